This is an optimization exercise on Yosys and OpenROAD, whose aim is a short achievable clock period and few clock cycles, not a production implementation. Where RTL was checked, it was by simulation tests only, not by an equivalence proof against the original. Order is by start time. A run may have started before the one above it ended, and the first run may already hold edits. The series may have gaps, and a smaller design here may also do less where the tests do not look. Function not checked in runs 1 and 2: the RTL went through the layout flow alone. Power figures rest on the tool's default switching activity, not on a simulated workload.

==> flow/design.v <==
module ALU(
        input [15:0] in1,in2,
        input [2:0] op,
        output [15:0] out,
        output [3:0] flags
    );
    wire z,s,o;
    reg c;
    reg [15:0] val;
    always @(*) begin
        c = 1'b0;
        case (op)
            3'b000: {c,val} = in1 + in2;
            3'b001: begin
                val = in1 - in2;
                c = !val[15];
            end
            3'b010: val = in1 * in2;
            3'b011: val = in1 >> in2;
            3'b100: val = in1 & in2;
            3'b101: val = in1 | in2;
            3'b110: val = in1 ^ in2;
            3'b111: val = in1 << in2;
        endcase
    end
    assign o = out[15] ^ out[14];
    assign z = (out == 0)? 1'b1 : 1'b0;
    assign s = out[15];
    assign flags = {c,z,s,o};
    assign out = val;
endmodule
module MCU  (
        input clk,reset,
        input [15:0] data_in,
        input mem_ready,
        output reg [15:0] addr_bus,
        output reg mem_en,write_en,
        output reg [15:0] data_out
    );
    localparam ST_FETCH = 3'b000;
    localparam ST_DECODE = 3'b001;
    localparam ST_EXECUTE = 3'b010;
    localparam ST_WRITEBACK = 3'b100;
    localparam ST_DONE = 3'b111;
    localparam REG_PC = 4'b0100;
    localparam REG_SP = 4'b0101;
    localparam REG_FLG = 4'b0110;
    localparam REG_CTL = 4'b0111;
    localparam OP_JUMP = 4'b1000;
    localparam OP_LOAD = 4'b1001;
    localparam OP_MOVE = 4'b1010;
    reg [2:0] state;
    reg [15:0] ir;
    reg [15:0] r[0:7];
    wire [3:0] op = ir[3:0];
    wire is_alu = !op[3];
    wire [3:0] x = ir[7:4];
    wire [3:0] y = ir[11:8];
    wire [3:0] z = ir[15:12];
    wire [3:0] flags = r[REG_FLG][3:0];
    wire [15:0] alu_op1 = x[3] ? {13'b0, x[2:0]} : r[x[2:0]];
    wire [15:0] alu_op2 = y[3] ? {13'b0, y[2:0]} : r[y[2:0]];
    wire [15:0] alu_out;
    wire [3:0] alu_flags;
    ALU alu(
            .op(op[2:0]),
            .in1(alu_op1),
            .in2(alu_op2),
            .flags(alu_flags),
            .out(alu_out)
        );
    reg mem_read,mem_write,jmp_en,decr_y,incr_z,reg_write;
    reg [15:0] out;  
    reg [15:0] new_pc;
    integer i;
    always @(posedge clk or negedge reset) begin
        if (!reset) begin
            for(i=0;i<8;i=i+1) begin
                r[i] <= 0;
            end
            state <= 0;
            ir <= 0;
            mem_read <= 0;
            mem_en <= 0;
            write_en <= 0;
        end else begin
            case(state)
                ST_FETCH: begin
                    mem_read <= 1'b0;
                    mem_write <= 1'b0;
                    incr_z <= 1'b0;
                    decr_y <= 1'b0;
                    jmp_en <= 1'b0;
                    reg_write <= 1'b0;
                    if (mem_ready) begin
                        ir <= data_in;
                        mem_en <= 1'b0;
                        state <= ST_DECODE;
                    end else begin
                        addr_bus <= r[REG_PC];
                        mem_en <= 1'b1;
                        write_en <= 1'b0;
                        state <= ST_FETCH;
                    end
                end
                ST_DECODE:begin
                    if (op == OP_MOVE) begin  
                        mem_read <= x[0];
                        mem_write <= x[1];
                        incr_z <= x[2];
                        decr_y <= x[3];
                        reg_write <= !x[1] && (z < 4'b0111);
                        out <= y[3] ? {13'b0, y[2:0]} : r[y[2:0]];
                    end else if (op == OP_JUMP) begin  
                        jmp_en <= ((x&flags)==y)?1'b1:1'b0;
                        out <= z[3] ? {13'b0, z[2:0]} : r[z[2:0]];
                        reg_write <= (z < 4'b0111);
                    end else if (op == OP_LOAD) begin  
                        out <= z[3] ? {x,y,r[z[2:0]][7:0]} : {r[z[2:0]][15:8],x,y};
                        reg_write <= (z[2:0] != 3'b111);
                    end else if (is_alu) begin
                        reg_write <= (z < 4'b0111);
                    end
                    state <= ST_EXECUTE;
                end
                ST_EXECUTE:begin
                    if (is_alu) begin
                        out <= alu_out;
                        new_pc <= r[REG_PC] + 1;
                        r[REG_FLG][3:0] <= {alu_flags};
                        state <= ST_WRITEBACK;
                    end else if(mem_read) begin
                        if (mem_ready) begin
                            out <= data_in;
                            mem_en <= 1'b0;
                            write_en <= 1'b0;
                            new_pc <= r[REG_PC] + 1;
                            state <= ST_WRITEBACK;
                        end else begin
                            addr_bus <= y[3]?{13'b0, y[2:0]}:r[y[2:0]];
                            mem_en <= 1'b1;
                            write_en <= 1'b0;
                            state <= ST_EXECUTE;
                        end
                    end else if (jmp_en) begin
                        new_pc <= out;
                        state <= ST_WRITEBACK;
                    end else begin
                        new_pc <= r[REG_PC] + 1;
                        state <= ST_WRITEBACK;
                    end
                end
                ST_WRITEBACK:begin
                    if(mem_write) begin
                        if (mem_ready) begin
                            mem_en <= 1'b0;
                            state <= ST_DONE;
                        end else begin
                            addr_bus <= z[3]?{13'b0, z[2:0]}:r[z[2:0]];
                            data_out <= out;
                            mem_en <= 1'b1;
                            write_en <= 1'b1;
                            state <= ST_WRITEBACK;
                        end
                    end else begin
                        if (reg_write) r[z[2:0]] <= out;
                        state <= ST_DONE;
                    end
                end
                ST_DONE: begin
                    r[REG_PC] <= new_pc;
                    if(incr_z && !z[3]) r[z[2:0]] <= r[z[2:0]] + 1;
                    if(decr_y && !y[3]) r[y[2:0]] <= r[y[2:0]] - 1;
                    state <= ST_FETCH;
                end
                default: state <= state;
            endcase
        end
    end
endmodule
==> flow/run.sh <==
#!/bin/bash
# synth_recipe.tcl (not shown) runs the flow's synth.tcl, then flattens the netlist and writes it again
# the make line also repeats each setting of config.mk as NAME=value (left out here)
make -C /OpenROAD-flow-scripts/flow DESIGN_CONFIG=/design/flow/config.mk WORK_HOME=/design/flow/orfs CLKGATE_MAP_FILE= SYNTH_SCRIPT=/design/flow/synth_recipe.tcl finish
==> flow/config.mk <==
export PLATFORM = sky130hd
export DESIGN_NAME = MCU
export DESIGN_NICKNAME = MCU
export VERILOG_FILES = /design/flow/design.v
export SDC_FILE = /design/flow/constraint.sdc
export NUM_CORES = 4
export LEC_CHECK = 0
export CAP_MARGIN = 20
export CORE_MARGIN = 2
export CORE_UTILIZATION = 40
export SLEW_MARGIN = 20
==> flow/constraint.sdc <==
create_clock -name core_clock -period 12.0 [get_ports {clk}]
set_input_delay 2.4000 -clock core_clock [delete_from_list [all_inputs] [get_ports {clk}]]
set_output_delay 2.4000 -clock core_clock [all_outputs]
set_load 0.01 [all_outputs]
==> results.json, run 1 <==
{
  "start_util": 0.406,
  "yosysMostFrequentCell": "nand2_1",
  "tns_ns": 0,
  "rsz0062_at_grt": "no",
  "synth-compound-area-share": 0.279,
  "holdPathStages": 2,
  "synth_area_leaders": "dfrtp_1 (15%), edfxtp_1 (8.2%), fa_1 (6.5%)",
  "portBuffers": 52,
  "area_growth_pct": 8.88,
  "cp-end-kind": "flop",
  "slew_headroom": 0.179,
  "r2r-end": "r[6][2]",
  "synth_edf_count": 69,
  "route.detailed.drc": 0,
  "status": "complete, no violations",
  "yosysUniqueCellTypes": 116,
  "fin_nets": 3301,
  "critical_path_arrival_ns": 10.08,
  "crit_type": "reg -> reg",
  "synthAdderAreaFrac": 0.114,
  "worst_hold_path.endpoint": "mem_en",
  "slowest_stage": "dfrtp_1",
  "dp_cells": 3907,
  "root_buffer": "clkbuf_16",
  "cts_hold_buf": 0,
  "die_width_um": 255,
  "die_h_um": 255,
  "syn_avg_cell_area_um2": 7.93,
  "seq_area_frac_synth": 0.232,
  "synth-simple-area-share": 0.197,
  "critPathMostFrequentCell": "inv_1",
  "antenna_found_initial": 3,
  "viasPerCell": 6.88,
  "skew_ns": 0.0551,
  "place_congestion": 1.13,
  "postCtsSetupRepairBufs": 0,
  "cp_max_fo": 21,
  "worstSkewPairLatency_ns": 0.64,
  "cp.required_ns": 12.52,
  "synth_xor_area_frac": 0.0342,
  "startpoint_type": "flop",
  "core_area_um2": 61900,
  "clock_sinks": 219,
  "post_drt_wl_per_cell_um": 34.8,
  "grt_max_degree": 75,
  "synth_top_cell_by_area": "dfrtp_1",
  "cts_resized": 0,
  "ys_seq_elements": 219,
  "synthArstFlopShare": 0.685,
  "reg2reg_from": "ir[6]",
  "drv_slew": 0,
  "worstMarginPinSlew_ns": 1.23,
  "fillCellCount": 6284,
  "max_freq_ghz": 0.105,
  "reg2reg_depth": 35,
  "hold_class": "reg -> reg",
  "final_antenna_net_count": 0,
  "cts_htree_levels": 1,
  "setup_violations": 0,
  "drive_above_1_share": 0.0950,
  "rows": 91,
  "cts_buffers": 29,
  "drt_iter0_markers": 3942,
  "grt_pass1_vias": 25800,
  "r2r_slack_ns": 2.43,
  "hpwl_mm": 102,
  "cpPeakStageDelay_ns": 1.01,
  "yosys-top-cells-count": "nand2_1 (372), nor2_1 (369), o21ai_0 (207)",
  "ios": 53,
  "synth.area.mux_share": 0.0649,
  "netlist_instances": 3168,
  "drt-total-wl_mm": 138,
  "syn_nets": 3366,
  "cts_tree": "yes",
  "hp-start": "mem_en",
  "synth_area_um2": 25100,
  "synth_warnings": 3,
  "synth_top_area_share": 0.149,
  "via_count": 27300,
  "cts.clk_slew.worst_paths_ns": 0.07,
  "fin_crit_sh": 0.797,
  "post-route-min-period_ns": 9.57,
  "grt_pass1_wl_mm": 194,
  "hold_viol_final": 0,
  "cts_max_path_buffers": 3,
  "instances_no_fill": 3965,
  "drt-pass1-iter-count": 8,
  "grt.total_usage": 0.419,
  "grt-ovfl-total": 0,
  "whs_ns": 0.481,
  "ys.flop_type": "dfrtp_1",
  "synth_top_family_by_area": "compound AO/OA/AOI/OAI gates",
  "drv_cap": 0,
  "dieArea_um2": 64900
}
## state kept, by name, indices dropped and copies added, names as in the netlist, 3 cells and up
signal,flops
r,128
addr_bus,16
data_out,16
ir,16
new_pc,16
out,16
state,3
## per-stage QoR
| stage | worst slack, ns | utilization | cell area (um2) |
|---|---|---|---|
| 4_1_cts | 2.63 | 0.441 | 27300 |
| 3_5_place_dp | 2.67 | 0.425 | 26300 |
| 3_3_place_gp | 2.82 | 0.424 | 26300 |
| 2_1_floorplan | 4.49 | - | 25100 |
| 6_report | 2.43 | 0.442 | 27400 |
| 5_1_grt | 1.92 | 0.442 | 27400 |
## kinds of logic (layout without fill, tap and decap cells)
kind of cell               after synthesis  in the layout
AOI/OAI and AO/OA                     1003           1003
xor gates and xnor gates                92             92
adders and majority gates              179            179
buffers and inverters                  440            398
DFF                                    219            219
muxes                                  152            152
other                                    0              2
and+or+nand+nor                       1083           1083
## critical path, delay by kind of cell (launching register included)
family,cells,cell delay (ns)
adder cells (fa/ha/maj),8,2.86
AO/OA/AOI/OAI,9,2.78
AND/OR/NAND/NOR,9,1.38
buffers and inverters,8,1.23
flip-flops,1,1.01
XOR/XNOR,1,0.22
## cell usage in the layout (no fill, tap or decap), types with 20 or more instances in the layout
cell,instances
nand2_1,370
a21oi_1,175
nor2b_1,33
edfxtp_1,69
a221oi_1,31
mux2i_1,127
o31ai_1,94
nor4_1,27
nand2b_1,42
o22ai_1,57
buf_4,101
o211ai_1,46
a211oi_1,143
a22oi_1,20
nor2_1,361
inv_1,173
ha_1,97
nor3_1,65
a31oi_1,27
nand3_1,48
dfrtp_1,144
clkdlybuf4s50_1,51
o21ai_0,203
xnor2_1,65
clkbuf_16,29
fa_1,82
o221ai_1,27
## per-layer routing
metal / GRT usage / vias up / share of wire
li1: - / 11400 / -
met1: 0.506 / 13400 / 0.36
met2: 0.637 / 1934 / 0.43
met3: 0.0896 / 557 / 0.10
met4: 0.357 / 0 / 0.10
met5: 0 / - / 0
## layout make-up
cell class,instances,area [um2],area share
tap,837,1050,0.0383
inverter,189,712,0.0260
clock buffer,35,758,0.0277
sequential,219,5830,0.213
timing repair buffer,155,1310,0.0477
antenna,2,5.00,0.000183
clock inverter,19,225,0.00823
multi-input combinational,2509,17500,0.639
## worst max-delay path by stage
stage / startpoint / end / depth (start not counted)
after floorplan: ir[10] / r[6][2] / 31
after global placement: ir[6] / r[6][2] / 35
after detailed placement: ir[6] / r[6][2] / 35
after CTS: ir[6] / r[6][2] / 35
after global routing: ir[6] / r[6][2] / 35
final: ir[6] / r[6][2] / 35
Power of run 1 is left out: the tool's default activity adds up to more than one toggle a clock period on the data nets, which glitch-free logic cannot reach.
==> inputs of run 2 (changes only) <==
==> flow/design.v (replaced) <==
module ALU(
        input [15:0] in1,in2,
        input [2:0] op,
        output reg [15:0] out,
        output [3:0] flags
    );
    wire [16:0] sum = {1'b0, in1} + {1'b0, in2};
    wire [15:0] diff = in1 - in2;
    wire [15:0] t = in1 ^ in2;
    wire [15:0] g = in1 | in2;
    wire [15:0] n = in1 & in2;
    reg c, zf;
    always @(*) begin
        c = 1'b0;
        case (op)
            3'd0: begin out = sum[15:0]; c = sum[16]; zf = (t == {g[14:0], 1'b0}); end
            3'd1: begin out = diff; c = !diff[15]; zf = (t == 16'h0); end
            3'd4: begin out = n; zf = (n == 16'h0); end
            3'd5: begin out = g; zf = (g == 16'h0); end
            default: begin out = t; zf = (t == 16'h0); end
        endcase
    end
    assign flags = {c, zf, out[15], out[15] ^ out[14]};
endmodule
module SHIFT(
        input [15:0] in1, in2,
        input left,
        output [15:0] out,
        output [3:0] flags
    );
    wire big = |in2[15:4];
    wire [15:0] shr = in1 >> in2[3:0];
    wire [15:0] shl = in1 << in2[3:0];
    wire [15:0] hmask = 16'hffff << in2[3:0];    
    wire [15:0] lmask = 16'hffff >> in2[3:0];    
    assign out = big ? 16'h0 : (left ? shl : shr);
    wire zf = big || ((in1 & (left ? lmask : hmask)) == 16'h0);
    assign flags = {1'b0, zf, out[15], out[15] ^ out[14]};
endmodule
module MULROWS(
        input [15:0] in1, in2,
        output [15:0] q0, q1, q2, q3
    );
    function [15:0] fs(input [15:0] a, input [15:0] b, input [15:0] d);
        fs = a ^ b ^ d;
    endfunction
    function [15:0] fc(input [15:0] a, input [15:0] b, input [15:0] d);
        fc = ((a & b) | (a & d) | (b & d)) << 1;
    endfunction
    wire [15:0] r [0:15];
    genvar gi;
    generate
        for (gi = 0; gi < 16; gi = gi + 1) begin : pp
            assign r[gi] = in2[gi] ? (in1 << gi) : 16'h0;
        end
    endgenerate
    wire [15:0] a0 = fs(r[0], r[1], r[2]),    a1 = fc(r[0], r[1], r[2]);
    wire [15:0] a2 = fs(r[3], r[4], r[5]),    a3 = fc(r[3], r[4], r[5]);
    wire [15:0] a4 = fs(r[6], r[7], r[8]),    a5 = fc(r[6], r[7], r[8]);
    wire [15:0] a6 = fs(r[9], r[10], r[11]),  a7 = fc(r[9], r[10], r[11]);
    wire [15:0] a8 = fs(r[12], r[13], r[14]), a9 = fc(r[12], r[13], r[14]);
    wire [15:0] a10 = r[15];
    wire [15:0] b0 = fs(a0, a1, a2), b1 = fc(a0, a1, a2);
    wire [15:0] b2 = fs(a3, a4, a5), b3 = fc(a3, a4, a5);
    wire [15:0] b4 = fs(a6, a7, a8), b5 = fc(a6, a7, a8);
    wire [15:0] b6 = a9, b7 = a10;
    wire [15:0] c0 = fs(b0, b1, b2), c1 = fc(b0, b1, b2);
    wire [15:0] c2 = fs(b3, b4, b5), c3 = fc(b3, b4, b5);
    wire [15:0] c4 = b6, c5 = b7;
    assign q0 = fs(c0, c1, c2);
    assign q1 = fc(c0, c1, c2);
    assign q2 = fs(c3, c4, c5);
    assign q3 = fc(c3, c4, c5);
endmodule
module MULSUM(
        input [15:0] q0, q1, q2, q3,
        output [15:0] out,
        output [3:0] flags
    );
    wire [15:0] d0 = q0 ^ q1 ^ q2;
    wire [15:0] d1 = ((q0 & q1) | (q0 & q2) | (q1 & q2)) << 1;
    wire [15:0] s = d0 ^ d1 ^ q3;
    wire [15:0] c = ((d0 & d1) | (d0 & q3) | (d1 & q3)) << 1;
    assign out = s + c;
    wire [15:0] t = s ^ c;
    wire [15:0] g = s | c;
    assign flags = {1'b0, t == {g[14:0], 1'b0}, out[15], out[15] ^ out[14]};
endmodule
module MCU  (
        input clk,reset,
        input [15:0] data_in,
        input mem_ready,
        output reg [15:0] addr_bus,
        output reg mem_en,write_en,
        output reg [15:0] data_out
    );
    localparam E_RUN = 2'd0;
    localparam E_MUL = 2'd1;
    localparam E_FIX = 2'd2;
    reg [15:0] r[0:7];       
    reg bdat;                
    reg [15:0] nfa;          
    reg issued;
    reg [15:0] ir, pcr;      
    reg irv;
    reg [1:0] es;
    reg ev;
    reg [15:0] ire, pce;
    reg ejd;                 
    reg [15:0] A, B, PZ;     
    reg [15:0] SA, SB;       
    reg [15:0] MA, MB;       
    reg [15:0] q0, q1, q2, q3;
    reg [15:0] waddr;        
    reg [15:0] mtgt;         
    reg [15:0] mnfa1;        
    reg [15:0] mdr;
    reg [2:0] mz;            
    reg m_w, m_rw, m_x1, m_conf, m_dec, m_zpc, m_redir;
    wire bus_free = !mem_en || mem_ready;
    wire [3:0] op = ire[3:0];
    wire [3:0] x = ire[7:4];
    wire [3:0] y = ire[11:8];
    wire [3:0] z = ire[15:12];
    wire [15:0] alu_out, sh_out, mres;
    wire [3:0] alu_flags, sh_flags, mflags;
    ALU alu(.in1(A), .in2(B), .op(op[2:0]), .out(alu_out), .flags(alu_flags));
    SHIFT shift(.in1(SA), .in2(SB), .left(op[2]), .out(sh_out), .flags(sh_flags));
    wire [15:0] q0_n, q1_n, q2_n, q3_n;
    MULROWS mulrows(.in1(MA), .in2(MB), .q0(q0_n), .q1(q1_n), .q2(q2_n), .q3(q3_n));
    MULSUM mulsum(.q0(q0), .q1(q1), .q2(q2), .q3(q3), .out(mres), .flags(mflags));
    wire is_sh = !op[3] && op[1:0] == 2'd3;
    wire is_mul = !op[3] && op[2:0] == 3'd2;
    wire is_alu = !op[3] && !is_sh && !is_mul;
    wire is_jmp = op == 4'd8;
    wire is_load = op == 4'd9;
    wire is_move = op == 4'd10;
    wire is_mem = is_move && (x[0] || x[1]);
    wire zlt7 = z < 4'd7;
    wire [15:0] cz = z[3] ? {13'b0, z[2:0]} : PZ;        
    wire jmp_take = (x & r[6][3:0]) == y;
    wire w_e = !x[0] && !x[1] && zlt7;                   
    wire readc = x[0] && !x[1] && zlt7;                  
    wire inc_now = x[2] && !z[3] && !readc;
    wire dec_conf = readc && x[3] && !y[3] && y[2:0] == z[2:0];
    wire dec_now = x[3] && !y[3] && !dec_conf;
    wire [15:0] binc = B + 16'd1;
    wire [15:0] pzinc = PZ + 16'd1;
    wire [15:0] incval = w_e ? binc : pzinc;
    wire [15:0] decval = B - 16'd1;
    wire dec_pc = dec_now && y[2:0] == 3'd4;
    wire mv_redir = (inc_now && w_e && z[2:0] == 3'd4) || dec_pc;
    wire [15:0] mv_tgt = dec_pc ? decval : incval;
    wire zdst = z[2:0] != 3'd4;
    wire wz_alu = is_alu && zlt7 && zdst;
    wire wz_sh = is_sh && zlt7 && zdst;
    wire wz_ld = is_load && z[2:0] != 3'd7 && zdst;
    wire wz_mv = is_move && (w_e || inc_now) && zdst;
    wire wz_en = wz_alu || wz_sh || wz_ld || wz_mv;
    wire [15:0] ld_v = z[3] ? {x, y, PZ[7:0]} : {PZ[15:8], x, y};
    wire [15:0] mv_v = inc_now ? incval : B;
    wire [15:0] oth_v = is_load ? ld_v : mv_v;       
    wire [15:0] wz_v = wz_alu ? alu_out : wz_sh ? sh_out : oth_v;
    wire wy_en = is_move && dec_now && y[2:0] != 3'd4;
    wire fl_en = is_alu || is_sh;
    wire [3:0] flv = is_sh ? sh_flags : alu_flags;
    wire [15:0] r6f = {r[6][15:4], flv};
    wire e_act = ev && es == E_RUN;                  
    wire e_slow = e_act && fl_en;                    
    wire e_redir = e_act && ((is_jmp && !ejd && jmp_take) || (is_move && !is_mem && mv_redir));
    wire [15:0] e_tgt = is_jmp ? cz : mv_tgt;
    wire d_rd = bdat && !write_en;                   
    wire ld_act = d_rd && m_w;                       
    wire pend_w = d_rd && m_rw;                      
    wire d_last = bdat && (write_en || !m_rw);       
    wire smc = m_x1 && waddr == mnfa1;               
    wire m_block = bdat && (m_conf || m_redir || smc);
    wire m_squash = d_last && (m_conf || m_redir || smc);
    wire [15:0] m_tgt = m_redir ? mtgt : mnfa1;
    wire mul2 = es == E_MUL;
    wire [15:0] fixval = m_dec ? mdr - 16'd1 : mdr + 16'd1;
    wire fix_redir = es == E_FIX && m_zpc;
    wire [3:0] rop = ir[3:0];
    wire [3:0] rx = ir[7:4];
    wire [3:0] ry = ir[11:8];
    wire [3:0] rz = ir[15:12];
    function [15:0] raw(input [2:0] k);
        case (k)
            3'd0: raw = r[0];
            3'd1: raw = r[1];
            3'd2: raw = r[2];
            3'd3: raw = r[3];
            3'd4: raw = pcr;
            3'd5: raw = r[5];
            3'd6: raw = r[6];
            default: raw = r[7];
        endcase
    endfunction
    function [15:0] rdf(input [3:0] f);
        reg [2:0] k;
        reg imm, kr, hy, hz, hf, hm, hmf, hl;
        begin
            k = f[2:0];
            imm = f[3];
            kr = !imm && k != 3'd4;
            hy = kr && e_act && wy_en && k == y[2:0];
            hz = kr && e_act && wz_en && k == z[2:0] && !hy;
            hf = kr && e_act && fl_en && k == 3'd6 && !hy && !hz;
            hm = kr && mul2 && m_w && k == mz;
            hmf = kr && mul2 && k == 3'd6 && !hm;
            hl = kr && ld_act && k == mz && !hy && !hz;
            rdf = ({16{imm}} & {13'b0, k})
                | ({16{hy}} & decval)
                | ({16{hz && wz_alu}} & alu_out)
                | ({16{hz && wz_sh}} & sh_out)
                | ({16{hz && !wz_alu && !wz_sh}} & oth_v)
                | ({16{hf}} & r6f)
                | ({16{hm}} & mres)
                | ({16{hmf}} & {r[6][15:4], mflags})
                | ({16{hl}} & data_in)
                | ({16{!imm && !hy && !hz && !hf && !hm && !hmf && !hl}} & raw(k));
        end
    endfunction
    wire [15:0] A_rr = rdf(rx);
    wire [15:0] B_rr = rdf(ry);
    wire [15:0] PZ_rr = rdf({1'b0, rz[2:0]});
    wire [15:0] cz_rr = rz[3] ? {13'b0, rz[2:0]} : PZ_rr;
    wire r_sh = !rop[3] && rop[1:0] == 2'd3;
    wire r_mul = !rop[3] && rop[2:0] == 3'd2;
    wire r_jmp = rop == 4'd8;
    wire r_mem = rop == 4'd10 && (rx[0] || rx[1]);
    wire r_zlt7 = rz < 4'd7;
    wire r_readc = rx[0] && !rx[1] && r_zlt7;
    wire r_dec_conf = r_readc && rx[3] && !ry[3] && ry[2:0] == rz[2:0];
    wire r_conf = r_readc && (rx[2] || r_dec_conf);
    wire r_dec_pc = rx[3] && !ry[3] && !r_dec_conf && ry[2:0] == 3'd4;
    wire sq_e = e_redir || m_squash || fix_redir;
    wire e_busy = e_act && is_mul;                   
    wire r_adv = irv && !sq_e && !e_busy && !m_block && !(r_mem && pend_w);
    wire jz_hit = !rz[3] && rz[2:0] == z[2:0];
    wire j_fast = !mul2 && !ld_act && !(e_act && (fl_en || (wz_en && (z[2:0] == 3'd6 || (jz_hit && !wz_ld)))
                                                  || (wy_en && (y[2:0] == 3'd6 || (!rz[3] && rz[2:0] == y[2:0])))));
    wire [15:0] j_tgt = rz[3] ? {13'b0, rz[2:0]} : ((e_act && wz_ld && jz_hit) ? ld_v : raw(rz[2:0]));
    wire r_redir = r_adv && r_jmp && j_fast && ((rx & r[6][3:0]) == ry);
    wire redir = sq_e || r_redir;
    wire [15:0] tgt = e_redir ? e_tgt : fix_redir ? fixval : m_squash ? m_tgt : j_tgt;
    wire f_land = mem_en && !bdat && !redir;
    wire k_next = f_land || (irv && !r_adv && !sq_e);   
    wire d_next = pend_w || (r_adv && r_mem);           
    wire f_ok = !d_next && !(k_next && r_adv && r_mul);
    wire [15:0] fa = redir ? tgt : (issued ? nfa + 16'd1 : nfa);
    integer i;
    always @(posedge clk or negedge reset) begin
        if (!reset) begin
            for (i = 0; i < 8; i = i + 1) r[i] <= 16'h0;
            mem_en <= 1'b0;
            write_en <= 1'b0;
            bdat <= 1'b0;
            nfa <= 16'h0;
            issued <= 1'b0;
            irv <= 1'b0;
            ev <= 1'b0;
            es <= E_RUN;
        end else if (bus_free) begin
            if (e_act) begin
                for (i = 0; i < 8; i = i + 1) begin
                    if (wy_en && y[2:0] == i) r[i] <= decval;
                    else if (wz_en && z[2:0] == i) r[i] <= wz_v;
                    else if (fl_en && i == 6) r[i][3:0] <= flv;
                end
                if (is_mul) begin
                    q0 <= q0_n;
                    q1 <= q1_n;
                    q2 <= q2_n;
                    q3 <= q3_n;
                    es <= E_MUL;
                end
            end
            if (mul2) begin
                r[6][3:0] <= mflags;
                if (m_w) r[mz] <= mres;
                es <= E_RUN;
            end
            if (es == E_FIX) begin
                if (!m_zpc) r[mz] <= fixval;
                es <= E_RUN;
            end
            if (ld_act) r[mz] <= data_in;
            if (d_rd) mdr <= data_in;
            if (d_last && m_conf) es <= E_FIX;
            if (r_adv) begin
                ire <= ir;
                pce <= pcr;
                ejd <= r_jmp && j_fast;
                A <= A_rr;
                B <= B_rr;
                PZ <= PZ_rr;
                if (r_sh) begin
                    SA <= A_rr;
                    SB <= B_rr;
                end
                if (r_mul) begin
                    MA <= A_rr;
                    MB <= B_rr;
                    mz <= rz[2:0];
                    m_w <= r_zlt7 && rz[2:0] != 3'd4;
                end
            end
            if (!(e_act && is_mul)) ev <= r_adv;
            if (mem_en && !bdat) begin
                ir <= data_in;
                pcr <= addr_bus;
            end
            irv <= f_land || (irv && !r_adv && !sq_e);
            if (pend_w) begin
                addr_bus <= waddr;
                data_out <= data_in;
                write_en <= 1'b1;
                mem_en <= 1'b1;
                bdat <= 1'b1;
            end else if (r_adv && r_mem) begin
                addr_bus <= rx[0] ? B_rr : cz_rr;
                write_en <= !rx[0];
                data_out <= B_rr;
                waddr <= cz_rr;
                mem_en <= 1'b1;
                bdat <= 1'b1;
                mtgt <= pcr - 16'd1;
                mnfa1 <= pcr + 16'd1;
                mz <= rz[2:0];
                m_w <= r_readc && rz[2:0] != 3'd4;
                m_rw <= rx[0] && rx[1];
                m_x1 <= rx[1];
                m_conf <= r_conf;
                m_dec <= r_dec_conf;
                m_zpc <= r_conf && rz[2:0] == 3'd4;
                m_redir <= r_dec_pc;
            end else if (f_ok) begin
                addr_bus <= fa;
                write_en <= 1'b0;
                mem_en <= 1'b1;
                bdat <= 1'b0;
            end else begin
                write_en <= 1'b0;
                mem_en <= 1'b0;
                bdat <= 1'b0;
            end
            if (!d_next && f_ok) begin
                nfa <= fa;
                issued <= 1'b1;
            end else if (redir) begin
                nfa <= tgt;
                issued <= 1'b0;
            end
        end
    end
endmodule
==> flow/flow/run.sh (new file) <==
#!/bin/bash
# Layout flow: the standard flow (standard.sh, unchanged synthesis), with
# timing repair aimed well below the clock period so that the resizer works on
# the paths that set the achieved period. The SDC is the standard flow's, unchanged.
bash standard.sh SETUP_SLACK_MARGIN=8.5 finish > standard.log 2>&1
==> flow/standard.sh (new file) <==
#!/bin/bash
# synth_recipe.tcl (not shown) runs the flow's synth.tcl, then flattens the netlist and writes it again
# the make line also repeats each setting of config.mk as NAME=value (left out here)
make -C /OpenROAD-flow-scripts/flow DESIGN_CONFIG=/design/flow/config.mk WORK_HOME=/design/flow/orfs CLKGATE_MAP_FILE= SYNTH_SCRIPT=/design/flow/synth_recipe.tcl "${@:-finish}"
--- a/flow/config.mk
+++ b/flow/config.mk
@@ -9,3 +9,3 @@
 export CORE_MARGIN = 2
-export CORE_UTILIZATION = 40
+export CORE_UTILIZATION = 25
 export SLEW_MARGIN = 20
removed: flow/run.sh
==> run 2 against run 1 <==
The layout now fails its checks (max-capacitance violations, max-slew violations); non-clock buffer count increased by 678; cell area increased by 110%; sequential share of layout area increased by 0.43 points; first-iteration DRC count increased by 110%; utilization decreased by 8.7 points; flip-flop and latch count increased by 217; critical path type is now in -> reg.
==> results.json, run 2 <==
{
  "hp-start": "ir[3]",
  "die_width_um": 407,
  "portBuffers": 52,
  "drt-pass1-iter-count": 8,
  "cp-end-kind": "flop",
  "syn_avg_cell_area_um2": 8.54,
  "viasPerCell": 6.52,
  "yosys-top-cells-count": "nor2_1 (452), nand2_1 (445), a21oi_1 (317)",
  "synth_edf_count": 300,
  "so_faults": "max-capacitance violations, max-slew violations",
  "drv_slew": 2,
  "drv_cap": 1,
  "power.density_nw_per_um2": 126,
  "yosysMostFrequentCell": "nor2_1",
  "via_count": 48900,
  "hpwl_mm": 190,
  "area_growth_pct": 40.6,
  "slew_headroom": -0.00417,
  "critical_path_arrival_ns": 4.48,
  "setup_violations": 0,
  "synth_top_area_share": 0.222,
  "worstMarginPinSlew_ns": 1.50,
  "synth_top_cell_by_area": "edfxtp_1",
  "yosysUniqueCellTypes": 111,
  "skew_ns": 0.0631,
  "cts_hold_buf": 0,
  "tns_ns": 0,
  "cts_buffers": 56,
  "crit_start": "data_in[12]",
  "largest_register_ffs": 112,
  "drt_iter0_markers": 8473,
  "vdd_ir_drop_max_mv": 0.133,
  "ys_seq_elements": 436,
  "ios": 53,
  "drive_above_1_share": 0.326,
  "crit_type": "in -> reg",
  "dieArea_um2": 166000,
  "post-route-min-period_ns": 4.02,
  "hold_viol_final": 0,
  "seq_area_frac_synth": 0.306,
  "die_h_um": 407,
  "route.detailed.drc": 0,
  "fin_crit_sh": 0.335,
  "holdPathStages": 0,
  "hold_class": "reg -> reg",
  "grt.total_usage": 0.321,
  "fin_util": 0.355,
  "synth_warnings": 4,
  "rsz0062_at_grt": "yes",
  "clock_sinks": 436,
  "cp_max_fo": 17,
  "startpoint_type": "input port",
  "cts_max_path_buffers": 3,
  "reg2reg_from": "ire[15]",
  "top_register": "r",
  "rows": 147,
  "fin_nets": 5496,
  "final_antenna_net_count": 0,
  "start_util": 0.252,
  "netlist_instances": 4756,
  "core_area_um2": 161000,
  "instances_no_fill": 7498,
  "synth_area_leaders": "edfxtp_1 (22%), dfrtp_1 (8.4%), fa_1 (4.3%)",
  "synth_area_um2": 40600,
  "synthArstFlopShare": 0.312,
  "cts_htree_levels": 2,
  "grt_pass1_wl_mm": 371,
  "final_cell_mix": "buf_4 (519), nand2_1 (410), nor2_1 (391)",
  "dp_cells": 6805,
  "worstSkewPairLatency_ns": 0.73,
  "fillCellCount": 16300,
  "grt-ovfl-total": 0,
  "drt-total-wl_mm": 282,
  "place_congestion": 1.07,
  "ys.flop_type": "edfxtp_1",
  "status": "finished with violations",
  "post_drt_wl_per_cell_um": 37.5,
  "cts.clk_slew.worst_paths_ns": 0.07,
  "grt_max_degree": 61,
  "reg2reg_depth": 17,
  "final_common_cell": "buf_4",
  "antenna_found_initial": 28,
  "grt_pass1_vias": 44100,
  "max_freq_ghz": 0.249,
  "root_buffer": "clkbuf_16",
  "cts_tree": "yes",
  "syn_nets": 4979,
  "cp.required_ns": 12.46,
  "p_leak_nw": 20.8
}
==> run 2: area by class of cell <==
cell class              instances  area [um2]  area share
flip-flops and latches        436       12400       0.217
inverters                     205         851      0.0149
well taps                    2160        2700      0.0473
clock buffers                  66        1480      0.0259
repair buffers                833        8370       0.147
diodes                         17        42.5    0.000745
clock inverters                40         430     0.00754
multi-input cells            3741       30800       0.540
==> run 2: cells by family after synthesis <==
group / synth area share
buffers and inverters: 0.0558
and+or+nand+nor: 0.184
muxes: 0.0679
xor gates and xnor gates: 0.0453
AOI/OAI and AO/OA: 0.262
adders and majority gates: 0.0790
DFF: 0.306
==> run 2: metrics by stage <==
stage          setup WS, ns  total power, mW  hold WS [ns]  instance area (um2)
3_3_place_gp           6.47             4.42         0.448                44600
3_5_place_dp           6.42             4.42         0.457                44600
5_1_grt                7.92             7.28         0.492                57100
6_report               7.98             7.21         0.483                57100
4_1_cts                8.00             6.66         0.467                52700
2_1_floorplan          7.47             3.33         0.421                41000
==> run 2: per-layer routing <==
layer	track usage	vias to the layer above	share of wire
li1	-	19000	-
met5	0	-	0.00074
met4	0.251	26	0.10
met3	0.131	1383	0.15
met2	0.447	4592	0.39
met1	0.389	23900	0.35
==> run 2: what timing repair did <==
action | CTS | global route
cloned | 22 | 10
resized for setup | 835 | 518
endpoints found under the setup margin | 619 | 415
setup buffers | 323 | 214
hold endpoints to repair | 0 | 0
pin swaps | 188 | 281
==> run 2: path summary, 6_finish.rpt <==
kind                            slack, ns            to
worst max-delay path                 7.98  addr_bus[12]
worst min-delay path                 0.48        ire[3]
worst max register to register       8.01     waddr[12]
worst min register to register       0.48        ire[3]
max in group asynchronous            9.13       r[5][6]
min in group asynchronous            1.66      r[1][10]
==> run 2: critical path: stages <==
cell             delay, ns
clkdlybuf4s50_1       0.41
buf_6                 0.23
a222oi_1              0.53
o2111ai_4             0.33
a222oi_1              0.46
nand2_1               0.09
==> run 2: power breakdown <==
| part | leakage, nW | switching (mW) | internal, mW | total, mW |
|---|---|---|---|---|
| sequential | 4.24 | 0.466 | 1.84 | 2.30 |
| combinational | 15.7 | 1.83 | 1.24 | 3.07 |
| clock | 0.903 | 0.835 | 1.00 | 1.84 |
==> inputs of run 3 (changes only) <==
--- a/flow/design.v
+++ b/flow/design.v
@@ -100,2 +100,4 @@
     reg [15:0] r[0:7];       
+    reg [15:0] ab, dout;
+    reg men, wen;
     reg bdat;                
@@ -108,3 +110,2 @@
     reg [15:0] ire, pce;
-    reg ejd;                 
     reg [15:0] A, B, PZ;     
@@ -113,2 +114,4 @@
     reg [15:0] q0, q1, q2, q3;
+    reg e_jmp, e_jres, e_mul, e_mem, e_we, e_inc, e_mvredir, e_decpc;
+    reg e_wz_alu, e_wz_sh, e_wz_ld, e_wz_en, e_wy_en, e_fl_en, e_sh;
     reg [15:0] waddr;        
@@ -119,3 +122,3 @@
     reg m_w, m_rw, m_x1, m_conf, m_dec, m_zpc, m_redir;
-    wire bus_free = !mem_en || mem_ready;
+    wire bus_free = !men || mem_ready;
     wire [3:0] op = ire[3:0];
@@ -131,46 +134,22 @@
     MULSUM mulsum(.q0(q0), .q1(q1), .q2(q2), .q3(q3), .out(mres), .flags(mflags));
-    wire is_sh = !op[3] && op[1:0] == 2'd3;
-    wire is_mul = !op[3] && op[2:0] == 3'd2;
-    wire is_alu = !op[3] && !is_sh && !is_mul;
-    wire is_jmp = op == 4'd8;
-    wire is_load = op == 4'd9;
-    wire is_move = op == 4'd10;
-    wire is_mem = is_move && (x[0] || x[1]);
-    wire zlt7 = z < 4'd7;
     wire [15:0] cz = z[3] ? {13'b0, z[2:0]} : PZ;        
     wire jmp_take = (x & r[6][3:0]) == y;
-    wire w_e = !x[0] && !x[1] && zlt7;                   
-    wire readc = x[0] && !x[1] && zlt7;                  
-    wire inc_now = x[2] && !z[3] && !readc;
-    wire dec_conf = readc && x[3] && !y[3] && y[2:0] == z[2:0];
-    wire dec_now = x[3] && !y[3] && !dec_conf;
     wire [15:0] binc = B + 16'd1;
     wire [15:0] pzinc = PZ + 16'd1;
-    wire [15:0] incval = w_e ? binc : pzinc;
+    wire [15:0] incval = e_we ? binc : pzinc;
     wire [15:0] decval = B - 16'd1;
-    wire dec_pc = dec_now && y[2:0] == 3'd4;
-    wire mv_redir = (inc_now && w_e && z[2:0] == 3'd4) || dec_pc;
-    wire [15:0] mv_tgt = dec_pc ? decval : incval;
-    wire zdst = z[2:0] != 3'd4;
-    wire wz_alu = is_alu && zlt7 && zdst;
-    wire wz_sh = is_sh && zlt7 && zdst;
-    wire wz_ld = is_load && z[2:0] != 3'd7 && zdst;
-    wire wz_mv = is_move && (w_e || inc_now) && zdst;
-    wire wz_en = wz_alu || wz_sh || wz_ld || wz_mv;
+    wire [15:0] mv_tgt = e_decpc ? decval : incval;
     wire [15:0] ld_v = z[3] ? {x, y, PZ[7:0]} : {PZ[15:8], x, y};
-    wire [15:0] mv_v = inc_now ? incval : B;
-    wire [15:0] oth_v = is_load ? ld_v : mv_v;       
-    wire [15:0] wz_v = wz_alu ? alu_out : wz_sh ? sh_out : oth_v;
-    wire wy_en = is_move && dec_now && y[2:0] != 3'd4;
-    wire fl_en = is_alu || is_sh;
-    wire [3:0] flv = is_sh ? sh_flags : alu_flags;
+    wire [15:0] mv_v = e_inc ? incval : B;
+    wire [15:0] oth_v = e_wz_ld ? ld_v : mv_v;       
+    wire [15:0] wz_v = e_wz_alu ? alu_out : e_wz_sh ? sh_out : oth_v;
+    wire [3:0] flv = e_sh ? sh_flags : alu_flags;
     wire [15:0] r6f = {r[6][15:4], flv};
     wire e_act = ev && es == E_RUN;                  
-    wire e_slow = e_act && fl_en;                    
-    wire e_redir = e_act && ((is_jmp && !ejd && jmp_take) || (is_move && !is_mem && mv_redir));
-    wire [15:0] e_tgt = is_jmp ? cz : mv_tgt;
-    wire d_rd = bdat && !write_en;                   
+    wire e_redir = e_act && ((e_jmp && !e_jres && jmp_take) || e_mvredir);
+    wire [15:0] e_tgt = e_jmp ? cz : mv_tgt;
+    wire d_rd = bdat && !wen;                        
     wire ld_act = d_rd && m_w;                       
     wire pend_w = d_rd && m_rw;                      
-    wire d_last = bdat && (write_en || !m_rw);       
+    wire d_last = bdat && (wen || !m_rw);            
     wire smc = m_x1 && waddr == mnfa1;               
@@ -200,3 +179,3 @@
         reg [2:0] k;
-        reg imm, kr, hy, hz, hf, hm, hmf, hl;
+        reg imm, kr, hy, hz, hf, hl;
         begin
@@ -205,7 +184,5 @@
             kr = !imm && k != 3'd4;
-            hy = kr && e_act && wy_en && k == y[2:0];
-            hz = kr && e_act && wz_en && k == z[2:0] && !hy;
-            hf = kr && e_act && fl_en && k == 3'd6 && !hy && !hz;
-            hm = kr && mul2 && m_w && k == mz;
-            hmf = kr && mul2 && k == 3'd6 && !hm;
+            hy = kr && e_act && e_wy_en && k == y[2:0];
+            hz = kr && e_act && e_wz_en && k == z[2:0] && !hy;
+            hf = kr && e_act && e_fl_en && k == 3'd6 && !hy && !hz;
             hl = kr && ld_act && k == mz && !hy && !hz;
@@ -213,10 +190,8 @@
                 | ({16{hy}} & decval)
-                | ({16{hz && wz_alu}} & alu_out)
-                | ({16{hz && wz_sh}} & sh_out)
-                | ({16{hz && !wz_alu && !wz_sh}} & oth_v)
+                | ({16{hz && e_wz_alu}} & alu_out)
+                | ({16{hz && e_wz_sh}} & sh_out)
+                | ({16{hz && !e_wz_alu && !e_wz_sh}} & oth_v)
                 | ({16{hf}} & r6f)
-                | ({16{hm}} & mres)
-                | ({16{hmf}} & {r[6][15:4], mflags})
                 | ({16{hl}} & data_in)
-                | ({16{!imm && !hy && !hz && !hf && !hm && !hmf && !hl}} & raw(k));
+                | ({16{!imm && !hy && !hz && !hf && !hl}} & raw(k));
         end
@@ -229,16 +204,37 @@
     wire r_mul = !rop[3] && rop[2:0] == 3'd2;
+    wire r_alu = !rop[3] && !r_sh && !r_mul;
     wire r_jmp = rop == 4'd8;
-    wire r_mem = rop == 4'd10 && (rx[0] || rx[1]);
+    wire r_load = rop == 4'd9;
+    wire r_move = rop == 4'd10;
+    wire r_mem = r_move && (rx[0] || rx[1]);
     wire r_zlt7 = rz < 4'd7;
+    wire r_zdst = rz[2:0] != 3'd4;
+    wire r_we = !rx[0] && !rx[1] && r_zlt7;
     wire r_readc = rx[0] && !rx[1] && r_zlt7;
+    wire r_inc = rx[2] && !rz[3] && !r_readc;
     wire r_dec_conf = r_readc && rx[3] && !ry[3] && ry[2:0] == rz[2:0];
+    wire r_dec = rx[3] && !ry[3] && !r_dec_conf;
     wire r_conf = r_readc && (rx[2] || r_dec_conf);
-    wire r_dec_pc = rx[3] && !ry[3] && !r_dec_conf && ry[2:0] == 3'd4;
+    wire r_dec_pc = r_dec && ry[2:0] == 3'd4;
+    wire r_mvredir = r_move && !r_mem && ((r_inc && r_we && rz[2:0] == 3'd4) || r_dec_pc);
+    wire r_wz_alu = r_alu && r_zlt7 && r_zdst;
+    wire r_wz_sh = r_sh && r_zlt7 && r_zdst;
+    wire r_wz_ld = r_load && rz[2:0] != 3'd7 && r_zdst;
+    wire r_wz_mv = r_move && (r_we || r_inc) && r_zdst;
+    wire r_wy_en = r_move && r_dec && ry[2:0] != 3'd4;
+    wire r_ux = !rop[3];
+    wire r_uy = !rop[3] || r_move;
+    wire r_uz = r_jmp || r_load || r_move;
+    function reads(input [2:0] k);
+        reads = (r_ux && !rx[3] && rx[2:0] == k) || (r_uy && !ry[3] && ry[2:0] == k)
+             || (r_uz && (r_load || !rz[3]) && rz[2:0] == k);
+    endfunction
+    wire mul_haz = (m_w && reads(mz)) || reads(3'd6) || r_jmp;
     wire sq_e = e_redir || m_squash || fix_redir;
-    wire e_busy = e_act && is_mul;                   
-    wire r_adv = irv && !sq_e && !e_busy && !m_block && !(r_mem && pend_w);
+    wire e_busy = e_act && e_mul;                    
+    wire r_adv = irv && !sq_e && !e_busy && !m_block && !(r_mem && pend_w) && !(mul2 && mul_haz);
     wire jz_hit = !rz[3] && rz[2:0] == z[2:0];
-    wire j_fast = !mul2 && !ld_act && !(e_act && (fl_en || (wz_en && (z[2:0] == 3'd6 || (jz_hit && !wz_ld)))
-                                                  || (wy_en && (y[2:0] == 3'd6 || (!rz[3] && rz[2:0] == y[2:0])))));
-    wire [15:0] j_tgt = rz[3] ? {13'b0, rz[2:0]} : ((e_act && wz_ld && jz_hit) ? ld_v : raw(rz[2:0]));
+    wire j_fast = !mul2 && !ld_act && !(e_act && (e_fl_en || (e_wz_en && (z[2:0] == 3'd6 || (jz_hit && !e_wz_ld)))
+                                                  || (e_wy_en && (y[2:0] == 3'd6 || (!rz[3] && rz[2:0] == y[2:0])))));
+    wire [15:0] j_tgt = rz[3] ? {13'b0, rz[2:0]} : ((e_act && e_wz_ld && jz_hit) ? ld_v : raw(rz[2:0]));
     wire r_redir = r_adv && r_jmp && j_fast && ((rx & r[6][3:0]) == ry);
@@ -246,7 +242,40 @@
     wire [15:0] tgt = e_redir ? e_tgt : fix_redir ? fixval : m_squash ? m_tgt : j_tgt;
-    wire f_land = mem_en && !bdat && !redir;
+    wire f_land = men && !bdat && !redir;
     wire k_next = f_land || (irv && !r_adv && !sq_e);   
     wire d_next = pend_w || (r_adv && r_mem);           
-    wire f_ok = !d_next && !(k_next && r_adv && r_mul);
+    wire f_ok = !d_next && !(k_next && r_adv && r_mul) && !(e_busy && (f_land || (irv && mul_haz)));
     wire [15:0] fa = redir ? tgt : (issued ? nfa + 16'd1 : nfa);
+    reg [15:0] ab_n, dout_n;
+    reg men_n, wen_n;
+    always @(*) begin
+        ab_n = fa;
+        dout_n = dout;
+        men_n = 1'b0;
+        wen_n = 1'b0;
+        if (pend_w) begin
+            ab_n = waddr;
+            dout_n = data_in;
+            wen_n = 1'b1;
+            men_n = 1'b1;
+        end else if (r_adv && r_mem) begin
+            ab_n = rx[0] ? B_rr : cz_rr;
+            dout_n = B_rr;
+            wen_n = !rx[0];
+            men_n = 1'b1;
+        end else if (f_ok) begin
+            men_n = 1'b1;
+        end
+    end
+    always @(posedge clk or negedge reset) begin
+        if (!reset) begin
+            mem_en <= 1'b0;
+        end else begin
+            mem_en <= bus_free ? men_n : men;
+        end
+    end
+    always @(posedge clk) begin
+        addr_bus <= bus_free ? ab_n : ab;
+        write_en <= bus_free ? wen_n : wen;
+        data_out <= bus_free ? dout_n : dout;
+    end
     integer i;
@@ -255,4 +284,4 @@
             for (i = 0; i < 8; i = i + 1) r[i] <= 16'h0;
-            mem_en <= 1'b0;
-            write_en <= 1'b0;
+            men <= 1'b0;
+            wen <= 1'b0;
             bdat <= 1'b0;
@@ -266,7 +295,7 @@
                 for (i = 0; i < 8; i = i + 1) begin
-                    if (wy_en && y[2:0] == i) r[i] <= decval;
-                    else if (wz_en && z[2:0] == i) r[i] <= wz_v;
-                    else if (fl_en && i == 6) r[i][3:0] <= flv;
+                    if (e_wy_en && y[2:0] == i) r[i] <= decval;
+                    else if (e_wz_en && z[2:0] == i) r[i] <= wz_v;
+                    else if (e_fl_en && i == 6) r[i][3:0] <= flv;
                 end
-                if (is_mul) begin
+                if (e_mul) begin
                     q0 <= q0_n;
@@ -293,3 +322,2 @@
                 pce <= pcr;
-                ejd <= r_jmp && j_fast;
                 A <= A_rr;
@@ -305,24 +333,34 @@
                     mz <= rz[2:0];
-                    m_w <= r_zlt7 && rz[2:0] != 3'd4;
+                    m_w <= r_zlt7 && r_zdst;
                 end
+                e_jmp <= r_jmp;
+                e_jres <= r_jmp && j_fast;
+                e_mul <= r_mul;
+                e_mem <= r_mem;
+                e_we <= r_we;
+                e_inc <= r_inc;
+                e_mvredir <= r_mvredir;
+                e_decpc <= r_dec_pc;
+                e_sh <= r_sh;
+                e_wz_alu <= r_wz_alu;
+                e_wz_sh <= r_wz_sh;
+                e_wz_ld <= r_wz_ld;
+                e_wz_en <= r_wz_alu || r_wz_sh || r_wz_ld || r_wz_mv;
+                e_wy_en <= r_wy_en;
+                e_fl_en <= r_alu || r_sh;
             end
-            if (!(e_act && is_mul)) ev <= r_adv;
-            if (mem_en && !bdat) begin
+            if (!e_busy) ev <= r_adv;
+            if (men && !bdat) begin
                 ir <= data_in;
-                pcr <= addr_bus;
+                pcr <= ab;
             end
             irv <= f_land || (irv && !r_adv && !sq_e);
+            ab <= ab_n;
+            dout <= dout_n;
+            men <= men_n;
+            wen <= wen_n;
+            bdat <= pend_w || (r_adv && r_mem);
             if (pend_w) begin
-                addr_bus <= waddr;
-                data_out <= data_in;
-                write_en <= 1'b1;
-                mem_en <= 1'b1;
-                bdat <= 1'b1;
             end else if (r_adv && r_mem) begin
-                addr_bus <= rx[0] ? B_rr : cz_rr;
-                write_en <= !rx[0];
-                data_out <= B_rr;
                 waddr <= cz_rr;
-                mem_en <= 1'b1;
-                bdat <= 1'b1;
                 mtgt <= pcr - 16'd1;
@@ -330,3 +368,3 @@
                 mz <= rz[2:0];
-                m_w <= r_readc && rz[2:0] != 3'd4;
+                m_w <= r_readc && r_zdst;
                 m_rw <= rx[0] && rx[1];
@@ -337,11 +375,2 @@
                 m_redir <= r_dec_pc;
-            end else if (f_ok) begin
-                addr_bus <= fa;
-                write_en <= 1'b0;
-                mem_en <= 1'b1;
-                bdat <= 1'b0;
-            end else begin
-                write_en <= 1'b0;
-                mem_en <= 1'b0;
-                bdat <= 1'b0;
             end
--- a/flow/config.mk
+++ b/flow/config.mk
@@ -7,5 +7,5 @@
 export LEC_CHECK = 0
-export CAP_MARGIN = 20
+export CAP_MARGIN = 30
 export CORE_MARGIN = 2
-export CORE_UTILIZATION = 25
-export SLEW_MARGIN = 20
+export CORE_UTILIZATION = 30
+export SLEW_MARGIN = 30
==> run 3 against run 2 <==
The run now finishes clean; power is 18% higher; clock power is 3% higher; non-clock buffer count shrank 178; flip-flop and latch count grew 45; synthesized cell count up 0.78%; maximum frequency is 0.98% higher; critical path type is now reg -> reg.
==> results.json, run 3 <==
{
  "synth_area_leaders": "edfxtp_1 (23%), dfrtp_1 (8.3%), o21ai_0 (4.5%)",
  "drt-pass1-iter-count": 10,
  "cts.clk_slew.worst_paths_ns": 0.07,
  "place_congestion": 1.07,
  "setup_violations": 0,
  "slew_headroom": 0.230,
  "yosysMostFrequentCell": "nand2_1",
  "cts_htree_levels": 2,
  "hold_class": "reg -> reg",
  "grt-ovfl-total": 0,
  "tns_ns": 0,
  "drv_cap": 0,
  "cts_max_path_buffers": 3,
  "syn_avg_cell_area_um2": 8.61,
  "final_cell_mix": "nand2_1 (433), buf_4 (415), nor2_1 (365)",
  "fillCellCount": 13400,
  "via_count": 47400,
  "max_freq_ghz": 0.251,
  "dieArea_um2": 140000,
  "status": "complete, no violations",
  "start_util": 0.301,
  "place_area_um2": 44300,
  "vdd_ir_drop_max_mv": 0.123,
  "die_h_um": 375,
  "root_buffer": "clkbuf_16",
  "r2r_slack_ns": 8.02,
  "p_leak_nw": 20.1,
  "power_mw": 8.49,
  "worst_hold_path.endpoint": "pcr[14]",
  "drt_iter0_markers": 8046,
  "worstSkewPairLatency_ns": 0.72,
  "drive_above_1_share": 0.278,
  "finalInstanceArea_um2": 54500,
  "ys_seq_elements": 481,
  "skew_ns": 0.0756,
  "synth_area_um2": 41200,
  "cts_tree": "yes",
  "cp.required_ns": 12.60,
  "fin_util": 0.398,
  "synth_top_cell_by_area": "edfxtp_1",
  "reg2reg_depth": 15,
  "largest_register_ffs": 112,
  "power.density_nw_per_um2": 156,
  "post_drt_wl_per_cell_um": 36.6,
  "rows": 136,
  "die_width_um": 375,
  "syn_nets": 5016,
  "final_antenna_net_count": 0,
  "cp-end-kind": "flop",
  "area_growth_pct": 32.0,
  "yosysUniqueCellTypes": 112,
  "drv_slew": 0,
  "final_common_cell": "nand2_1",
  "grt.total_usage": 0.343,
  "portBuffers": 52,
  "synthArstFlopShare": 0.283,
  "synth_top_area_share": 0.227,
  "critical_path_arrival_ns": 4.58,
  "startpoint_type": "flop",
  "route.detailed.drc": 0,
  "cts_hold_buf": 0,
  "viasPerCell": 6.79,
  "seq_area_frac_synth": 0.326,
  "crit_type": "reg -> reg",
  "core_area_um2": 137000,
  "worstMarginPinSlew_ns": 1.15,
  "synth_warnings": 4,
  "netlist_instances": 4793,
  "synth_edf_count": 312,
  "yosys-top-cells-count": "nand2_1 (461), nor2_1 (409), o21ai_0 (372)",
  "hp-start": "ab[14]",
  "cp_max_fo": 3,
  "fin_crit_sh": 0.331,
  "antenna_found_initial": 22,
  "holdPathStages": 0,
  "drt-total-wl_mm": 255,
  "hpwl_mm": 166,
  "grt_pass1_vias": 42400,
  "ys.flop_type": "edfxtp_1",
  "rsz0062_at_grt": "yes",
  "post-route-min-period_ns": 3.98,
  "top_register": "r",
  "grt_max_degree": 119,
  "clock_sinks": 481,
  "grt_pass1_wl_mm": 343,
  "reg2reg_from": "A[0]",
  "r2r-end": "addr_bus[10]",
  "ios": 53,
  "cts_buffers": 56,
  "hold_viol_final": 0,
  "fin_nets": 5348
}
run 3: metrics by stage:
| step | hold WS (ns) | setup slack [ns] | cells |
|---|---|---|---|
| final | 0.452 | 8.02 | 6984 |
| after detailed placement | 0.442 | 6.29 | 6435 |
| after floorplan | 0.421 | 7.55 | 4793 |
| after global placement | 0.436 | 6.08 | 6428 |
| after global routing | 0.461 | 8.00 | 6969 |
| after CTS | 0.458 | 8.12 | 6802 |
run 3: cell type report:
type	instances	area [um2]	share of cell area
diodes	18	45.0	0.000827
clock buffers	68	1500	0.0275
clock inverters	37	459	0.00843
inverters	205	832	0.0153
multi-input cells	3726	29200	0.536
flip-flops and latches	481	13500	0.247
well taps	1794	2240	0.0412
repair buffers	655	6750	0.124
run 3: worst max-delay path, cell delays in order, from the launching register on:
cell      delay [ns]
edfxtp_1        0.49
buf_6           0.17
ha_4            0.16
fa_2            0.44
a211oi_4        0.25
o21ai_2         0.09
o21a_1          0.16
a21bo_2         0.22
a2111o_1        0.34
and3_4          0.21
a2111o_1        0.45
nand2_2         0.14
o211ai_4        0.16
a22o_1          0.29
o22a_1          0.17
buf_4           0.14
run 3: how the worst max path moves through the flow:
stage	from	to	cells past startpoint
floorplan	mem_ready	A[0]	6
global placement	mem_ready	A[5]	8
detailed placement	mem_ready	A[6]	8
CTS	A[0]	ab[10]	14
global route	A[0]	ab[10]	14
finish	A[0]	addr_bus[10]	15
run 3: timing repair:
action,in CTS,in global routing
endpoints found under the setup margin,642,424
gates cloned,17,10
pin swaps,149,224
buffers inserted,245,153
resized for setup,792,418
run 3: logic make-up (layout without fill, tap and decap cells):
kind of cell | after synthesis | count (layout) | synth area share
flops | 481 | 481 | 0.326
xor+xnor | 206 | 206 | 0.0439
buf+inv | 591 | 965 | 0.0570
simple gates | 1540 | 1544 | 0.178
mux | 184 | 184 | 0.0571
compound gates | 1587 | 1588 | 0.261
fa+ha+maj | 204 | 204 | 0.0777
other cells | 0 | 18 | 0
run 3: layer usage:
layer  track usage  vias to the layer above  share of wire
li1              -                    18700              -
met1         0.414                    23000           0.35
met2         0.481                     4471           0.40
met3         0.145                     1284           0.15
met4         0.261                        8           0.10
met5      0.000343                        -        0.00043
run 3: power by group:
group          switching [mW]  internal, mW
registers               0.649          2.09
clock network           0.836          1.05
logic                    2.36          1.50
Testbench counts for the RTL of run 3, summed over its fixed seeds: cycles 39,285.
==> inputs of run 4 (changes only) <==
--- a/flow/design.v
+++ b/flow/design.v
@@ -88,2 +88,11 @@
 endmodule
+module JGO(
+        input [15:0] w,
+        input [3:0] f6,
+        input [2:0] rz,
+        output go
+    );
+    wire [3:0] c = (f6 & ~(w[7:4] ^ w[11:8])) | (~f6 & ~w[11:8]);
+    assign go = w[3:0] == 4'd8 && w[15:12] == {1'b0, rz} && (&c);
+endmodule
 module MCU  (
@@ -104,3 +113,2 @@
     reg [15:0] nfa;          
-    reg issued;
     reg [15:0] ir, pcr;      
@@ -240,2 +248,21 @@
     wire r_redir = r_adv && r_jmp && j_fast && ((rx & r[6][3:0]) == ry);
+    wire [3:0] dop = data_in[3:0];
+    wire [3:0] dx = data_in[7:4];
+    wire [3:0] dy = data_in[11:8];
+    wire [3:0] dz = data_in[15:12];
+    wire r_wz_any = r_wz_alu || r_wz_sh || r_wz_ld || r_wz_mv;
+    wire i0_w6 = irv && ((r_wz_any && rz[2:0] == 3'd6) || (r_wy_en && ry[2:0] == 3'd6) || r_alu || r_sh);
+    wire i0_bad = irv && (r_mul || r_mem || r_jmp || r_mvredir);
+    wire i0_pe = e_act && ((e_wz_en && z[2:0] == rz[2:0]) || (e_wy_en && y[2:0] == rz[2:0]));
+    wire i0_pe_ld = e_act && e_wz_ld && z[2:0] == rz[2:0] && !(e_wy_en && y[2:0] == rz[2:0]);
+    wire e_w6 = e_act && ((e_wz_en && z[2:0] == 3'd6) || (e_wy_en && y[2:0] == 3'd6) || e_fl_en);
+    wire [15:0] i0_p = i0_pe_ld ? ld_v : raw(rz[2:0]);
+    wire [15:0] i0_ldv = rz[3] ? {rx, ry, i0_p[7:0]} : {i0_p[15:8], rx, ry};
+    wire fj_g = es == E_RUN && !e_busy && !i0_w6 && !i0_bad && !e_w6 && irv && r_wz_ld
+             && !(r_wy_en && ry[2:0] == rz[2:0]) && !(i0_pe && !i0_pe_ld);
+    wire fj_ok = dop == 4'd8 && fj_g && dz == {1'b0, rz[2:0]};
+    wire [3:0] f6 = r[6][3:0];
+    wire fj_go;
+    JGO jgo(.w(data_in), .f6(f6), .rz(rz[2:0]), .go(fj_go));
+    wire [15:0] fj_tgt = i0_ldv;
     wire redir = sq_e || r_redir;
@@ -243,2 +270,4 @@
     wire f_land = men && !bdat && !redir;
+    wire fj = f_land && fj_ok;                         
+    wire fj_take = men && !bdat && !sq_e && fj_g && fj_go;
     wire k_next = f_land || (irv && !r_adv && !sq_e);   
@@ -246,3 +275,6 @@
     wire f_ok = !d_next && !(k_next && r_adv && r_mul) && !(e_busy && (f_land || (irv && mul_haz)));
-    wire [15:0] fa = redir ? tgt : (issued ? nfa + 16'd1 : nfa);
+    reg fjt;
+    reg [15:0] jt;
+    wire [15:0] ab_eff = fjt ? jt : ab;
+    wire [15:0] fa = redir ? tgt : ((men && !bdat) ? ab_eff + 16'd1 : nfa);
     reg [15:0] ab_n, dout_n;
@@ -276,3 +308,3 @@
     always @(posedge clk) begin
-        addr_bus <= bus_free ? ab_n : ab;
+        addr_bus <= bus_free ? (fj_take ? fj_tgt : ab_n) : ab_eff;
         write_en <= bus_free ? wen_n : wen;
@@ -287,4 +319,4 @@
             bdat <= 1'b0;
+            fjt <= 1'b0;
             nfa <= 16'h0;
-            issued <= 1'b0;
             irv <= 1'b0;
@@ -354,6 +386,8 @@
                 ir <= data_in;
-                pcr <= ab;
+                pcr <= ab_eff;
             end
-            irv <= f_land || (irv && !r_adv && !sq_e);
+            irv <= (f_land && !fj_ok) || (irv && !r_adv && !sq_e);
             ab <= ab_n;
+            fjt <= fj_take;
+            jt <= fj_tgt;
             dout <= dout_n;
@@ -376,9 +410,3 @@
             end
-            if (!d_next && f_ok) begin
-                nfa <= fa;
-                issued <= 1'b1;
-            end else if (redir) begin
-                nfa <= tgt;
-                issued <= 1'b0;
-            end
+            if (d_next || !f_ok) nfa <= fa;
         end
==> run 4 against run 3 <==
Still clean; combinational power rose by 19%; die area rose by 2.6%; register-to-register slack got worse by 0.14 ns; critical path depth rose by 3; cell area rose by 4.0%; utilization rose by 0.77 points; wire length rose by 0.27%; clock power rose by 7%; power rose by 12%; largest power group unchanged; highest routed layer unchanged.
==> results.json, run 4 <==
{
  "rows": 137,
  "top_register": "r",
  "power.density_nw_per_um2": 168,
  "netlist_instances": 4873,
  "r2r-end": "addr_bus[3]",
  "grt_pass1_vias": 42500,
  "drv_slew": 0,
  "clock_sinks": 497,
  "synth_top_cell_by_area": "edfxtp_1",
  "vdd_ir_drop_max_mv": 0.115,
  "largest_register_ffs": 112,
  "crit_chain": "buf_12 > ha_4 > inv_2 > fa_2 > nor2b_2 > o211ai_1 > a211o_1 > a31o_4 > buf_6 > o32ai_2 > a21oi_1 > nor4_1 > buf_4 > a221o_4 > a2bb2oi_4 > o211ai_1 > o211ai_1 > o21ai_1",
  "drt-total-wl_mm": 256,
  "ys_seq_elements": 497,
  "grt_max_degree": 120,
  "antenna_found_initial": 15,
  "cp_max_fo": 4,
  "die_width_um": 380,
  "place_congestion": 1.04,
  "post_drt_wl_per_cell_um": 35.7,
  "area_growth_pct": 33.8,
  "ys.flop_type": "edfxtp_1",
  "fin_nets": 5464,
  "setup_violations": 0,
  "fin_util": 0.405,
  "cts_htree_levels": 2,
  "cts_buffers": 60,
  "cp-end-kind": "flop",
  "fin_crit_sh": 0.343,
  "critPathMostFrequentCell": "o211ai_1",
  "fillCellCount": 13600,
  "grt_pass1_wl_mm": 347,
  "root_buffer": "clkbuf_16",
  "dieArea_um2": 144000,
  "drv_cap": 0,
  "portBuffers": 52,
  "r2r_slack_ns": 7.88,
  "startpoint_type": "flop",
  "yosysMostFrequentCell": "nand2_1",
  "synth_top_area_share": 0.233,
  "fin_ws_ns": 7.88,
  "grt-ovfl-total": 0,
  "hold_viol_final": 0,
  "synth_area_um2": 42300,
  "worstMarginPinSlew_ns": 1.32,
  "cts.clk_slew.worst_paths_ns": 0.07,
  "start_util": 0.303,
  "syn_nets": 5102,
  "yosysUniqueCellTypes": 100,
  "rsz0062_at_grt": "yes",
  "synth_warnings": 4,
  "skew_ns": 0.0781,
  "multi_input_area_um2": 30200,
  "grt.total_usage": 0.337,
  "crit_type": "reg -> reg",
  "place_ws_ns": 6.11,
  "viasPerCell": 6.57,
  "regArea_um2": 13900,
  "route.detailed.drc": 0,
  "worstSkewPairLatency_ns": 0.73,
  "core_area_um2": 140000,
  "max_freq_ghz": 0.243,
  "seq_area_frac_synth": 0.329,
  "cp.required_ns": 12.52,
  "slew_headroom": 0.118,
  "hpwl_mm": 168,
  "via_count": 47100,
  "yosys-top-cells-count": "nand2_1 (476), nor2_1 (413), o21ai_0 (350)",
  "cpPeakStageDelay_ns": 0.47,
  "critical_path_arrival_ns": 4.64,
  "final_antenna_net_count": 0,
  "p_leak_nw": 20.7,
  "cts_tree": "yes",
  "slowest_stage": "a221o_4",
  "die_h_um": 380,
  "final_cell_mix": "nand2_1 (450), buf_4 (403), nor2_1 (374)",
  "synthArstFlopShare": 0.274,
  "final_common_cell": "nand2_1",
  "drive_above_1_share": 0.292,
  "crit_start": "B[0]",
  "drt-pass1-iter-count": 8,
  "synth_area_leaders": "edfxtp_1 (23%), dfrtp_1 (8.0%), nand2_1 (4.2%)",
  "syn_avg_cell_area_um2": 8.68,
  "drt_iter0_markers": 7639,
  "ios": 53,
  "critPathCapture": "addr_bus[3]",
  "reg2reg_depth": 18,
  "hold_class": "reg -> reg",
  "status": "complete, no violations",
  "post-route-min-period_ns": 4.12,
  "tns_ns": 0,
  "cts_max_path_buffers": 3,
  "synth_edf_count": 328,
  "reg2reg_from": "B[0]"
}
run 4: cells by family (layout without fill, tap and decap cells):
logic type,Yosys count,after routing,share of synthesized area
AO/OA/AOI/OAI,1621,1623,0.256
AND/OR/NAND/NOR,1503,1507,0.168
buffers and inverters,608,1014,0.0562
flip-flops,497,497,0.329
multiplexers,228,228,0.0708
adder cells (fa/ha/maj),210,210,0.0775
XOR/XNOR,206,206,0.0428
other,0,9,0
run 4: layout make-up:
| cell class | count | share of cell area |
|---|---|---|
| clock inverter | 34 | 0.00791 |
| inverter | 200 | 0.0142 |
| tap | 1876 | 0.0415 |
| clock buffer | 78 | 0.0295 |
| multi-input combinational | 3774 | 0.533 |
| sequential | 497 | 0.246 |
| timing repair inverter | 1 | 0.000133 |
| timing repair buffer | 701 | 0.127 |
| antenna | 9 | 0.000398 |
run 4: worst min path at each step:
stage / startpoint / endpoint / depth (start not counted)
floorplan: ir[12] / ire[12] / 0
global placement: nfa[14] / nfa[14] / 1
detailed placement: nfa[0] / nfa[0] / 2
CTS: nfa[0] / nfa[0] / 2
global route: dout[6] / data_out[6] / 2
finish: dout[9] / data_out[9] / 2
run 4: what timing repair did:
item / CTS / global route
buffers inserted: 295 / 152
resized for setup: 894 / 410
pin swaps: 205 / 246
cloned: 15 / 5
setup endpoints to repair: 682 / 479
hold buffers: 0 / 0
run 4: worst max-delay path, delay by kind of cell (launching register included):
kind            cells  cell delay (ns)
compound gates     10             2.47
simple gates        2             0.13
flops               1             0.43
buf+inv             4             0.53
fa+ha+maj           2             0.37
run 4: per-layer routing:
layer  part of all wire  GRT usage  vias up
met5             0.0013          0        -
met4               0.10      0.256       14
met3               0.14      0.127     1116
met2               0.40      0.476     3884
met1               0.36      0.414    23000
li1                   -          -    19000
run 4: metrics by stage:
stage	cell area (um2)	power, mW	instances	hold WS [ns]
2_1_floorplan	42800	4.45	4873	0.421
3_3_place_gp	45400	6.08	6578	0.459
3_5_place_dp	45600	6.11	6582	0.474
4_1_cts	53500	8.79	7004	0.487
5_1_grt	56600	9.64	7161	0.498
6_report	56600	9.52	7170	0.462
run 4: power breakdown:
group          internal (mW)  switching, mW  leakage [nW]
clock                   1.18          0.858          1.00
combinational           1.81           2.79          14.9
sequential              2.20          0.675          4.87
Testbench counts for the RTL of run 4, summed over its fixed seeds: cycles 37,929.
==> inputs of run 5 (changes only) <==
--- a/flow/design.v
+++ b/flow/design.v
@@ -262,3 +262,9 @@
              && !(r_wy_en && ry[2:0] == rz[2:0]) && !(i0_pe && !i0_pe_ld);
-    wire fj_ok = dop == 4'd8 && fj_g && dz == {1'b0, rz[2:0]};
+    reg fjg_q;
+    wire d_i0ok = dop == 4'd9 && dz[2:0] != 3'd7 && dz[2:0] != 3'd4 && dz[2:0] != 3'd6;
+    wire r_eok = !(r_wz_any && rz[2:0] == 3'd6) && !(r_wy_en && ry[2:0] == 3'd6) && !r_alu && !r_sh
+              && !r_mul && !r_mem && !r_jmp && !r_mvredir
+              && !(r_wz_any && !r_wz_ld && rz[2:0] == dz[2:0]) && !(r_wy_en && ry[2:0] == dz[2:0]);
+    wire fjg_n = f_land && d_i0ok && (r_adv ? r_eok : (!irv && !e_busy));
+    wire fj_ok = dop == 4'd8 && fjg_q && dz == {1'b0, rz[2:0]};
     wire [3:0] f6 = r[6][3:0];
@@ -271,3 +277,3 @@
     wire fj = f_land && fj_ok;                         
-    wire fj_take = men && !bdat && !sq_e && fj_g && fj_go;
+    wire fj_take = men && !bdat && fjg_q && fj_go;
     wire k_next = f_land || (irv && !r_adv && !sq_e);   
@@ -312,2 +318,30 @@
     end
+    reg [15:0] rn [0:7];
+    integer k2;
+    reg s_y, s_z, s_za, s_zs, s_zo, s_f, s_m, s_mf, s_x, s_l, s_h;
+    always @(*) begin
+        for (k2 = 0; k2 < 8; k2 = k2 + 1) begin
+            s_y = e_act && e_wy_en && y[2:0] == k2;
+            s_z = e_act && e_wz_en && z[2:0] == k2 && !s_y;
+            s_za = s_z && e_wz_alu;
+            s_zs = s_z && e_wz_sh;
+            s_zo = s_z && !e_wz_alu && !e_wz_sh;
+            s_f = k2 == 6 && e_act && e_fl_en && !s_y && !s_z;
+            s_m = mul2 && m_w && mz == k2;
+            s_mf = k2 == 6 && mul2 && !s_m;
+            s_x = es == E_FIX && !m_zpc && mz == k2;
+            s_l = ld_act && mz == k2;
+            s_h = !s_y && !s_z && !s_m && !s_x && !s_l;
+            rn[k2] = ({16{s_y}} & decval)
+                   | ({16{s_za}} & alu_out)
+                   | ({16{s_zs}} & sh_out)
+                   | ({16{s_zo}} & oth_v)
+                   | ({16{s_m}} & mres)
+                   | ({16{s_x}} & fixval)
+                   | ({16{s_l}} & data_in)
+                   | ({{12{s_h}}, {4{s_h && !s_f && !s_mf}}} & r[k2])
+                   | ({12'b0, {4{s_f}}} & flv)
+                   | ({12'b0, {4{s_mf}}} & mflags);
+        end
+    end
     integer i;
@@ -320,2 +354,3 @@
             fjt <= 1'b0;
+            fjg_q <= 1'b0;
             nfa <= 16'h0;
@@ -325,8 +360,4 @@
         end else if (bus_free) begin
+            for (i = 0; i < 8; i = i + 1) if (i != 4) r[i] <= rn[i];
             if (e_act) begin
-                for (i = 0; i < 8; i = i + 1) begin
-                    if (e_wy_en && y[2:0] == i) r[i] <= decval;
-                    else if (e_wz_en && z[2:0] == i) r[i] <= wz_v;
-                    else if (e_fl_en && i == 6) r[i][3:0] <= flv;
-                end
                 if (e_mul) begin
@@ -339,12 +370,4 @@
             end
-            if (mul2) begin
-                r[6][3:0] <= mflags;
-                if (m_w) r[mz] <= mres;
-                es <= E_RUN;
-            end
-            if (es == E_FIX) begin
-                if (!m_zpc) r[mz] <= fixval;
-                es <= E_RUN;
-            end
-            if (ld_act) r[mz] <= data_in;
+            if (mul2) es <= E_RUN;
+            if (es == E_FIX) es <= E_RUN;
             if (d_rd) mdr <= data_in;
@@ -391,2 +414,3 @@
             fjt <= fj_take;
+            fjg_q <= fjg_n;
             jt <= fj_tgt;
==> run 5 against run 4 <==
Still clean; sequential share of layout area increased by 0.48 points; flip-flop and latch count increased by 1; sequential power decreased by 2%; via count increased by 0.95%; die area decreased by 0.83%; critical path type unchanged; critical endpoint is now addr_bus[0]; largest cell class unchanged; highest routed layer unchanged.
==> results.json, run 5 <==
{
  "drt_iter0_markers": 9057,
  "hold_viol_final": 0,
  "yosys-top-cells-count": "nand2_1 (574), edfxtp_1 (328), o21ai_0 (309)",
  "power.density_nw_per_um2": 169,
  "synth_area_um2": 42000,
  "skew_ns": 0.0734,
  "p_leak_nw": 20.7,
  "ios": 53,
  "viasPerCell": 6.80,
  "place_congestion": 1.10,
  "post_drt_wl_per_cell_um": 38.2,
  "grt_max_degree": 67,
  "seq_area_frac_synth": 0.332,
  "cts_htree_levels": 2,
  "slew_headroom": 0.192,
  "fin_crit_sh": 0.321,
  "grt_pass1_wl_mm": 358,
  "final_cell_mix": "nand2_1 (545), buf_4 (419), edfxtp_1 (328)",
  "syn_avg_cell_area_um2": 8.90,
  "netlist_instances": 4714,
  "clock_sinks": 498,
  "rsz0062_at_grt": "yes",
  "cts_buffers": 61,
  "route.detailed.drc": 0,
  "drt-pass1-iter-count": 13,
  "fillCellCount": 13700,
  "synth_edf_count": 328,
  "cts.clk_slew.worst_paths_ns": 0.06,
  "synth_top_area_share": 0.235,
  "tns_ns": 0,
  "dieArea_um2": 143000,
  "root_buffer": "clkbuf_16",
  "vdd_ir_drop_max_mv": 0.137,
  "grt_pass1_vias": 43100,
  "start_util": 0.302,
  "cp.required_ns": 12.64,
  "top_register": "r",
  "portBuffers": 52,
  "worstMarginPinSlew_ns": 1.21,
  "worstSkewPairLatency_ns": 0.72,
  "rows": 137,
  "startpoint_type": "flop",
  "cts_tree": "yes",
  "die_width_um": 378,
  "largest_register_ffs": 112,
  "final_antenna_net_count": 0,
  "cp-end-kind": "flop",
  "antenna_found_initial": 18,
  "drt-total-wl_mm": 267,
  "yosysMostFrequentCell": "nand2_1",
  "reg2reg_depth": 11,
  "post-route-min-period_ns": 3.85,
  "via_count": 47500,
  "setup_violations": 0,
  "critical_path_arrival_ns": 4.49,
  "drive_above_1_share": 0.302,
  "status": "complete, no violations",
  "crit_type": "reg -> reg",
  "grt-ovfl-total": 0,
  "synth_area_leaders": "edfxtp_1 (23%), dfrtp_1 (8.2%), nand2_1 (5.1%)",
  "ys.flop_type": "edfxtp_1",
  "max_freq_ghz": 0.260,
  "drv_cap": 0,
  "area_growth_pct": 32.8,
  "hold_class": "reg -> reg",
  "fin_nets": 5268,
  "holdPathStages": 2,
  "drv_slew": 0,
  "yosysUniqueCellTypes": 106,
  "fin_util": 0.400,
  "core_area_um2": 139000,
  "ys_seq_elements": 498,
  "grt.total_usage": 0.359,
  "cts_hold_buf": 0,
  "synth_top_cell_by_area": "edfxtp_1",
  "die_h_um": 378,
  "cts_max_path_buffers": 3,
  "synth_warnings": 5,
  "final_common_cell": "nand2_1",
  "hpwl_mm": 183,
  "syn_nets": 4943,
  "synthArstFlopShare": 0.275,
  "cp_max_fo": 10
}
[run 5: changes by cell type after synthesis, moves of 41 or more]
cell | previous run | this run
a22o_1 | 15 | 59
o21ai_0 | 350 | 309
a21oi_1 | 328 | 237
a222oi_1 | 11 | 78
nor2_1 | 413 | 277
a211oi_1 | 82 | 40
o22ai_1 | 117 | 73
nand2_1 | 476 | 574
[run 5: routing by layer]
layer,GRT usage,vias up,part of all wire
met5,0.00755,-,0.0010
met4,0.254,16,0.095
met3,0.177,1312,0.16
met2,0.479,4501,0.38
met1,0.443,23200,0.36
li1,-,18500,-
[run 5: final timing paths]
path | slack [ns] | start | to
hold / removal | 0.47 | dout[14] | data_out[14]
setup / recovery | 8.15 | SB[0] | addr_bus[0]
setup reg to reg | 8.15 | SB[0] | addr_bus[0]
max in group asynchronous | 8.73 | reset | r[2][10]
min in group asynchronous | 1.64 | reset | irv
hold reg to reg | 0.47 | dout[14] | data_out[14]
[run 5: critical path, cell delays in order (launching register included)]
cell	delay (ns)
edfxtp_1	0.48
bufbuf_16	0.34
nor2b_1	0.32
a22oi_1	0.21
mux2_2	0.34
o22ai_2	0.43
xor2_1	0.13
o21ai_0	0.42
o21ai_4	0.14
o211ai_1	0.50
o211ai_1	0.26
a31oi_1	0.21
[run 5: metrics by stage]
step	setup slack [ns]	std cells	area (um2)	hold slack (ns)	power, mW
after detailed placement	6.75	6452	45600	0.471	6.11
final	8.15	6992	55700	0.467	9.40
after CTS	8.24	6832	52900	0.488	8.71
after global routing	8.07	6969	55700	0.496	9.46
after floorplan	7.56	4714	42600	0.421	4.33
after global placement	6.76	6449	45400	0.467	6.10
[run 5: kinds of logic after synthesis]
group,Yosys count,share of synthesized area
buf+inv,594,0.0555
xor+xnor,208,0.0436
compound gates,1470,0.246
simple gates,1499,0.171
mux,235,0.0744
fa+ha+maj,210,0.0782
flops,498,0.332
[run 5: final cells by class]
cell class	count	area [um2]	share of cell area
Inverter	210	836	0.0150
Timing Repair inverter	2	12.5	0.000224
Timing Repair Buffer	641	6530	0.117
Clock inverter	47	643	0.0115
Clock buffer	69	1570	0.0281
Tap cell	1876	2350	0.0421
Sequential cell	498	14000	0.251
Multi-Input combinational cell	3625	29700	0.534
Antenna cell	24	60.1	0.00108
[run 5: power by group]
part / switching, mW / internal [mW] / leakage (nW) / total, mW
Clock: 0.864 / 1.21 / 1.06 / 2.07
Combinational: 2.88 / 1.61 / 14.7 / 4.49
Sequential: 0.567 / 2.26 / 4.95 / 2.83
Total: 4.31 / 5.09 / 20.7 / 9.40
[run 5: what timing repair did]
item / in CTS / in global routing
pin swaps: 173 / 190
cloned: 13 / 5
gates resized for setup: 868 / 334
endpoints found under the setup margin: 755 / 356
buffers inserted: 251 / 130
Testbench counts for the RTL of run 5, summed over its fixed seeds: cycles 37,929.
==> inputs of run 6 (changes only) <==
--- a/flow/design.v
+++ b/flow/design.v
@@ -206,2 +206,24 @@
     endfunction
+    function [15:0] rdm(input [3:0] f);
+        reg [2:0] k;
+        reg imm, kr, hy, hz, hl;
+        begin
+            k = f[2:0];
+            imm = f[3];
+            kr = !imm && k != 3'd4;
+            hy = kr && e_act && e_wy_en && k == y[2:0];
+            hz = kr && e_act && e_wz_en && k == z[2:0] && !hy;
+            hl = kr && ld_act && k == mz && !hy && !hz;
+            rdm = ({16{imm}} & {13'b0, k})
+                | ({16{hy}} & decval)
+                | ({16{hz}} & oth_v)
+                | ({16{hl}} & data_in)
+                | ({16{!imm && !hy && !hz && !hl}} & raw(k));
+        end
+    endfunction
+    function slow(input [3:0] f);
+        slow = !f[3] && e_act && ((e_wz_en && (e_wz_alu || e_wz_sh) && f[2:0] == z[2:0]
+                                   && !(e_wy_en && f[2:0] == y[2:0]))
+                                  || (e_fl_en && f[2:0] == 3'd6));
+    endfunction
     wire [15:0] A_rr = rdf(rx);
@@ -210,2 +232,4 @@
     wire [15:0] cz_rr = rz[3] ? {13'b0, rz[2:0]} : PZ_rr;
+    wire [15:0] B_rm = rdm(ry);
+    wire [15:0] cz_rm = rdm(rz);
     wire r_sh = !rop[3] && rop[1:0] == 2'd3;
@@ -242,3 +266,4 @@
     wire e_busy = e_act && e_mul;                    
-    wire r_adv = irv && !sq_e && !e_busy && !m_block && !(r_mem && pend_w) && !(mul2 && mul_haz);
+    wire mem_slow = r_mem && (((rx[0] || rx[1]) && slow(ry)) || (rx[1] && slow(rz)));
+    wire r_adv = irv && !sq_e && !e_busy && !m_block && !(r_mem && pend_w) && !(mul2 && mul_haz) && !mem_slow;
     wire jz_hit = !rz[3] && rz[2:0] == z[2:0];
@@ -275,3 +300,4 @@
     wire [15:0] tgt = e_redir ? e_tgt : fix_redir ? fixval : m_squash ? m_tgt : j_tgt;
-    wire f_land = men && !bdat && !redir;
+    wire f_drop = men && !bdat && !redir && irv && !r_adv && !sq_e;
+    wire f_land = men && !bdat && !redir && !f_drop;
     wire fj = f_land && fj_ok;                         
@@ -284,3 +310,3 @@
     wire [15:0] ab_eff = fjt ? jt : ab;
-    wire [15:0] fa = redir ? tgt : ((men && !bdat) ? ab_eff + 16'd1 : nfa);
+    wire [15:0] fa = redir ? tgt : f_drop ? ab_eff : ((men && !bdat) ? ab_eff + 16'd1 : nfa);
     reg [15:0] ab_n, dout_n;
@@ -298,4 +324,4 @@
         end else if (r_adv && r_mem) begin
-            ab_n = rx[0] ? B_rr : cz_rr;
-            dout_n = B_rr;
+            ab_n = rx[0] ? B_rm : cz_rm;
+            dout_n = B_rm;
             wen_n = !rx[0];
@@ -407,3 +433,3 @@
             if (!e_busy) ev <= r_adv;
-            if (men && !bdat) begin
+            if (men && !bdat && !f_drop) begin
                 ir <= data_in;
@@ -422,3 +448,3 @@
             end else if (r_adv && r_mem) begin
-                waddr <= cz_rr;
+                waddr <= cz_rm;
                 mtgt <= pcr - 16'd1;
==> run 6 against run 5 <==
Still clean; via count increased by 4.7%; flip-flop and latch count did not move; register-to-register slack got worse by 0.03 ns; power decreased by 2.1%; first-iteration DRC count up 4.3%; sequential power hardly changed; wire length is 7.2% higher; critical endpoint is now addr_bus[8]; largest power group unchanged.
==> results.json, run 6 <==
{
  "status": "complete, no violations",
  "drv_cap": 0,
  "drt-pass1-iter-count": 17,
  "tns_ns": 0,
  "grt_max_degree": 64,
  "via_count": 49800,
  "holdPathStages": 2,
  "seq_area_frac_synth": 0.326,
  "cts_max_path_buffers": 3,
  "ios": 53,
  "synth_top_area_share": 0.230,
  "post-route-min-period_ns": 3.87,
  "fin_ws_ns": 8.13,
  "worstMarginPinSlew_ns": 1.11,
  "area_growth_pct": 32.9,
  "worstSkewPairLatency_ns": 0.75,
  "syn_nets": 5071,
  "fin_nets": 5380,
  "setup_violations": 0,
  "start_util": 0.302,
  "drt_iter0_markers": 9446,
  "grt-ovfl-total": 0,
  "reg2reg_from": "e_we",
  "crit_type": "reg -> reg",
  "finalInstanceArea_um2": 56800,
  "yosysMostFrequentCell": "nand2_1",
  "post_drt_wl_per_cell_um": 40.2,
  "cp_max_fo": 6,
  "netlist_instances": 4848,
  "synth_top_cell_by_area": "edfxtp_1",
  "viasPerCell": 6.99,
  "cts_buffers": 58,
  "synth_area_um2": 42700,
  "slew_headroom": 0.256,
  "core_area_um2": 141000,
  "yosys-top-cells-count": "nand2_1 (504), nor2_1 (380), edfxtp_1 (328)",
  "clock_sinks": 498,
  "largest_register_ffs": 112,
  "top_register": "r",
  "synth_area_leaders": "edfxtp_1 (23%), dfrtp_1 (8.0%), nand2_1 (4.4%)",
  "startpoint_type": "flop",
  "final_cell_mix": "nand2_1 (479), buf_4 (442), nor2_1 (333)",
  "vdd_ir_drop_max_mv": 0.127,
  "cts_tree": "yes",
  "drt-total-wl_mm": 286,
  "synthArstFlopShare": 0.275,
  "cts.clk_slew.worst_paths_ns": 0.07,
  "ys.flop_type": "edfxtp_1",
  "hp-start": "dout[8]",
  "cp.required_ns": 12.65,
  "final_antenna_net_count": 0,
  "max_freq_ghz": 0.258,
  "portBuffers": 52,
  "place_area_um2": 46400,
  "die_h_um": 381,
  "hpwl_mm": 192,
  "yosysUniqueCellTypes": 110,
  "p_leak_nw": 20.8,
  "syn_avg_cell_area_um2": 8.81,
  "power.density_nw_per_um2": 162,
  "hold_viol_final": 0,
  "cts_hold_buf": 0,
  "drv_slew": 0,
  "place_congestion": 1.05,
  "grt.total_usage": 0.373,
  "rsz0062_at_grt": "yes",
  "root_buffer": "clkbuf_16",
  "die_width_um": 381,
  "crit_start": "e_we",
  "dieArea_um2": 145000,
  "hold_class": "reg -> reg",
  "rows": 138,
  "reg2reg_depth": 16,
  "regArea_um2": 14000,
  "synth_edf_count": 328,
  "fillCellCount": 13800,
  "cp-end-kind": "flop",
  "fin_crit_sh": 0.323,
  "antenna_found_initial": 34,
  "synth_warnings": 5,
  "cts_htree_levels": 2,
  "drive_above_1_share": 0.297,
  "critical_path_arrival_ns": 4.52,
  "skew_ns": 0.0672,
  "grt_pass1_wl_mm": 381,
  "place_ws_ns": 6.47,
  "route.detailed.drc": 0,
  "final_common_cell": "nand2_1",
  "multi_input_area_um2": 30600,
  "grt_pass1_vias": 44700,
  "ys_seq_elements": 498
}
[run 6: cell types whose count changed in the layout (fill, tap and decap cells not counted), sizes merged, moves of 13 or more]
cell,delta
o21ai,-57
nor2,+102
xor2,-17
a221o,+16
o221a,-16
a31oi,+22
mux4,-20
nand2,-70
a211oi,+16
o22ai,-33
and3,+19
o221ai,+32
a221oi,+13
[run 6: cell families (layout without fill, tap and decap cells)]
family / Yosys count / count (layout) / share of synthesized area
AO/OA/AOI/OAI: 1554 / 1555 / 0.263
XOR/XNOR: 199 / 199 / 0.0408
adder cells (fa/ha/maj): 205 / 205 / 0.0752
buffers and inverters: 615 / 971 / 0.0559
flip-flops: 498 / 498 / 0.326
multiplexers: 217 / 217 / 0.0630
other: 0 / 21 / 0
AND/OR/NAND/NOR: 1560 / 1562 / 0.176
[run 6: worst max-delay path, stage by stage, from the launching register on]
cell	delay [ns]
edfxtp_1	0.44
buf_12	0.17
buf_12	0.12
mux2_4	0.21
ha_4	0.16
nand4b_1	0.21
a222oi_1	0.46
buf_4	0.22
mux2i_4	0.26
o311ai_4	0.17
clkbuf_16	0.24
a221oi_4	0.37
nor2_1	0.07
a21oi_1	0.15
a21oi_2	0.13
o31a_1	0.18
a21bo_1	0.20
[run 6: area by class of cell]
class                   count  share of cell area
diodes                     21            0.000925
inverters                 197              0.0136
well taps                1890              0.0416
clock buffers              70              0.0285
repair buffers            664               0.120
multi-input cells        3738               0.539
flip-flops and latches    498               0.246
clock inverters            40             0.00998
[run 6: power by group]
| part | leakage, nW | total (mW) | switching, mW | internal [mW] |
|---|---|---|---|---|
| Sequential | 4.93 | 2.83 | 0.582 | 2.24 |
| Clock | 1.03 | 2.06 | 0.889 | 1.18 |
| Combinational | 14.8 | 4.31 | 2.75 | 1.56 |
[run 6: repair_timing]
item                                    CTS  global route
gates resized for setup                 795           421
gates cloned                             22             7
setup buffers                           215           148
pin swaps                               124           196
hold endpoints to repair                  0             0
endpoints found under the setup margin  754           467
[run 6: worst paths after layout]
kind                               end  slack [ns]
setup / recovery           addr_bus[8]        8.13
hold / removal             data_out[8]        0.47
setup reg to reg           addr_bus[8]        8.13
hold reg to reg            data_out[8]        0.47
max in group asynchronous      r[6][0]        8.65
min in group asynchronous      r[0][5]        1.60
[run 6: per-layer routing]
layer,vias up,GRT usage,wire [um]
li1,19100,-,-
met1,24300,0.454,102000
met3,1487,0.196,47300
met4,31,0.256,28100
met2,4802,0.500,108000
met5,-,0.0284,707
[run 6: stage by stage]
stage | util | hold slack [ns] | power [mW] | cells
4_1_cts | 0.378 | 0.477 | 8.45 | 6942
5_1_grt | 0.401 | 0.506 | 9.22 | 7099
6_report | 0.402 | 0.473 | 9.20 | 7118
3_5_place_dp | 0.328 | 0.471 | 5.97 | 6595
2_1_floorplan | - | 0.421 | 4.28 | 4848
3_3_place_gp | 0.327 | 0.466 | 5.97 | 6591
Testbench counts for the RTL of run 6, summed over its fixed seeds: cycles 38,147.
==> inputs of run 7 (changes only) <==
--- a/flow/config.mk
+++ b/flow/config.mk
@@ -9,3 +9,3 @@
 export CORE_MARGIN = 2
-export CORE_UTILIZATION = 30
+export CORE_UTILIZATION = 35
 export SLEW_MARGIN = 30
==> run 7 against run 6 <==
Count of clock-buffer cells in the layout fell by 2; setup slack improved by 0.092 ns; global-route usage rose by 5.8 points; utilization rose by 6.5 points; first-iteration DRC count rose by 3.9%; wire length barely moved; sequential power rose by 3%; hold slack got worse by 0.0088 ns; critical path type is now in -> reg; critical endpoint is now addr_bus[6]; largest cell class unchanged.
==> results.json, run 7 <==
{
  "hp-start": "dout[12]",
  "area_growth_pct": 32.5,
  "setup_violations": 0,
  "ys.flop_type": "edfxtp_1",
  "power.density_nw_per_um2": 163,
  "final_cell_mix": "nand2_1 (477), buf_4 (466), nor2_1 (339)",
  "rows": 128,
  "route.detailed.drc": 0,
  "worstSkewPairLatency_ns": 0.73,
  "synth_edf_count": 328,
  "final_common_cell": "nand2_1",
  "ys_seq_elements": 498,
  "critical_path_arrival_ns": 4.39,
  "crit_chain": "buf_2 > buf_4 > a22oi_1 > a21oi_2 > a211oi_2 > o31ai_4 > a211o_1",
  "rsz0062_at_grt": "yes",
  "drv_cap": 0,
  "worstMarginPinSlew_ns": 1.15,
  "max_freq_ghz": 0.264,
  "drt-total-wl_mm": 286,
  "post-route-min-period_ns": 3.78,
  "grt_pass1_vias": 44700,
  "cts.clk_slew.worst_paths_ns": 0.06,
  "via_count": 50300,
  "drive_above_1_share": 0.296,
  "synth.area.mux_share": 0.0630,
  "tns_ns": 0,
  "path_buf_inv": 2,
  "cts_tree": "yes",
  "post_drt_wl_per_cell_um": 41.5,
  "fillCellCount": 11500,
  "yosysUniqueCellTypes": 110,
  "synth_xor_area_frac": 0.0408,
  "grt_pass1_wl_mm": 377,
  "skew_ns": 0.0428,
  "synth_area_um2": 42700,
  "hold_viol_final": 0,
  "clock_sinks": 498,
  "synth_warnings": 5,
  "root_buffer": "clkbuf_16",
  "synth_top_area_share": 0.230,
  "cts_htree_levels": 2,
  "drt_iter0_markers": 9819,
  "top_register": "r",
  "hpwl_mm": 187,
  "crit_type": "in -> reg",
  "slowest_stage": "a22oi_1",
  "ios": 53,
  "core_area_um2": 121000,
  "portBuffers": 52,
  "synth_top_family_by_area": "compound AO/OA/AOI/OAI gates",
  "hold_class": "reg -> reg",
  "synth-compound-area-share": 0.263,
  "synth-simple-area-share": 0.176,
  "cts_buffers": 58,
  "netlist_instances": 4848,
  "place_ws_ns": 6.53,
  "grt_max_degree": 90,
  "seq_area_frac_synth": 0.326,
  "place_congestion": 1.08,
  "fin_nets": 5411,
  "yosysMostFrequentCell": "nand2_1",
  "cp-end-kind": "flop",
  "vdd_ir_drop_max_mv": 0.132,
  "syn_nets": 5071,
  "startpoint_type": "input port",
  "synth_area_leaders": "edfxtp_1 (23%), dfrtp_1 (8.0%), nand2_1 (4.4%)",
  "crit_start": "data_in[6]",
  "die_width_um": 353,
  "start_util": 0.352,
  "drt-pass1-iter-count": 17,
  "synthArstFlopShare": 0.275,
  "final_antenna_net_count": 0,
  "cpPeakStageDelay_ns": 0.57,
  "reg2reg_from": "ir[9]",
  "dieArea_um2": 125000,
  "cp_top_family": "compound AO/OA/AOI/OAI gates",
  "largest_register_ffs": 112,
  "grt-ovfl-total": 0,
  "syn_avg_cell_area_um2": 8.81,
  "slew_headroom": 0.214,
  "antenna_found_initial": 32,
  "grt.total_usage": 0.431,
  "cts_max_path_buffers": 3,
  "cp.required_ns": 12.61,
  "fin_ws_ns": 8.22,
  "fin_crit_sh": 0.315,
  "cp_max_fo": 15,
  "die_h_um": 353,
  "synth_top_cell_by_area": "edfxtp_1",
  "synthAdderAreaFrac": 0.0752,
  "p_leak_nw": 20.9,
  "yosys-top-cells-count": "nand2_1 (504), nor2_1 (380), edfxtp_1 (328)",
  "drv_slew": 0,
  "viasPerCell": 7.31,
  "status": "complete, no violations"
}
==> run 7: cell counts after synthesis <==
Identical to the previous run, type by type.
==> run 7: worst register-to-register path: stages (launching register included) <==
cell and delay (ns):
edfxtp_1 0.43, buf_12 0.16, buf_4 0.21, nor2_1 0.53
and2_1 0.22, o32ai_1 0.07, a21oi_1 0.68, a222oi_1 0.21
o211ai_1 0.42, o211ai_1 0.31, o211ai_2 0.16, nor2_1 0.07
a211oi_1 0.22
==> run 7: metrics by stage <==
step | utilization | hold slack (ns) | power, mW | std cells | area, um2
after floorplan | - | 0.421 | 4.28 | 4848 | 43300
after global placement | 0.378 | 0.464 | 6.00 | 6317 | 45900
after detailed placement | 0.379 | 0.477 | 6.00 | 6320 | 46000
after CTS | 0.434 | 0.493 | 8.38 | 6683 | 52700
after global routing | 0.466 | 0.477 | 9.23 | 6866 | 56600
final | 0.467 | 0.465 | 9.22 | 6892 | 56600
==> run 7: cell type report <==
cell class | count | area, um2 | area share
timing repair buffer | 693 | 7130 | 0.126
inverter | 197 | 779 | 0.0138
tap | 1625 | 2030 | 0.0359
timing repair inverter | 1 | 5.00 | 0.0000884
clock inverter | 42 | 533 | 0.00941
sequential | 498 | 14000 | 0.247
multi-input combinational | 3739 | 30600 | 0.540
antenna | 29 | 72.6 | 0.00128
clock buffer | 68 | 1530 | 0.0270
==> run 7: worst paths after layout <==
path	endpoint	slack [ns]	depth (start not counted)
max in group asynchronous	r[0][6]	9.12	3
max reg2reg	addr_bus[7]	8.23	12
min in group asynchronous	wen	1.61	1
min	data_out[12]	0.46	2
min reg2reg	data_out[12]	0.46	2
max	addr_bus[6]	8.22	7
==> run 7: cell families after synthesis <==
kind of cell / after synthesis
xor+xnor: 199
simple gates: 1560
fa+ha+maj: 205
flops: 498
compound gates: 1554
buf+inv: 615
mux: 217
==> run 7: power breakdown <==
| part | internal, mW | switching [mW] |
|---|---|---|
| combinational | 1.58 | 2.77 |
| clock | 1.10 | 0.864 |
| sequential | 2.24 | 0.663 |
==> run 7: repair_timing <==
action | 4_1_cts | 5_1_grt
gates cloned | 20 | 16
endpoints found under the setup margin | 736 | 532
hold buffers | 0 | 0
buffers inserted | 233 | 162
gates resized for setup | 754 | 431
pin swaps | 132 | 166
==> run 7: per-layer routing <==
| layer | track usage | wire length, um | vias to the layer above |
|---|---|---|---|
| met2 | 0.561 | 106000 | 5088 |
| met4 | 0.322 | 30100 | 40 |
| li1 | - | - | 19200 |
| met3 | 0.220 | 48000 | 1557 |
| met5 | 0.0181 | 683 | - |
| met1 | 0.534 | 102000 | 24500 |

## what the ideal ports hide
Ports are ideal in the flow. The routed layouts listed here were re-timed in OpenROAD.
Step 1: set_driving_cell puts a clkbuf_16 on clk and a buf_2 on each other input, an assumption about the parent block.
Step 2 times the ports against the registers' clock, not the clock port: input delays grow and output delays shrink by t, the midpoint of the rising clock arrivals with the driver on.
Three values: no drivers, after step 1, after step 2; two values: the first two.
run	shift t [ns]	setup slack, ns	slew at the worst register clock pin (ns)	worst data-port slew with drivers (ns)	pins driven straight from the clock port
run 1	0.661	2.431 / 2.431 / 2.431	0.08 / 0.08	0.06	1
run 2	0.780	7.984 / 7.924 / 7.261	0.08 / 0.08	0.05	1
run 3	0.756	8.023 / 8.023 / 7.407	0.08 / 0.08	0.05	1
run 4	0.768	7.881 / 7.881 / 7.332	0.09 / 0.09	0.07	1
run 5	0.764	8.152 / 8.152 / 7.589	0.07 / 0.07	0.04	1
run 6	0.808	8.126 / 8.126 / 7.528	0.08 / 0.08	0.07	1
run 7	0.791	8.218 / 8.204 / 7.484	0.07 / 0.07	0.06	1
For run 7, which loses most, drivers alone change the setup slack by -0.014 ns; drivers and shift together by -0.734 ns.
